From an optimization exercise on the open Yosys and OpenROAD flow, aimed at small area and a short achievable clock period; shortcuts taken in it are not production practice.
In this exercise RTL edits were held to simulation tests only and were not proved equivalent to the original.
The runs stand in the order in which they began. Some may have run side by side, so a run need not build on the results above it, and the first need not be the original design.
Some runs may be left out. An edit can pass the tests and still lose a function that they never use.
No driver is modelled on the clock port, so clocking that relies on it looks cheaper here than on a real chip.
Power and IR drop assume default switching activity.

$ cat design/flow/run.sh
#!/bin/bash
# synth_recipe.tcl (not shown) runs the flow's synth.tcl, then flattens the netlist and writes it again
# the make line also repeats each setting of config.mk as NAME=value (left out here)
make -C /OpenROAD-flow-scripts/flow DESIGN_CONFIG=/design/flow/config.mk WORK_HOME=/design/flow/orfs CLKGATE_MAP_FILE= SYNTH_SCRIPT=/design/flow/synth_recipe.tcl finish
$ cat design/flow/config.mk
export PLATFORM = sky130hd
export DESIGN_NAME = RV32I
export DESIGN_NICKNAME = RV32I
export VERILOG_FILES = /design/flow/design.v
export SDC_FILE = /design/flow/constraint.sdc
export NUM_CORES = 4
export LEC_CHECK = 0
export CAP_MARGIN = 20
export CORE_MARGIN = 2
export CORE_UTILIZATION = 40
export PLACE_DENSITY = 0.6
export SETUP_SLACK_MARGIN = 0.6
export SLEW_MARGIN = 20
$ cat design/flow/constraint.sdc
create_clock -name core_clock -period 12.0 [get_ports {clk}]
set_input_delay 2.4000 -clock core_clock [delete_from_list [all_inputs] [get_ports {clk}]]
set_output_delay 2.4000 -clock core_clock [all_outputs]
set_load 0.01 [all_outputs]
$ cat design/flow/design.v
`timescale 1ns / 1ps
module ALU(A,B,flag_ex,ans_ex,op_dec
    );
input [31:0] A,B;
input [3:0] op_dec;
output [2:0] flag_ex;
output [31:0] ans_ex;
wire [31:0] ans_temp1,ans_temp2,ans_temp3,ans_temp4,ans_temp5,ans_temp6,ans_temp7,ans_temp8,ans_temp9;
wire [2:0] flag_ex1,flag_ex2,flag_ex3,flag_ex4,flag_ex5,flag_ex6,flag_ex7,flag_ex8,flag_ex9;
wire carry_add_temp;
wire carry_sub_temp;
wire previous_carry_add;
wire previous_carry_sub;
assign {previous_carry_add,ans_temp1[30:0]} =( A[30:0] + B[30:0]);
assign {carry_add_temp,ans_temp1[31]} = (A[31] + B[31] + previous_carry_add);
assign flag_ex1[2] =   previous_carry_add ^ carry_add_temp;
assign flag_ex1[0] =  (flag_ex1[2]&carry_add_temp) + ((~flag_ex1[2])&ans_temp1[31]);
assign flag_ex1[1] =  (ans_temp1 == 32'b0000_0000_0000_0000_0000_0000_0000_0000) ? 1'b1 : 1'b0;
wire [31 : 0] comp_B = (~B) + 1'b1;
assign {previous_carry_sub,ans_temp2[30:0]} =( A[30:0] + comp_B[30:0]);
assign {carry_sub_temp,ans_temp2[31]} = (A[31] + comp_B[31] + previous_carry_sub);
assign flag_ex2[2] = previous_carry_sub ^ carry_sub_temp;
assign flag_ex2[1] =  (ans_temp2 == 32'b0000_0000_0000_0000_0000_0000_0000_0000) ? 1'b1 : 1'b0;
assign flag_ex2[0] =  (flag_ex2[2]&carry_sub_temp) + ((~flag_ex2[2])&ans_temp2[31]);
assign ans_temp3 = (flag_ex2[2]==1'b1)?(32'b0000_0000_0000_0000_0000_0000_0000_0001):(32'b0000_0000_0000_0000_0000_0000_0000_0000);
assign flag_ex3[2] = 1'b0;
assign flag_ex3[1] =  (ans_temp3 == 32'b0000_0000_0000_0000_0000_0000_0000_0000) ? 1'b1 : 1'b0;
assign flag_ex3[0] =  1'b0;
assign ans_temp4 = A & B;
assign flag_ex4[0] = 1'b0;
assign flag_ex4[2] = 1'b0;
assign flag_ex4[1] = (ans_temp4 == 32'b0000_0000_0000_0000_0000_0000_0000_0000) ? 1'b1 : 1'b0;
assign ans_temp5 = A | B;
assign flag_ex5[0] = 1'b0;
assign flag_ex5[2] = 1'b0;
assign flag_ex5[1] = (ans_temp5 == 32'b0000_0000_0000_0000_0000_0000_0000_0000) ? 1'b1 : 1'b0;
assign ans_temp6 = A ^ B;
assign flag_ex6[0] = 1'b0;
assign flag_ex6[2] = 1'b0;
assign flag_ex6[1] = (ans_temp6 == 32'b0000_0000_0000_0000_0000_0000_0000_0000) ? 1'b1 : 1'b0;
assign ans_temp7 = A<<B;
assign flag_ex7[0] = 1'b0;
assign flag_ex7[2] = 1'b0;
assign flag_ex7[1] = (ans_temp7 == 32'b0000_0000_0000_0000_0000_0000_0000_0000) ? 1'b1 : 1'b0;
assign ans_temp8 = A>>B;
assign flag_ex8[0] = 1'b0;
assign flag_ex8[2] = 1'b0;
assign flag_ex8[1] = (ans_temp8 == 32'b0000_0000_0000_0000_0000_0000_0000_0000) ? 1'b1 : 1'b0;
assign ans_temp9 = $signed(A)>>>B;
assign flag_ex9[0] = 1'b0;
assign flag_ex9[2] = 1'b0;
assign flag_ex9[1] = (ans_temp9 == 32'b0000_0000_0000_0000_0000_0000_0000_0000) ? 1'b1 : 1'b0;
assign ans_ex = ((op_dec==4'b0000) ? ans_temp1 : (((op_dec==4'b0001) ? ans_temp2 : (((op_dec==4'b0010) ? ans_temp3 : (((op_dec==4'b0011) ? ans_temp4 : (((op_dec==4'b0100) ? ans_temp5 : (((op_dec==4'b0101) ? ans_temp6 : (((op_dec==4'b0110) ? ans_temp7 : (((op_dec==4'b0111) ? ans_temp8 :  ans_temp9)))))))))))))));
assign flag_ex = ((op_dec==4'b0000) ? flag_ex1 : (((op_dec==4'b0001) ? flag_ex2 : (((op_dec==4'b0010) ? flag_ex3 : (((op_dec==4'b0011) ? flag_ex4 : (((op_dec==4'b0100) ? flag_ex5 : (((op_dec==4'b0101) ? flag_ex6 : (((op_dec==4'b0110) ? flag_ex7 : (((op_dec==4'b0111) ? flag_ex8 :  flag_ex9)))))))))))))));
endmodule
`timescale 1ns / 1ps
module Controlunit(ins,op_dec,imm,immsel,enloadsize,enbranch,seldmresult,selrw,dm_en,dm_rw
    );
input [31:0] ins;
output [3:0] op_dec;
output [11:0] imm;
output immsel;
output [1:0] enloadsize;
output [1:0] enbranch;
output seldmresult;
output selrw;
output dm_en;
output dm_rw;  
assign op_dec = (({ins[31:25],ins[14:12],ins[6:0]} == 17'b00000000000110011) || ({ins[14:12],ins[6:0]} == 10'b0000010011) || (ins[6:0] == 7'b0000011) || (ins[6:0] == 7'b0100011)) ? 4'b0000 : ((({ins[31:25],ins[14:12],ins[6:0]} == 17'b01000000000110011) || ({ins[14:12],ins[6:0]} == 10'b0110010011) || ({ins[14:12],ins[6:0]} == 10'b0001100011) || ({ins[14:12],ins[6:0]} == 10'b0011100011) ) ? 4'b0001 : ((({ins[14:12],ins[6:0]} == 10'b0010110011) || ({ins[14:12],ins[6:0]} == 10'b0010010011)) ? 4'b0110 : ((({ins[31:25],ins[14:12],ins[6:0]} == 17'b00000001010110011) || ({ins[31:25],ins[14:12],ins[6:0]} == 17'b00000001010010011)) ? 4'b0111 : ((({ins[31:25],ins[14:12],ins[6:0]} == 17'b01000001010110011) || ({ins[31:25],ins[14:12],ins[6:0]} == 17'b01000001010010011)) ? 4'b1000 : ((({ins[14:12],ins[6:0]} == 10'b1100110011) || ({ins[14:12],ins[6:0]} == 10'b1100010011)) ? 4'b0011 : ( (({ins[14:12],ins[6:0]} == 10'b1110110011) || ({ins[14:12],ins[6:0]} == 10'b1110010011)) ? 4'b0100 : ((({ins[14:12],ins[6:0]} == 10'b1000110011) || ({ins[14:12],ins[6:0]} == 10'b1000010011)) ? 4'b0101 : 4'b0010 ) ) ) ) ) ) ) ;
assign imm = ((ins[6:0] == 7'b0000011) || (ins[6:0] == 7'b0010011)) ? ins[31:20] : ((ins[6:0] == 7'b0100011) ? ({ins[31:25],ins[11:7]}) : ((ins[6:0] == 7'b1100011) ? ({ins[31],ins[7],ins[30:25],ins[11:8]}) : 12'b000000000000) );
assign immsel = ((ins[6:0] == 7'b0000011) || (ins[6:0] == 7'b0010011) || (ins[6:0] == 7'b0100011) || (ins[6:0] == 7'b1100011)) ? 1'b1 : 1'b0 ;
assign enloadsize = (ins[6:0] == 7'b0100011) ? ins[13:12] : 2'b11 ;
assign enbranch = (ins[6:0] == 7'b1100011) ? {1'b1,ins[12]} : 2'b00 ;
assign seldmresult = (ins[6:0] == 7'b0000011) ? 1'b1 : 1'b0 ;
assign selrw = (ins[6:0] == 7'b0100011) ? 1'b1 : 1'b0 ;
assign dm_en = ((ins[6:0] == 7'b0000011) || (ins[6:0] == 7'b0100011)) ? 1'b1 : 1'b0 ;
assign dm_rw = (ins[6:0] == 7'b0100011) ? 1'b1 : 1'b0 ;
endmodule
`timescale 1ns / 1ps
module Decode_Block(writedata_wb,rw_wb,reset,clk,ins,op_dec,imm,immsel,enloadsize,enbranch,seldmresult,dm_en,dm_rw,pc_in,pc_out,A,B,rw
    );
input [31:0] writedata_wb;
input [4:0] rw_wb;
input reset,clk;
input [31:0] ins,pc_in;
output reg [31:0] pc_out;
output reg [31:0] A,B;
output reg [3:0] op_dec;
output reg [11:0] imm;
output reg immsel;
output reg [1:0] enloadsize;
output reg [1:0] enbranch;
output reg seldmresult;
output reg dm_en;
output reg dm_rw;  
output reg [4:0] rw;
wire selrw;
wire [4:0] rw_temp;
assign rw_temp = (selrw == 1'b1) ? ins[24:20] : ins[11:7] ;
wire [3:0] op_dec_temp;
wire [11:0] imm_temp;
wire immsel_temp;
wire [1:0] enloadsize_temp;
wire [1:0] enbranch_temp;
wire seldmresult_temp;
wire selrw_temp;
wire dm_en_temp;
wire dm_rw_temp;  
Controlunit inst1(ins,op_dec_temp,imm_temp,immsel_temp,enloadsize_temp,enbranch_temp,seldmresult_temp,selrw,dm_en_temp,dm_rw_temp);
reg [31:0] Reg_Bank[0 : 31];
integer k;
wire [31:0] temp , temp1;
assign temp = (reset == 0) ? 32'b0000_0000_0000_0000_0000_0000_0000_0000 : Reg_Bank[ins[19 : 15]];
assign temp1 = (reset == 0) ? 32'b0000_0000_0000_0000_0000_0000_0000_0000 : Reg_Bank[ins[24 : 20]];
always@(posedge clk)
begin
		A <= temp;
		B <= temp1;
		if (reset == 1'b0)
			for (k = 0; k < 32; k = k + 1)
				Reg_Bank[k] <= k;
		else
			Reg_Bank[rw_wb] <= writedata_wb;
		rw <= rw_temp;
		op_dec <= op_dec_temp;
		imm <= imm_temp;
		immsel <= immsel_temp;
		enloadsize <= enloadsize_temp;
		enbranch <= enbranch_temp;
		seldmresult <= seldmresult_temp;
		dm_en <= dm_en_temp;
		dm_rw <= dm_rw_temp;  
		pc_out <= pc_in;
end
endmodule
`timescale 1ns / 1ps
module ExecutionBlock(op_dec,A,B,imm,reset,clk,flag_ex,ans_ex,B_Bypass,pcsrc,immsel,enloadsize,enbranch,bjumppc,pc,seldmresult_in,dm_en_in,dm_rw_in,rw_in,seldmresult_out,dm_en_out,dm_rw_out,rw_out
    );
input [31:0] A,B;
input [3:0] op_dec;
input [11:0] imm;
input reset,clk;
output reg [2:0] flag_ex;
output reg [31:0] ans_ex;
output reg [31:0] B_Bypass;
output pcsrc;
input immsel;
input [1:0] enloadsize;
input [1:0] enbranch;
output [31:0] bjumppc;
input [31:0] pc;
output reg seldmresult_out;
output reg dm_en_out;
output reg dm_rw_out;  
output reg [4:0] rw_out;
input seldmresult_in,dm_en_in,dm_rw_in;
input [4:0] rw_in;
wire [2:0] flag_ex_temp;
wire [31:0] ans_ex_temp;
wire [31:0] ALUBin;
assign ALUBin = (immsel == 1'b1) ? {{20{imm[11]}},imm} : B ;
ALU inst1(A,ALUBin,flag_ex_temp,ans_ex_temp,op_dec);
wire [31:0] B_Bypass_temp;
assign B_Bypass_temp = (enloadsize[1] == 1'b1) ? B :((enloadsize[0] == 1'b1)? {16'b0000000000000000,B[15:0]} : {24'b000000000000000000000000,B[7:0]});
assign pcsrc = enbranch[1]&(enbranch[0]^flag_ex_temp[1]);
assign bjumppc = pc + {imm,1'b0}; 
wire [31:0] B_Bypass_tempr;
wire [2:0] flag_ex_tempr;
wire [31:0] ans_ex_tempr;
assign B_Bypass_tempr = (reset == 1'b0)? 32'b0000_0000_0000_0000_0000_0000_0000_0000 : B_Bypass_temp ;
assign ans_ex_tempr = (reset == 1'b0) ? 32'b0000_0000_0000_0000_0000_0000_0000_0000 : ans_ex_temp;
assign flag_ex_tempr = (reset == 1'b0) ? 3'b000 : flag_ex_temp;
always@(posedge clk)
begin
	ans_ex <= ans_ex_tempr;
	flag_ex <= flag_ex_tempr;
   B_Bypass <= B_Bypass_tempr;	  
	seldmresult_out <= seldmresult_in;
	dm_en_out <= dm_en_in;
	dm_rw_out <= dm_rw_in;  
	rw_out <= rw_in;
end
endmodule
`timescale 1ns / 1ps
module PC_and_IM_Block(bjumppc,pcsrc,reset,clk,ins,current_address_out,imem_addr,imem_rdata
    );
input [31:0] bjumppc;
input pcsrc,clk,reset;
output reg [31:0] ins;
output reg [31:0] current_address_out;
output [31:0] imem_addr;
input [31:0] imem_rdata;
wire [31:0] ins_temp,ins_tempr;
wire [31:0] current_address_temp,current_address,increment_temp,increment_temp_r;
reg [31:0] next_address;
assign current_address =(pcsrc==1'b0)?next_address:bjumppc;
assign increment_temp=current_address+1'b1;
assign imem_addr = current_address_temp;
assign ins_temp = imem_rdata;
assign increment_temp_r = (reset == 1'b0) ? 8'b0000_0000 : increment_temp;
assign current_address_temp = (reset == 1'b0) ? 8'b0000_0000 : current_address;
assign ins_tempr = (reset == 1'b0) ? 32'b0000_0000_0000_0000_0000_0000_0000_0000 : ins_temp;
always@(posedge clk)
begin
   next_address<=increment_temp_r;
	ins <= ins_tempr;
	current_address_out <= 	current_address_temp;
end
endmodule
`timescale 1ns / 1ps
module Data_Memory_Block(ans_ex,B_Bypass,seldmresult,dm_en,dm_rw,rw_in,rw_out,writedata,clk,dmem_en,dmem_we,dmem_addr,dmem_wdata,dmem_rdata
    );
input clk;
input [31:0] ans_ex,B_Bypass;
input seldmresult,dm_en,dm_rw;
output reg [4:0] rw_out;
input [4:0] rw_in;
output reg [31:0] writedata;
output dmem_en,dmem_we;
output [31:0] dmem_addr,dmem_wdata;
input [31:0] dmem_rdata;
wire [31:0] writedata_temp;
wire [31:0] dmout;
assign writedata_temp = (seldmresult == 1'b1) ? dmout : ans_ex ;
assign dmem_en = dm_en;
assign dmem_we = dm_rw;
assign dmem_addr = ans_ex;
assign dmem_wdata = B_Bypass;
assign dmout = dmem_rdata;
always@(posedge clk)
begin
	rw_out <= rw_in;
	writedata <= writedata_temp; 
end
endmodule
`timescale 1ns / 1ps
module Writeback(writedata_in,writedata_out,rw_out,rw_in,clk,reset
    );
input [31:0] writedata_in;
output reg [31:0] writedata_out;
output reg [4:0] rw_out;
input [4:0] rw_in;
input clk,reset;
wire [31:0] writedata_out_temp;
assign writedata_out_temp = (reset == 0) ? 32'b0000_0000_0000_0000_0000_0000_0000_0000 : writedata_in;
always@(posedge clk)
begin
	rw_out <= rw_in;
	writedata_out <= writedata_out_temp; 
end
endmodule
`timescale 1ns / 1ps
module RV32I(clk,reset,imem_addr,imem_rdata,dmem_en,dmem_we,dmem_addr,dmem_wdata,dmem_rdata,wb_rd,wb_data
    );
input clk,reset;
output [7:0] imem_addr;
input [31:0] imem_rdata;
output dmem_en,dmem_we;
output [8:0] dmem_addr;
output [31:0] dmem_wdata;
input [31:0] dmem_rdata;
output [4:0] wb_rd;
output [31:0] wb_data;
wire [31:0] imem_addr_full,dmem_addr_full;
wire [31:0] bjumppc;
wire pcsrc;
wire [31:0] ins;
wire [31:0] pc_in;
wire [31:0] pc_out;
wire [31:0] A,B;
wire [3:0] op_dec;
wire [11:0] imm;
wire immsel;
wire [1:0] enloadsize;
wire [1:0] enbranch;
wire seldmresult;
wire dm_en;
wire dm_rw;  
wire [4:0] rw;
wire [2:0] flag_ex;
wire [31:0] ans_ex;
wire [31:0] B_Bypass;
wire seldmresult_ex;
wire dm_en_ex;
wire dm_rw_ex;  
wire [4:0] rw_ex;
wire [4:0] rw_dm;
wire [4:0] rw_wb;
wire [31:0] writedata;
wire [31:0] writedata_wb;
PC_and_IM_Block inst1(bjumppc,pcsrc,reset,clk,ins,pc_in,imem_addr_full,imem_rdata);
Decode_Block inst2(writedata_wb,rw_wb,reset,clk,ins,op_dec,imm,immsel,enloadsize,enbranch,seldmresult,dm_en,dm_rw,pc_in,pc_out,A,B,rw);
ExecutionBlock inst3(op_dec,A,B,imm,reset,clk,flag_ex,ans_ex,B_Bypass,pcsrc,immsel,enloadsize,enbranch,bjumppc,pc_out,seldmresult,dm_en,dm_rw,rw,seldmresult_ex,dm_en_ex,dm_rw_ex,rw_ex);
Data_Memory_Block inst4(ans_ex,B_Bypass,seldmresult_ex,dm_en_ex,dm_rw_ex,rw_ex,rw_dm,writedata,clk,dmem_en,dmem_we,dmem_addr_full,dmem_wdata,dmem_rdata);
Writeback inst5(writedata,writedata_wb,rw_wb,rw_dm,clk,reset);
assign imem_addr = imem_addr_full[7:0];
assign dmem_addr = dmem_addr_full[8:0];
assign wb_rd = rw_wb;
assign wb_data = writedata_wb;
endmodule
==> impl_metrics.py, run 1 <==
metrics = {
    "status": {
        "status": "no timing/DRC/antenna violations",
    },
    "synth": {
        "async_reset_ff_frac": 0,
        "yosys-mux-area-fraction": 0.235,
        "sequential_share_of_the_synthesized_area": 0.487,
        "synth_compound_gate_area_share": 0.0699,
        "post_synth_xor_area_fraction": 0.00862,
        "synth_simple_gate_area_frac": 0.146,
        "yosys_warnings": 5,
        "dominantRegCellSynth": "sky130_fd_sc_hd__edfxtp_1",
        "ys_types": 89,
        "synthesized_nets": 5980,
        "synth_cells": 5808,
        "synth.avg_cell_area_sq_um": 12.9,
        "post_synth_fa_ha_maj_area_fraction": 0.0182,
        "postSynthRegisterBits": 1319,
        "synth_enable_flop_cells": 1024,
        "synthesis.area_sq_um": 75200,
        "synth_top_family_by_area": "multiplexers",
    },
    "sta": {
        "maxSlewViolCount": 0,
        "timing.slew.headroom": 0.194,
        "post-route-min-period_ns": 11.06,
        "rsz0062_at_grt": "no",
        "pnr_worst_setup_slack_ns": 0.942,
        "timing.setup.tns_ns": 0,
        "finalSetupViolCount": 0,
        "timing.final.crit_share": 0.922,
        "number_of_failing_hold_endpoints_at_the_final_stage": 0,
        "tightestPinTransition_ns": 1.21,
        "fin_worst_skew_ns": 0.0609,
        "fmax_mhz": 90.4,
    },
    "power_and_ir_drop": {
        "switching_power_share_of_the_total": 0.298,
        "combinational_share_of_power": 0.186,
        "power.share.clock": 0.382,
        "leakagePower_nw": 29.7,
        "vdd_ir_drop_max_uv": 125,
        "pwr_density_cell_nw_per_um2": 143,
        "p_seq_frac": 0.432,
        "power.net_switching_mw": 3.63,
        "power.internal_mw": 8.53,
    },
    "worst_setup_path": {
        "worst_setup_sp_type": "register",
        "crit_path_top_delay_cell": "sky130_fd_sc_hd__a2111oi_1",
        "cp.buffers_inverters": 5,
        "worst_setup_path_end_kind": "output port",
        "startpoint": "inst2.immsel",
        "crit_path_max_fanout": 46,
        "r2r_cells": 32,
        "critical_path_class": "register to output port",
        "crit_required_ns": 9.60,
        "critPathTopFamily": "compound AO/OA/AOI/OAI gates",
        "rrSetupSlack_ns": 3.59,
        "cp.arrival_ns": 8.66,
        "cpMostUsedCell": "sky130_fd_sc_hd__buf_4",
        "max_incr_delay_on_cp_ns": 1.01,
        "critical_path.reg2reg.endpoint": "inst1.next_address[6]",
        "path_cells": "buf_4 -> mux2i_4 -> buf_4 -> inv_2 -> ha_1 -> inv_1 -> fa_1 -> nor2b_1 -> o31ai_1 -> a21oi_1 -> o21ai_0 -> xnor2_1 -> a2111oi_1 -> o2111ai_1 -> and4b_1 -> and3_1 -> nor2_1 -> o2111ai_2 -> nand3_1 -> a21oi_2 -> clkdlybuf4s50_1",
        "timing.rr.start": "inst2.immsel",
    },
    "floorplan": {
        "io_pins": 154,
        "fp-row-count": 159,
        "core_region_area_sq_um": 187000,
        "die_width_um": 438,
        "initial_core_util": 0.402,
        "chipHeight_um": 438,
        "fp.dieArea_sq_um": 191000,
    },
    "placement": {
        "dp_wirelength_um": 195000,
        "buffer_ports.inserted": 153,
        "routabilityCongestion": 0.999,
        "place_ws_ns": 0.481,
    },
    "worst_hold_path": {
        "worstHoldPathType": "register to register",
        "worstHoldStart": "inst1.current_address_out[3]",
        "worstHoldEndpoint": "inst2.pc_out[3]",
        "hold_depth": 0,
    },
    "routing": {
        "drt_iter0_markers": 7433,
        "vias_per_cell": 6.38,
        "detailedRoute.firstPassIterationCount": 6,
        "drc": 0,
        "postRouteAntennaNets": 0,
        "routed_length_per_placed_instance_um": 35.4,
        "vias": 53473,
        "aggregate_routed_wire_length_um": 297000,
    },
    "clocking": {
        "largest_buffer_count_on_any_clock_path": 3,
        "tritoncts": "yes",
        "cts-buffers-inserted": 150,
        "clock_sink_count": 1319,
        "clock_latency_ns": 0.84,
        "clk_root_buffer_cell": "sky130_fd_sc_hd__clkbuf_16",
        "htree_num_levels": 4,
        "clk_pin_slew_worst_paths_ns": 0.06,
    },
    "job": {
        "maxCapViolCount": 0,
    },
    "finish": {
        "fill_cells": 16606,
        "fin_util": 0.454,
        "fin_nets": 5921,
        "multi_input_area_sq_um": 36800,
        "share_of_cells_above_drive_strength_1": 0.221,
        "area_delta_synth_final_pct": 13.1,
        "seqCellArea_sq_um": 36700,
    },
    "global_routing": {
        "global_route.overflow_total": 0,
        "gr-usage-all-layers": 0.306,
        "via_count_of_the_first_global_routing_pass": 52721,
        "antenna_violations_before_repair": 19,
        "grt_pass1_wl_um": 413000,
        "grt_max_degree": 126,
    },
}
## through the flow
step           power (mW)  instances  hold slack (ns)  instance area, sq um
2_1_floorplan        6.60       5808            0.310                 75200
6_report             12.2       8380            0.322                 85000
3_3_place_gp         7.53       8084            0.314                 79800
5_1_grt              12.5       8375            0.331                 85000
3_5_place_dp         7.52       8085            0.314                 79800
4_1_cts              12.1       8365            0.327                 84800
## cell type report
cell class	instances	area share
tap	2495	0.0367
clock inverter	78	0.00973
antenna	10	0.000294
multi-input combinational	3835	0.433
sequential	1319	0.432
timing repair buffer	343	0.0360
clock buffer	200	0.0484
inverter	100	0.00445
## worst register-to-register path: cells and delay by family (launching register included)
family | cells | cell delay (ns)
AND/OR/NAND/NOR | 12 | 2.55
AO/OA/AOI/OAI | 11 | 2.47
buffers and inverters | 4 | 1.26
adder cells (fa/ha/maj) | 3 | 1.17
flip-flops | 1 | 0.49
multiplexers | 1 | 0.26
XOR/XNOR | 1 | 0.13
## state kept, by name, indices dropped and copies added, names as in the netlist, 2 cells and up
signal	flops
inst5.rw_out	5
inst2.enloadsize	2
inst3.ans_ex	32
inst2.rw	5
inst2.Reg_Bank	1024
inst3.rw_out	5
inst1.next_address	8
inst2.op_dec	4
inst3.B_Bypass	32
inst2.B	32
inst1.ins	32
inst2.enbranch	2
inst4.writedata	32
inst1.current_address_out	8
inst2.imm	12
inst4.rw_out	5
inst5.writedata_out	32
inst2.pc_out	8
inst2.A	32
## routing by layer
metal,up-vias,track usage,routed length [um]
li1,22097,-,-
met1,27396,0.397,112000
met2,3244,0.496,141000
met3,732,0.0571,26700
met4,4,0.147,16600
met5,-,0,23
## kinds of logic (layout without fill, tap and decap cells)
kind of cell,Yosys count,in the layout
simple gates,1975,1975
fa+ha+maj,107,107
buf+inv,654,721
xor+xnor,74,74
compound gates,786,786
mux,893,893
other cells,0,10
flops,1319,1319
## cell usage after synthesis, drive strengths merged, types with 11 or more instances
library cell  instances  share of area
nor2                289          0.014
mux4                693           0.21
o21ai               199          0.013
a21o                 27         0.0027
or3                  94         0.0078
o21a                 21         0.0021
dfxtp               295          0.079
buf                 116         0.0073
xnor2                59         0.0069
clkbuf              438          0.022
o31ai                12         0.0014
o221ai               23         0.0028
mux2i               157          0.021
a211oi               57         0.0057
o2111ai              14         0.0017
or2                  15         0.0012
nand3                69         0.0046
o22ai                16         0.0013
nand4                31         0.0026
nor4                 30         0.0028
a311oi               14         0.0016
a21oi               179          0.012
o211ai               48         0.0049
ha                  102          0.017
and2               1039          0.086
edfxtp             1024           0.41
nand2               219          0.011
nand2b               21         0.0017
a31oi                16         0.0013
and3                 37         0.0031
nand3b               11         0.0011
nor2b                14         0.0012
mux2                 43         0.0064
a221oi               24         0.0028
xor2                 15         0.0017
inv                  95         0.0047
nor3                 75         0.0050
a2111oi              11         0.0014
## worst max-delay path by stage
stage	endpoint	slack (ns)	cells after the start
2_1_floorplan	imem_addr[3]	2.36	33
3_3_place_gp	imem_addr[0]	0.62	28
3_5_place_dp	imem_addr[0]	0.48	28
4_1_cts	imem_addr[1]	0.61	32
5_1_grt	imem_addr[2]	0.63	32
6_report	imem_addr[1]	0.94	21
## power by group through the flow
| stage | clock network, mW | logic (mW) | registers [mW] |
|---|---|---|---|
| global route | 4.88 | 2.34 | 5.27 |
| floorplan | 0 | 1.35 | 5.26 |
| global placement | 0 | 2.20 | 5.33 |
| finish | 4.64 | 2.27 | 5.25 |
| CTS | 4.70 | 2.19 | 5.25 |
| detailed placement | 0 | 2.18 | 5.34 |
## layout by cell type, fill, tap and decap left out, drive strengths merged, types with 37 or more instances in the layout
cell           instances
a211oi                57
a21oi                179
and2                1039
and3                  37
buf                  190
clkbuf               201
clkdlybuf4s50        150
clkinv                64
dfxtp                295
edfxtp              1024
ha                   102
inv                  104
mux2                  43
mux2i                157
mux4                 693
nand2                219
nand3                 69
nor2                 289
nor3                  75
o211ai                48
o21ai                199
or3                   94
xnor2                 59
## what timing repair did
| action | 4_1_cts | 5_1_grt |
|---|---|---|
| hold buffers | 0 | 0 |
| buffers inserted | 2 | 4 |
| endpoints found under the setup margin | 8 | 8 |
| resized for setup | 16 | 19 |
| cloned | 0 | 1 |
| pin swaps | 1 | 4 |
==> run 2: changes to the inputs <==
==> design/flow/design.v (replaced) <==
module RV32I(clk,reset,imem_addr,imem_rdata,dmem_en,dmem_we,dmem_addr,dmem_wdata,dmem_rdata,wb_rd,wb_data
    );
input clk,reset;
output [7:0] imem_addr;
input [31:0] imem_rdata;
output dmem_en,dmem_we;
output [8:0] dmem_addr;
output [31:0] dmem_wdata;
input [31:0] dmem_rdata;
output [4:0] wb_rd;
output [31:0] wb_data;
integer j;
genvar g;
reg        rst_q;       
reg  [7:0] pc_d;        
reg        br_q;        
reg  [7:0] bt_q;        
reg [31:0] ins;
wire [7:0] seq = pc_d + {7'd0, rst_q};
wire [7:0] cur = br_q ? bt_q : seq;
assign imem_addr = cur & {8{reset}};
always @(posedge clk) begin
  rst_q <= reset;
  pc_d  <= imem_addr;
  ins   <= imem_rdata & {32{reset}};
end
wire [6:0] opc = ins[6:0];
wire [2:0] f3  = ins[14:12];
wire [6:0] f7  = ins[31:25];
wire is_ld = (opc == 7'b0000011);
wire is_im = (opc == 7'b0010011);
wire is_st = (opc == 7'b0100011);
wire is_br = (opc == 7'b1100011);
wire is_rr = (opc == 7'b0110011);
wire is_ri = is_rr | is_im;
wire f7z = (f7 == 7'b0000000);
wire f7s = (f7 == 7'b0100000);
localparam OP_ADD = 4'd0, OP_SUB = 4'd1, OP_SLT = 4'd2, OP_AND = 4'd3,
           OP_OR  = 4'd4, OP_XOR = 4'd5, OP_SLL = 4'd6, OP_SRL = 4'd7,
           OP_SRA = 4'd8;
reg [3:0] op_n;
always @* begin
  if ((is_rr & f7z & (f3 == 3'b000)) | (is_im & (f3 == 3'b000)) | is_ld | is_st)
    op_n = OP_ADD;
  else if ((is_rr & f7s & (f3 == 3'b000)) | (is_im & (f3 == 3'b011)) | (is_br & (f3[2:1] == 2'b00)))
    op_n = OP_SUB;
  else if (is_ri & (f3 == 3'b001))
    op_n = OP_SLL;
  else if (is_ri & f7z & (f3 == 3'b101))
    op_n = OP_SRL;
  else if (is_ri & f7s & (f3 == 3'b101))
    op_n = OP_SRA;
  else if (is_ri & (f3 == 3'b110))
    op_n = OP_AND;
  else if (is_ri & (f3 == 3'b111))
    op_n = OP_OR;
  else if (is_ri & (f3 == 3'b100))
    op_n = OP_XOR;
  else
    op_n = OP_SLT;
end
wire [11:0] bimm = {ins[31], ins[7], ins[30:25], ins[11:8]};
wire [11:0] imm_n = (is_ld | is_im) ? ins[31:20] :
                    is_st ? {ins[31:25], ins[11:7]} :
                    is_br ? bimm : 12'd0;
wire immsel_n = is_ld | is_im | is_st | is_br;
wire [1:0] els_n = is_st ? f3[1:0] : 2'b11;
wire [4:0] rw_n = is_st ? ins[24:20] : ins[11:7];
reg  [4:0] rw_wb;
reg [31:0] wbd;
wire [1023:0] rf;
wire [31:0] wd0 = wbd & {32{reset}};      
wire [4:0]  wd1 = wbd[4:0] | {5{~reset}};  
generate
  for (g = 0; g < 32; g = g + 1) begin : regs
    reg [31:0] r;
    wire we = ~reset | (rw_wb == g);
    wire [4:0] gi = g;
    wire [31:0] d = {wd0[31:5], (wd1 & gi) | (wd0[4:0] & ~gi)};
    always @(posedge clk)
      if (we) r <= d;
    assign rf[g*32 +: 32] = r;
  end
endgenerate
wire [4:0] rs1 = ins[19:15];
wire [4:0] rs2 = ins[24:20];
reg [31:0] ra, rb;
always @* begin
  ra = 32'd0;
  rb = 32'd0;
  for (j = 0; j < 32; j = j + 1) begin
    ra = ra | (rf[j*32 +: 32] & {32{rs1 == j}});
    rb = rb | (rf[j*32 +: 32] & {32{rs2 == j}});
  end
end
wire bs = bimm[11];
wire hi_match = (ra[30:11] == {20{bs}});
wire lo_eq = (ra[10:0] == bimm[10:0]);
wire lo_lt = (ra[10:0] < bimm[10:0]);
wire b_eq  = hi_match & (ra[31] == bs) & lo_eq;         
wire b_ovf = hi_match & (ra[31] != bs) & (lo_lt ^ bs);  
wire b_zero = (f3[2:1] == 2'b00) ? b_eq : ~b_ovf;
wire br_n = is_br & (f3[0] ^ b_zero);
wire [7:0] bt_n = pc_d + {bimm[6:0], 1'b0};
reg [31:0] A, B;
reg [3:0]  op;
reg [11:0] imm;
reg        immsel;
reg [1:0]  els;
reg        sel_d, dmen_d, dmwe_d;
reg [4:0]  rw_d;
always @(posedge clk) begin
  br_q   <= br_n;
  bt_q   <= bt_n;
  A      <= ra;
  B      <= rb;
  op     <= op_n;
  imm    <= imm_n;
  immsel <= immsel_n;
  els    <= els_n;
  sel_d  <= is_ld;
  dmen_d <= is_ld | is_st;
  dmwe_d <= is_st;
  rw_d   <= rw_n;
end
wire [31:0] bv = immsel ? {{20{imm[11]}}, imm} : B;
wire sub = (op == OP_SUB) | (op == OP_SLT);
wire [31:0] bx = bv ^ {32{sub}};
wire [31:0] sum = A + bx + {31'd0, sub};
wire b_min = bv[31] & ~|bv[30:0];
wire ovf = ((A[31] == bx[31]) & (sum[31] != A[31])) ^ b_min;
wire big = |bv[31:5];
wire left = (op == OP_SLL);
wire fill = (op == OP_SRA) & A[31];
reg [31:0] a_rev;
always @* for (j = 0; j < 32; j = j + 1) a_rev[j] = A[31-j];
wire [31:0] sin = left ? a_rev : A;
wire [63:0] sext = {{32{fill}}, sin};
wire [31:0] sr = big ? {32{fill}} : sext[bv[4:0] +: 32];
reg [31:0] sl;
always @* for (j = 0; j < 32; j = j + 1) sl[j] = sr[31-j];
reg [31:0] res;
always @* begin
  case (op)
    OP_ADD, OP_SUB: res = sum;
    OP_AND: res = A & bv;
    OP_OR:  res = A | bv;
    OP_XOR: res = A ^ bv;
    OP_SLL: res = sl;
    OP_SRL, OP_SRA: res = sr;
    default: res = {31'd0, ovf};
  endcase
end
wire [31:0] bb_n = els[1] ? B : els[0] ? {16'd0, B[15:0]} : {24'd0, B[7:0]};
reg [31:0] ans_ex, bb;
reg        sel_e, dmen_e, dmwe_e;
reg [4:0]  rw_e;
always @(posedge clk) begin
  ans_ex <= res;
  bb     <= bb_n;
  sel_e  <= sel_d;
  dmen_e <= dmen_d;
  dmwe_e <= dmwe_d;
  rw_e   <= rw_d;
end
assign dmem_en    = dmen_e;
assign dmem_we    = dmwe_e;
assign dmem_addr  = ans_ex[8:0];
assign dmem_wdata = bb;
reg [31:0] wdm;
reg [4:0]  rw_m;
always @(posedge clk) begin
  wdm  <= sel_e ? dmem_rdata : ans_ex;
  rw_m <= rw_e;
end
always @(posedge clk) begin
  wbd   <= wdm;
  rw_wb <= rw_m;
end
assign wb_rd   = rw_wb;
assign wb_data = wbd;
endmodule
==> impl_metrics.py, run 2 <==
metrics = {
    "power_and_ir_drop": {
        "power.total_mw": 11.5,
        "vdd_ir_drop_max_uv": 139,
        "pwr_density_cell_nw_per_um2": 171,
        "leakagePower_nw": 24.3,
    },
    "routing": {
        "routed_length_per_placed_instance_um": 43.1,
        "detailedRoute.firstPassIterationCount": 14,
        "aggregate_routed_wire_length_um": 283000,
        "drt_iter0_markers": 11730,
        "vias": 48770,
        "drc": 0,
        "vias_per_cell": 7.42,
        "postRouteAntennaNets": 0,
    },
    "floorplan": {
        "io_pins": 154,
        "initial_core_util": 0.403,
        "core_region_area_sq_um": 143000,
        "chipHeight_um": 384,
        "fp-row-count": 139,
        "die_width_um": 384,
        "fp.dieArea_sq_um": 147000,
    },
    "placement": {
        "dp_wirelength_um": 161000,
        "buffer_ports.inserted": 153,
        "detailed_place.area_sq_um": 62400,
        "place_ws_ns": 5.82,
        "routabilityCongestion": 1.02,
        "dp_cells": 6305,
    },
    "synth": {
        "yosys-mux-area-fraction": 0.0302,
        "synthesis.area_sq_um": 57800,
        "ys_top_cells_by_area": "sky130_fd_sc_hd__edfxtp_1 53%, sky130_fd_sc_hd__dfxtp_1 9.9%, sky130_fd_sc_hd__a22oi_1 9.5%, sky130_fd_sc_hd__ha_1 2.4%, sky130_fd_sc_hd__a221oi_1 1.9%",
        "post_synth_xor_area_fraction": 0.0103,
        "sequential_share_of_the_synthesized_area": 0.632,
        "postSynthRegisterBits": 1311,
        "dominantRegCellSynth": "sky130_fd_sc_hd__edfxtp_1",
        "synth_top_family_by_area": "compound AO/OA/AOI/OAI gates",
        "synth_cells": 4414,
        "ys_types": 88,
        "synth_enable_flop_cells": 1024,
        "yosys.area.top_type_share": 0.532,
        "async_reset_ff_frac": 0,
        "synth_simple_gate_area_frac": 0.0963,
        "synth_compound_gate_area_share": 0.178,
        "synth.avg_cell_area_sq_um": 13.1,
        "post_synth_fa_ha_maj_area_fraction": 0.0252,
        "synthesized_nets": 4595,
        "synth.top_cells.by_count": "1024 x sky130_fd_sc_hd__edfxtp_1, 732 x sky130_fd_sc_hd__a22oi_1, 287 x sky130_fd_sc_hd__dfxtp_1",
        "yosys_warnings": 1,
        "synth_most_common_cell": "sky130_fd_sc_hd__edfxtp_1",
        "library_cell_occupying_the_most_area_in_the_post_synthesis_netlist": "sky130_fd_sc_hd__edfxtp_1",
    },
    "sta": {
        "post-route-min-period_ns": 6.20,
        "timing.final.crit_share": 0.517,
        "finalSetupViolCount": 0,
        "hold_ws_ns": 0.320,
        "timing.setup.tns_ns": 0,
        "maxSlewViolCount": 0,
        "timing.slew.headroom": 0.138,
        "pnr_worst_setup_slack_ns": 5.80,
        "tightestPinTransition_ns": 1.29,
        "rsz0062_at_grt": "no",
        "fmax_mhz": 161,
        "number_of_failing_hold_endpoints_at_the_final_stage": 0,
        "fin_worst_skew_ns": 0.0385,
    },
    "finish": {
        "fin_util": 0.467,
        "area_delta_synth_final_pct": 16.1,
        "fill_cells": 12617,
        "registers.top_by_ff_count": "regs.r",
        "mostFrequentLayoutCells": "1024 x sky130_fd_sc_hd__edfxtp_1, 732 x sky130_fd_sc_hd__a22oi_1, 286 x sky130_fd_sc_hd__dfxtp_1",
        "multi_input_area_sq_um": 20500,
        "seqCellArea_sq_um": 36500,
        "share_of_cells_above_drive_strength_1": 0.124,
        "largest_reg_flops": 1024,
        "cell_area_after_layout_sq_um": 67000,
        "layout_commonest_cell": "sky130_fd_sc_hd__edfxtp_1",
        "fin_nets": 4722,
        "layout.cells.non_filler": 6574,
    },
    "worst_setup_path": {
        "cp.arrival_ns": 3.80,
        "worst_setup_path_end_kind": "output port",
        "crit_path_top_delay_cell": "sky130_fd_sc_hd__clkdlybuf4s50_1",
        "crit_required_ns": 9.60,
        "max_incr_delay_on_cp_ns": 0.57,
        "critical_path_class": "input pin to output port",
        "crit_path_max_fanout": 65,
        "path_cells": "buf_6 -> nor2b_1 -> clkdlybuf4s50_1",
        "worst_setup_sp_type": "input pin",
    },
    "global_routing": {
        "via_count_of_the_first_global_routing_pass": 45023,
        "global_route.overflow_total": 0,
        "grt_max_degree": 66,
        "gr-usage-all-layers": 0.372,
        "antenna_violations_before_repair": 15,
        "grt_pass1_wl_um": 376000,
    },
    "clocking": {
        "cts.repair.resized": 0,
        "clock_latency_ns": 0.81,
        "clock_sink_count": 1311,
        "cts_hold_buffers": 0,
        "clk_root_buffer_cell": "sky130_fd_sc_hd__clkbuf_16",
        "htree_num_levels": 4,
        "clk_pin_slew_worst_paths_ns": 0.06,
        "setup_buffers_after_cts": 0,
        "cts-buffers-inserted": 137,
        "largest_buffer_count_on_any_clock_path": 3,
        "tritoncts": "yes",
    },
    "worst_hold_path": {
        "worstHoldPathType": "register to register",
    },
    "job": {
        "maxCapViolCount": 0,
    },
    "status": {
        "status": "no timing/DRC/antenna violations",
    },
}
-- run 2: cell count changes after synthesis, moves of 61 or more --
cell / change
sky130_fd_sc_hd__o21ai_0: -81
sky130_fd_sc_hd__and2_1: -945
sky130_fd_sc_hd__a22oi_1: +722
sky130_fd_sc_hd__clkbuf_1: -203
sky130_fd_sc_hd__a221oi_1: +100
sky130_fd_sc_hd__or3_1: -68
sky130_fd_sc_hd__a21oi_1: -86
sky130_fd_sc_hd__nand2_1: -61
sky130_fd_sc_hd__mux4_2: -667
sky130_fd_sc_hd__and3_1: +101
sky130_fd_sc_hd__mux2i_1: -87
sky130_fd_sc_hd__a22o_1: +103
sky130_fd_sc_hd__nor2_1: -133
sky130_fd_sc_hd__nand4_1: +112
-- run 2: cell type report --
cell class / instances / share of cell area
inverters: 94 / 0.00526
clock buffers: 170 / 0.0547
clock inverters: 81 / 0.0136
repair buffers: 298 / 0.0397
multi-input cells: 2699 / 0.306
well taps: 1903 / 0.0355
flip-flops and latches: 1311 / 0.544
diodes: 18 / 0.000672
-- run 2: where the power goes --
group | switching (mW) | total (mW) | internal [mW]
logic | 1.06 | 1.57 | 0.514
clock network | 1.88 | 4.40 | 2.52
registers | 0.278 | 5.48 | 5.20
-- run 2: worst paths after layout --
path,startpoint,end,slack (ns),depth (start not counted)
max reg2reg,ins[16],br_q,6.19,18
min reg2reg,rw_m[4],rw_wb[4],0.32,0
min,rw_m[4],rw_wb[4],0.32,0
max,reset,imem_addr[1],5.80,3
-- run 2: layer usage --
metal	up-vias	global-route usage	share of wire
li1	18148	-	-
met1	23411	0.442	0.33
met2	5529	0.527	0.41
met3	1666	0.175	0.17
met4	16	0.270	0.094
met5	-	0.00195	0.00071
-- run 2: worst max-delay path: cells and delay by family --
kind	cells	cell delay, ns
buf+inv	2	1.13
simple gates	1	0.27
-- run 2: kinds of logic (layout without fill, tap and decap cells) --
logic type               after synthesis  after routing
multiplexers                         136            136
other                                  0             18
flip-flops                          1311           1311
XOR/XNOR                              68             68
buffers and inverters                404            643
AND/OR/NAND/NOR                     1008           1008
AO/OA/AOI/OAI                       1372           1372
adder cells (fa/ha/maj)              115            115
==> run 3: changes to the inputs <==
--- a/design/flow/design.v
+++ b/design/flow/design.v
@@ -15,15 +15,16 @@
 reg  [7:0] pc_d;        
 reg        br_q;        
 reg  [7:0] bt_q;        
-reg [31:0] ins;
+reg [31:0] ins_q;      
 wire [7:0] seq = pc_d + {7'd0, rst_q};
 wire [7:0] cur = br_q ? bt_q : seq;
 assign imem_addr = cur & {8{reset}};
 always @(posedge clk) begin
   rst_q <= reset;
   pc_d  <= imem_addr;
-  ins   <= imem_rdata & {32{reset}};
+  ins_q <= imem_rdata;
 end
+wire [31:0] ins = ins_q & {32{rst_q}};
 wire [6:0] opc = ins[6:0];
 wire [2:0] f3  = ins[14:12];
 wire [6:0] f7  = ins[31:25];
@@ -69,12 +70,12 @@
 reg  [4:0] rw_wb;
 reg [31:0] wbd;
 wire [1023:0] rf;
-wire [31:0] wd0 = wbd & {32{reset}};      
-wire [4:0]  wd1 = wbd[4:0] | {5{~reset}};  
+wire [31:0] wd0 = wbd & {32{rst_q}};      
+wire [4:0]  wd1 = wbd[4:0] | {5{~rst_q}};  
 generate
   for (g = 0; g < 32; g = g + 1) begin : regs
     reg [31:0] r;
-    wire we = ~reset | (rw_wb == g);
+    wire we = ~rst_q | (rw_wb == g);
     wire [4:0] gi = g;
     wire [31:0] d = {wd0[31:5], (wd1 & gi) | (wd0[4:0] & ~gi)};
     always @(posedge clk)
@@ -126,7 +127,24 @@
 wire [31:0] bv = immsel ? {{20{imm[11]}}, imm} : B;
 wire sub = (op == OP_SUB) | (op == OP_SLT);
 wire [31:0] bx = bv ^ {32{sub}};
-wire [31:0] sum = A + bx + {31'd0, sub};
+wire [31:0] xp = A ^ bx;    
+wire [31:0] xg = A & bx;    
+reg [31:0] cg, cp;
+integer l, i;
+always @* begin
+  cg = xg;
+  cp = xp;
+  cg[0] = xg[0] | (xp[0] & sub);
+  for (l = 1; l < 32; l = l * 2)
+    for (i = 2 * l - 1; i < 32; i = i + 2 * l) begin
+      cg[i] = cg[i] | (cp[i] & cg[i - l]);
+      cp[i] = cp[i] & cp[i - l];
+    end
+  for (l = 8; l >= 1; l = l / 2)
+    for (i = 3 * l - 1; i < 32; i = i + 2 * l)
+      cg[i] = cg[i] | (cp[i] & cg[i - l]);
+end
+wire [31:0] sum = xp ^ {cg[30:0], sub};
 wire b_min = bv[31] & ~|bv[30:0];
 wire ovf = ((A[31] == bx[31]) & (sum[31] != A[31])) ^ b_min;
 wire big = |bv[31:5];
@@ -139,18 +157,16 @@
 wire [31:0] sr = big ? {32{fill}} : sext[bv[4:0] +: 32];
 reg [31:0] sl;
 always @* for (j = 0; j < 32; j = j + 1) sl[j] = sr[31-j];
-reg [31:0] res;
-always @* begin
-  case (op)
-    OP_ADD, OP_SUB: res = sum;
-    OP_AND: res = A & bv;
-    OP_OR:  res = A | bv;
-    OP_XOR: res = A ^ bv;
-    OP_SLL: res = sl;
-    OP_SRL, OP_SRA: res = sr;
-    default: res = {31'd0, ovf};
-  endcase
-end
+wire r_sum = (op == OP_ADD) | (op == OP_SUB);
+wire r_and = (op == OP_AND);
+wire r_or  = (op == OP_OR);
+wire r_xor = (op == OP_XOR);
+wire r_sl  = (op == OP_SLL);
+wire r_sr  = (op == OP_SRL) | (op == OP_SRA);
+wire r_slt = ~(r_sum | r_and | r_or | r_xor | r_sl | r_sr);
+wire [31:0] res = ({32{r_sum}} & sum) | ({32{r_and}} & xg) | ({32{r_or}} & (xp | xg)) |
+                  ({32{r_xor}} & xp) | ({32{r_sl}} & sl) | ({32{r_sr}} & sr) |
+                  {31'd0, r_slt & ovf};
 wire [31:0] bb_n = els[1] ? B : els[0] ? {16'd0, B[15:0]} : {24'd0, B[7:0]};
 reg [31:0] ans_ex, bb;
 reg        sel_e, dmen_e, dmwe_e;
==> impl_metrics.py, run 3 <==
metrics = {
    "placement": {
        "routabilityCongestion": 0.954,
        "dp_wirelength_um": 149000,
        "buffer_ports.inserted": 153,
        "place_ws_ns": 5.63,
    },
    "worst_setup_path": {
        "crit_required_ns": 9.60,
        "path_cells": "clkdlybuf4s50_1 -> nor2b_1 -> clkdlybuf4s50_1",
        "max_incr_delay_on_cp_ns": 0.77,
        "crit_path_top_delay_cell": "sky130_fd_sc_hd__clkdlybuf4s50_1",
        "cp.arrival_ns": 3.98,
        "cpMostUsedCell": "sky130_fd_sc_hd__clkdlybuf4s50_1",
        "critical_path_class": "input pin to output port",
        "crit_path_max_fanout": 9,
        "worst_setup_sp_type": "input pin",
        "worst_setup_path_end_kind": "output port",
    },
    "finish": {
        "share_of_cells_above_drive_strength_1": 0.115,
        "seqCellArea_sq_um": 36500,
        "multi_input_area_sq_um": 20000,
        "layout_commonest_cell": "sky130_fd_sc_hd__edfxtp_1",
        "mostFrequentLayoutCells": "1024 x sky130_fd_sc_hd__edfxtp_1, 609 x sky130_fd_sc_hd__a22oi_1, 374 x sky130_fd_sc_hd__nand3_1",
        "area_delta_synth_final_pct": 15.6,
        "fin_nets": 4745,
        "largest_reg_flops": 1024,
        "fill_cells": 12474,
        "registers.top_by_ff_count": "regs.r",
    },
    "clocking": {
        "clk_pin_slew_worst_paths_ns": 0.06,
        "clock_latency_ns": 0.81,
        "cts_hold_buffers": 0,
        "clk_root_buffer_cell": "sky130_fd_sc_hd__clkbuf_16",
        "tritoncts": "yes",
        "setup_buffers_after_cts": 0,
        "htree_num_levels": 4,
        "cts.repair.resized": 0,
        "largest_buffer_count_on_any_clock_path": 3,
        "clock_sink_count": 1311,
        "cts-buffers-inserted": 137,
    },
    "routing": {
        "detailedRoute.firstPassIterationCount": 14,
        "postRouteAntennaNets": 0,
        "routed_length_per_placed_instance_um": 40.9,
        "vias": 48257,
        "drt_iter0_markers": 11100,
        "drc": 0,
        "vias_per_cell": 7.33,
        "aggregate_routed_wire_length_um": 270000,
    },
    "power_and_ir_drop": {
        "power.total_mw": 11.9,
        "power.share.clock": 0.368,
        "power.internal_mw": 8.49,
        "combinational_share_of_power": 0.134,
        "switching_power_share_of_the_total": 0.284,
        "pwr_density_cell_nw_per_um2": 179,
        "vdd_ir_drop_max_uv": 144,
        "p_seq_frac": 0.498,
        "power.net_switching_mw": 3.36,
        "leakagePower_nw": 23.8,
    },
    "synth": {
        "postSynthRegisterBits": 1311,
        "ys_types": 77,
        "library_cell_occupying_the_most_area_in_the_post_synthesis_netlist": "sky130_fd_sc_hd__edfxtp_1",
        "yosys_warnings": 1,
        "dominantRegCellSynth": "sky130_fd_sc_hd__edfxtp_1",
        "synth.top_cells.by_count": "1024 x sky130_fd_sc_hd__edfxtp_1, 609 x sky130_fd_sc_hd__a22oi_1, 374 x sky130_fd_sc_hd__nand3_1",
        "async_reset_ff_frac": 0,
        "ys_top_cells_by_area": "sky130_fd_sc_hd__edfxtp_1 54%, sky130_fd_sc_hd__dfxtp_1 10%, sky130_fd_sc_hd__a22oi_1 8.0%, sky130_fd_sc_hd__nand3_1 3.3%, sky130_fd_sc_hd__nand4_1 2.4%",
        "synthesized_nets": 4655,
        "yosys.area.top_type_share": 0.536,
        "synthesis.area_sq_um": 57400,
        "synth_cells": 4489,
        "synth_most_common_cell": "sky130_fd_sc_hd__edfxtp_1",
        "sequential_share_of_the_synthesized_area": 0.636,
        "synth_enable_flop_cells": 1024,
        "synth.avg_cell_area_sq_um": 12.8,
    },
    "status": {
        "status": "no timing/DRC/antenna violations",
    },
    "floorplan": {
        "initial_core_util": 0.404,
        "core_region_area_sq_um": 142000,
        "fp.dieArea_sq_um": 146000,
        "chipHeight_um": 383,
        "die_width_um": 383,
        "io_pins": 154,
        "fp-row-count": 138,
    },
    "global_routing": {
        "antenna_violations_before_repair": 17,
        "gr-usage-all-layers": 0.356,
        "global_route.overflow_total": 0,
        "grt_pass1_wl_um": 363000,
        "via_count_of_the_first_global_routing_pass": 44437,
        "grt_max_degree": 58,
    },
    "sta": {
        "pnr_worst_setup_slack_ns": 5.62,
        "tightestPinTransition_ns": 1.20,
        "maxSlewViolCount": 0,
        "number_of_failing_hold_endpoints_at_the_final_stage": 0,
        "fmax_mhz": 157,
        "timing.final.crit_share": 0.532,
        "timing.slew.headroom": 0.200,
        "post-route-min-period_ns": 6.38,
        "timing.setup.tns_ns": 0,
        "rsz0062_at_grt": "no",
        "fin_worst_skew_ns": 0.0270,
        "finalSetupViolCount": 0,
    },
    "job": {
        "maxCapViolCount": 0,
    },
    "worst_hold_path": {
        "worstHoldPathType": "register to register",
    },
}
==> run 3: area by class of cell <==
type,count,share of cell area
multi-input cells,2743,0.301
clock inverters,71,0.0115
flip-flops and latches,1311,0.550
inverters,87,0.00492
repair buffers,299,0.0397
well taps,1890,0.0357
clock buffers,175,0.0568
diodes,7,0.000264
==> run 3: worst max-delay path: cells and delay by family <==
kind / cells / cell delay (ns)
buffers and inverters: 2 / 1.34
and+or+nand+nor: 1 / 0.24
==> run 3: worst paths after layout <==
kind | start | to | slack, ns | cells past startpoint
worst min-delay path | rw_m[3] | rw_wb[3] | 0.32 | 0
worst min register to register | rw_m[3] | rw_wb[3] | 0.32 | 0
worst max register to register | rst_q | br_q | 5.79 | 20
worst max-delay path | reset | imem_addr[0] | 5.62 | 3
==> run 3: metal layers <==
metal	wire, um	part of all wire	GRT usage	vias up
met5	180	0.00067	0.00265	-
met4	23100	0.086	0.228	14
met2	111000	0.41	0.510	5370
met3	45900	0.17	0.153	1535
met1	89800	0.33	0.439	23123
li1	-	-	-	18215
==> run 3: power groups by stage <==
| stage | Combinational [mW] | Sequential [mW] | Clock (mW) |
|---|---|---|---|
| 6_report | 1.58 | 5.91 | 4.36 |
| 5_1_grt | 1.64 | 5.94 | 4.53 |
| 4_1_cts | 1.51 | 5.89 | 4.36 |
| 3_5_place_dp | 1.51 | 5.98 | 0 |
| 3_3_place_gp | 1.49 | 5.98 | 0 |
| 2_1_floorplan | 0.827 | 5.79 | 0 |
==> run 3: cells by family (layout without fill, tap and decap cells) <==
logic type | after synthesis | after routing | synth area share
adders and majority gates | 100 | 100 | 0.0240
muxes | 131 | 131 | 0.0297
and+or+nand+nor | 1290 | 1290 | 0.120
other | 0 | 7 | 0
AOI/OAI and AO/OA | 1173 | 1173 | 0.153
DFF | 1311 | 1311 | 0.636
buffers and inverters | 435 | 632 | 0.0296
xor gates and xnor gates | 49 | 49 | 0.00748
==> run 3: stage by stage <==
step / cells / hold WS (ns) / utilization / area, sq um
floorplan: 4489 / 0.310 / - / 57400
global placement: 6329 / 0.310 / 0.435 / 61700
detailed placement: 6329 / 0.312 / 0.435 / 61700
CTS: 6575 / 0.321 / 0.467 / 66300
global route: 6577 / 0.325 / 0.467 / 66300
finish: 6583 / 0.319 / 0.467 / 66300
==> run 4: changes to the inputs <==
==> design/flow/flow/run.sh (new file) <==
#!/bin/bash
# Layout flow: the standard ORFS flow (standard.sh, unchanged synthesis),
# with three layout choices made differently:
#  * ports are buffered with buf_2 cells instead of the default delay-buffer cell;
#  * clock tree: smaller clock buffers, no dummy loads;
#  * after CTS, one extra setup repair pass aimed at the achieved period.
# Each tool's output goes to its own log under orfs/logs (ORFS) and to
# make.log in the work folder.
set -euo pipefail
W=$(pwd)
bash standard.sh \
  "BUFFER_PORTS_ARGS=-buffer_cell sky130_fd_sc_hd__buf_2" \
  "CTS_ARGS=-sink_clustering_enable -repair_clock_nets -dont_use_dummy_load" \
  "POST_CTS_TCL=$W/flow/post_cts.tcl" \
  finish > "$W/make.log" 2>&1
==> design/flow/flow/post_cts.tcl (new file) <==
# Extra setup repair after CTS, toward the period the design can reach
# (the clock stays at the design's period; only the repair's margin changes).
estimate_parasitics -placement
repair_timing -setup -setup_margin 6.4 -repair_tns 0 -skip_last_gasp -verbose
detailed_placement
check_placement -verbose
report_checks -path_delay max -format end -group_path_count 5
==> design/flow/standard.sh (new file) <==
#!/bin/bash
# synth_recipe.tcl (not shown) runs the flow's synth.tcl, then flattens the netlist and writes it again
# the make line also repeats each setting of config.mk as NAME=value (left out here)
make -C /OpenROAD-flow-scripts/flow DESIGN_CONFIG=/design/flow/config.mk WORK_HOME=/design/flow/orfs CLKGATE_MAP_FILE= SYNTH_SCRIPT=/design/flow/synth_recipe.tcl "${@:-finish}"
removed: design/flow/run.sh
==> impl_metrics.py, run 4 <==
metrics = {
    "global_routing": {
        "global_route.overflow_total": 0,
        "grt_pass1_wl_um": 366000,
        "gr-usage-all-layers": 0.359,
        "via_count_of_the_first_global_routing_pass": 44883,
        "antenna_violations_before_repair": 17,
        "grt_max_degree": 57,
    },
    "worst_setup_path": {
        "timing.rr.start": "ins_q[16]",
        "cp.arrival_ns": 6.69,
        "worst_setup_sp_type": "register",
        "critical_path_class": "register to register",
        "worst_setup_path_end_kind": "register",
        "cp-endpoint": "br_q",
        "startpoint": "ins_q[16]",
        "rrSetupSlack_ns": 6.04,
        "r2r_cells": 20,
        "crit_required_ns": 12.72,
        "crit_path_max_fanout": 35,
        "critical_path.reg2reg.endpoint": "br_q",
    },
    "synth": {
        "dominantRegCellSynth": "sky130_fd_sc_hd__edfxtp_1",
        "ys_top_cells_by_area": "sky130_fd_sc_hd__edfxtp_1 54%, sky130_fd_sc_hd__dfxtp_1 10%, sky130_fd_sc_hd__a22oi_1 8.0%, sky130_fd_sc_hd__nand3_1 3.3%, sky130_fd_sc_hd__nand4_1 2.4%",
        "synthesized_nets": 4655,
        "synth_enable_flop_cells": 1024,
        "postSynthRegisterBits": 1311,
        "library_cell_occupying_the_most_area_in_the_post_synthesis_netlist": "sky130_fd_sc_hd__edfxtp_1",
        "yosys_warnings": 1,
        "synth_cells": 4489,
        "synthesis.area_sq_um": 57400,
        "ys_types": 77,
        "async_reset_ff_frac": 0,
        "synth.top_cells.by_count": "1024 x sky130_fd_sc_hd__edfxtp_1, 609 x sky130_fd_sc_hd__a22oi_1, 374 x sky130_fd_sc_hd__nand3_1",
        "synth_most_common_cell": "sky130_fd_sc_hd__edfxtp_1",
        "synth.avg_cell_area_sq_um": 12.8,
        "sequential_share_of_the_synthesized_area": 0.636,
        "yosys.area.top_type_share": 0.536,
    },
    "job": {
        "maxCapViolCount": 0,
    },
    "sta": {
        "number_of_failing_hold_endpoints_at_the_final_stage": 0,
        "post-route-min-period_ns": 5.96,
        "maxSlewViolCount": 0,
        "rsz0062_at_grt": "no",
        "fmax_mhz": 168,
        "tightestPinTransition_ns": 1.20,
        "timing.slew.headroom": 0.202,
        "timing.final.crit_share": 0.497,
        "finalSetupViolCount": 0,
        "timing.setup.tns_ns": 0,
        "pnr_worst_setup_slack_ns": 6.04,
        "fin_worst_skew_ns": 0.0536,
    },
    "power_and_ir_drop": {
        "leakagePower_nw": 23.5,
        "pwr_density_cell_nw_per_um2": 172,
        "power.total_mw": 11.1,
        "vdd_ir_drop_max_uv": 131,
    },
    "clocking": {
        "clock_latency_ns": 0.81,
        "clk_pin_slew_worst_paths_ns": 0.06,
        "clock_sink_count": 1311,
        "tritoncts": "yes",
    },
    "worst_hold_path": {
        "hold_depth": 0,
        "worstHoldPathType": "register to register",
    },
    "finish": {
        "layout.cells.non_filler": 6499,
        "mostFrequentLayoutCells": "1024 x sky130_fd_sc_hd__edfxtp_1, 609 x sky130_fd_sc_hd__a22oi_1, 374 x sky130_fd_sc_hd__nand3_1",
        "fin_nets": 4754,
        "layout_commonest_cell": "sky130_fd_sc_hd__edfxtp_1",
        "area_delta_synth_final_pct": 12.6,
        "share_of_cells_above_drive_strength_1": 0.139,
        "largest_reg_flops": 1024,
        "fill_cells": 12676,
        "registers.top_by_ff_count": "regs.r",
    },
    "floorplan": {
        "fp.dieArea_sq_um": 146000,
        "chipHeight_um": 383,
        "core_region_area_sq_um": 142000,
        "initial_core_util": 0.404,
        "io_pins": 154,
        "die_width_um": 383,
        "fp-row-count": 138,
    },
    "placement": {
        "dp_wirelength_um": 153000,
        "buffer_ports.inserted": 153,
        "routabilityCongestion": 0.969,
        "dp_cells": 6338,
        "place_ws_ns": 6.26,
    },
    "routing": {
        "drc": 0,
        "wl_met2_um": 110000,
        "detailedRoute.firstPassIterationCount": 15,
        "wl_met1_um": 91100,
        "vias_per_cell": 7.46,
        "topRoutingLayerUsed": "met5",
        "vias": 48515,
        "postRouteAntennaNets": 0,
        "wl_met3_um": 46100,
        "drt_iter0_markers": 11741,
        "aggregate_routed_wire_length_um": 272000,
        "routed_length_per_placed_instance_um": 41.8,
    },
    "status": {
        "status": "no timing/DRC/antenna violations",
    },
}
==> run 4: worst min path at each step <==
stage            start        to  slack (ns)
6_report       wdm[31]   wbd[31]        0.31
5_1_grt        wdm[31]   wbd[31]        0.30
3_5_place_dp   rw_d[2]   rw_e[2]        0.31
3_3_place_gp   rw_m[0]  rw_wb[0]        0.31
2_1_floorplan   dmen_d    dmen_e        0.31
==> run 4: power by group <==
part / total, mW / switching [mW] / internal (mW) / leakage [nW]
sequential: 5.93 / 0.426 / 5.50 / 12.9
combinational: 1.54 / 1.08 / 0.455 / 8.88
clock: 3.66 / 1.67 / 2.00 / 1.69
total: 11.1 / 3.17 / 7.96 / 23.5
==> run 4: cell families (layout without fill, tap and decap cells) <==
logic type / count (synthesis) / count (layout) / share of synthesized area
AOI/OAI and AO/OA: 1173 / 1173 / 0.153
xor gates and xnor gates: 49 / 49 / 0.00748
and+or+nand+nor: 1290 / 1290 / 0.120
other: 0 / 23 / 0
adders and majority gates: 100 / 100 / 0.0240
buffers and inverters: 435 / 532 / 0.0296
DFF: 1311 / 1311 / 0.636
muxes: 131 / 131 / 0.0297
==> run 4: stage by stage <==
step | area (sq um) | hold slack (ns) | utilization
floorplan | 57400 | 0.310 | -
global placement | 61000 | 0.310 | 0.430
detailed placement | 61100 | 0.312 | 0.430
global route | 64600 | 0.300 | 0.455
finish | 64600 | 0.307 | 0.455
==> run 4: worst max-delay path, cell delays in order, from the launching register on <==
cell	delay [ns]
sky130_fd_sc_hd__dfxtp_1	0.61
sky130_fd_sc_hd__nor4bb_4	0.36
sky130_fd_sc_hd__buf_4	0.38
sky130_fd_sc_hd__buf_4	0.56
sky130_fd_sc_hd__and2_1	0.47
sky130_fd_sc_hd__buf_4	0.52
sky130_fd_sc_hd__a22oi_1	0.19
sky130_fd_sc_hd__nand2_1	0.12
sky130_fd_sc_hd__a2111oi_0	0.08
sky130_fd_sc_hd__and3_1	0.37
sky130_fd_sc_hd__ha_1	0.27
sky130_fd_sc_hd__nor2b_1	0.12
sky130_fd_sc_hd__o21a_1	0.11
sky130_fd_sc_hd__o21ai_0	0.07
sky130_fd_sc_hd__a211o_1	0.27
sky130_fd_sc_hd__o211a_1	0.23
sky130_fd_sc_hd__o311ai_1	0.25
sky130_fd_sc_hd__o311ai_0	0.24
sky130_fd_sc_hd__or3_1	0.37
sky130_fd_sc_hd__a21o_1	0.18
sky130_fd_sc_hd__nand3_1	0.07
==> run 4: area by class of cell <==
| class | count | area [sq um] | share of cell area |
|---|---|---|---|
| sequential | 1311 | 36500 | 0.565 |
| multi-input combinational | 2743 | 20000 | 0.309 |
| clock buffer | 137 | 3430 | 0.0531 |
| tap | 1890 | 2360 | 0.0366 |
| timing repair buffer | 308 | 1980 | 0.0307 |
| inverter | 87 | 327 | 0.00505 |
| antenna | 23 | 57.6 | 0.000891 |
==> run 4: metal layers <==
layer | vias to the layer above | GRT usage
li1 | 18158 | -
met1 | 23131 | 0.436
met2 | 5559 | 0.513
met3 | 1661 | 0.160
met4 | 6 | 0.241
met5 | - | 0.00397
==> run 5: changes to the inputs <==
--- a/design/flow/design.v
+++ b/design/flow/design.v
@@ -13,19 +13,20 @@
 genvar g;
 reg        rst_q;       
 reg  [7:0] pc_d;        
-reg        br_q;        
-reg  [7:0] bt_q;        
-reg [31:0] ins_q;      
-wire [7:0] seq = pc_d + {7'd0, rst_q};
-wire [7:0] cur = br_q ? bt_q : seq;
-assign imem_addr = cur & {8{reset}};
+reg  [7:0] cur_q;
+reg [31:0] ins_q;       
+assign imem_addr = cur_q & {8{reset}};
+wire       br_n;        
+wire [7:0] bt_n;        
+wire [7:0] seq_n = imem_addr + {7'd0, reset};
 always @(posedge clk) begin
   rst_q <= reset;
   pc_d  <= imem_addr;
+  cur_q <= br_n ? bt_n : seq_n;
   ins_q <= imem_rdata;
 end
-wire [31:0] ins = ins_q & {32{rst_q}};
-wire [6:0] opc = ins[6:0];
+wire [31:0] ins = ins_q;
+wire [6:0] opc = ins[6:0] & {7{rst_q}};
 wire [2:0] f3  = ins[14:12];
 wire [6:0] f7  = ins[31:25];
 wire is_ld = (opc == 7'b0000011);
@@ -66,32 +67,50 @@
                     is_br ? bimm : 12'd0;
 wire immsel_n = is_ld | is_im | is_st | is_br;
 wire [1:0] els_n = is_st ? f3[1:0] : 2'b11;
-wire [4:0] rw_n = is_st ? ins[24:20] : ins[11:7];
+wire [4:0] rw_n = (is_st ? ins[24:20] : ins[11:7]) & {5{rst_q}};
 reg  [4:0] rw_wb;
 reg [31:0] wbd;
+reg  [4:0] rw_wb_n;
+reg        rst_q_n;
 wire [1023:0] rf;
 wire [31:0] wd0 = wbd & {32{rst_q}};      
 wire [4:0]  wd1 = wbd[4:0] | {5{~rst_q}};  
 generate
   for (g = 0; g < 32; g = g + 1) begin : regs
     reg [31:0] r;
-    wire we = ~rst_q | (rw_wb == g);
     wire [4:0] gi = g;
+    wire ld = ~rst_q | (rw_wb == gi);           
+    wire hd = ~rst_q_n & (rw_wb_n != ~gi);      
     wire [31:0] d = {wd0[31:5], (wd1 & gi) | (wd0[4:0] & ~gi)};
     always @(posedge clk)
-      if (we) r <= d;
+      r <= ({32{ld}} & d) | ({32{hd}} & r);
     assign rf[g*32 +: 32] = r;
   end
 endgenerate
-wire [4:0] rs1 = ins[19:15];
-wire [4:0] rs2 = ins[24:20];
+reg [3:0] h1, h2;
+reg [7:0] l1, l2;
+reg [31:0] s1, s2;
+always @* begin
+  for (j = 0; j < 4; j = j + 1) begin
+    h1[j] = rst_q & (ins[19:18] == j);
+    h2[j] = rst_q & (ins[24:23] == j);
+  end
+  for (j = 0; j < 8; j = j + 1) begin
+    l1[j] = (ins[17:15] == j);
+    l2[j] = (ins[22:20] == j);
+  end
+  for (j = 0; j < 32; j = j + 1) begin
+    s1[j] = h1[j / 8] & l1[j % 8];
+    s2[j] = h2[j / 8] & l2[j % 8];
+  end
+end
 reg [31:0] ra, rb;
 always @* begin
   ra = 32'd0;
   rb = 32'd0;
   for (j = 0; j < 32; j = j + 1) begin
-    ra = ra | (rf[j*32 +: 32] & {32{rs1 == j}});
-    rb = rb | (rf[j*32 +: 32] & {32{rs2 == j}});
+    ra = ra | (rf[j*32 +: 32] & {32{s1[j]}});
+    rb = rb | (rf[j*32 +: 32] & {32{s2[j]}});
   end
 end
 wire bs = bimm[11];
@@ -101,8 +120,8 @@
 wire b_eq  = hi_match & (ra[31] == bs) & lo_eq;         
 wire b_ovf = hi_match & (ra[31] != bs) & (lo_lt ^ bs);  
 wire b_zero = (f3[2:1] == 2'b00) ? b_eq : ~b_ovf;
-wire br_n = is_br & (f3[0] ^ b_zero);
-wire [7:0] bt_n = pc_d + {bimm[6:0], 1'b0};
+assign br_n = is_br & (f3[0] ^ b_zero);
+assign bt_n = pc_d + {bimm[6:0], 1'b0};
 reg [31:0] A, B;
 reg [3:0]  op;
 reg [11:0] imm;
@@ -111,8 +130,6 @@
 reg        sel_d, dmen_d, dmwe_d;
 reg [4:0]  rw_d;
 always @(posedge clk) begin
-  br_q   <= br_n;
-  bt_q   <= bt_n;
   A      <= ra;
   B      <= rb;
   op     <= op_n;
@@ -147,26 +164,29 @@
 wire [31:0] sum = xp ^ {cg[30:0], sub};
 wire b_min = bv[31] & ~|bv[30:0];
 wire ovf = ((A[31] == bx[31]) & (sum[31] != A[31])) ^ b_min;
-wire big = |bv[31:5];
+wire big  = |bv[31:5];
 wire left = (op == OP_SLL);
-wire fill = (op == OP_SRA) & A[31];
-reg [31:0] a_rev;
-always @* for (j = 0; j < 32; j = j + 1) a_rev[j] = A[31-j];
-wire [31:0] sin = left ? a_rev : A;
-wire [63:0] sext = {{32{fill}}, sin};
-wire [31:0] sr = big ? {32{fill}} : sext[bv[4:0] +: 32];
-reg [31:0] sl;
-always @* for (j = 0; j < 32; j = j + 1) sl[j] = sr[31-j];
-wire r_sum = (op == OP_ADD) | (op == OP_SUB);
-wire r_and = (op == OP_AND);
-wire r_or  = (op == OP_OR);
-wire r_xor = (op == OP_XOR);
-wire r_sl  = (op == OP_SLL);
-wire r_sr  = (op == OP_SRL) | (op == OP_SRA);
-wire r_slt = ~(r_sum | r_and | r_or | r_xor | r_sl | r_sr);
-wire [31:0] res = ({32{r_sum}} & sum) | ({32{r_and}} & xg) | ({32{r_or}} & (xp | xg)) |
-                  ({32{r_xor}} & xp) | ({32{r_sl}} & sl) | ({32{r_sr}} & sr) |
-                  {31'd0, r_slt & ovf};
+wire sra  = (op == OP_SRA);
+wire fill = sra & A[31];
+integer k;
+reg [31:0] x, xr;
+always @* begin
+  for (i = 0; i < 32; i = i + 1) x[i] = left ? A[31-i] : A[i];
+  for (k = 0; k < 5; k = k + 1)
+    for (i = 0; i < 32; i = i + 1)
+      if (bv[k]) x[i] = (i + (1 << k) < 32) ? x[i + (1 << k)] : fill;
+  for (i = 0; i < 32; i = i + 1) xr[i] = x[31-i];
+end
+wire c_sum  = (op == OP_ADD) | (op == OP_SUB);
+wire c_and  = (op == OP_AND);
+wire c_or   = (op == OP_OR);
+wire c_xor  = (op == OP_XOR);
+wire c_sr   = ((op == OP_SRL) | sra) & ~big;
+wire c_sl   = left & ~big;
+wire c_fill = sra & big & A[31];
+wire c_slt  = ~(c_sum | c_and | c_or | c_xor | left | (op == OP_SRL) | sra);
+wire [31:0] res = ({32{c_sum}} & sum) | ({32{c_and | c_or}} & xg) | ({32{c_xor | c_or}} & xp) |
+                  ({32{c_sr}} & x) | ({32{c_sl}} & xr) | {32{c_fill}} | {31'd0, c_slt & ovf};
 wire [31:0] bb_n = els[1] ? B : els[0] ? {16'd0, B[15:0]} : {24'd0, B[7:0]};
 reg [31:0] ans_ex, bb;
 reg        sel_e, dmen_e, dmwe_e;
@@ -190,8 +210,10 @@
   rw_m <= rw_e;
 end
 always @(posedge clk) begin
-  wbd   <= wdm;
-  rw_wb <= rw_m;
+  wbd     <= wdm;
+  rw_wb   <= rw_m;
+  rw_wb_n <= ~rw_m;
+  rst_q_n <= ~reset;
 end
 assign wb_rd   = rw_wb;
 assign wb_data = wbd;
==> design/flow/flow/run.sh (replaced) <==
#!/bin/bash
# Layout flow: the standard ORFS flow (standard.sh, with its unchanged
# synthesis), with these layout choices made differently:
#  * ports are buffered with buf_2 cells instead of the default delay-buffer cell;
#  * clock tree: clkbuf_16 buffers in clusters of up to 25 sinks within 70 um,
#    no dummy loads;
set -euo pipefail
W=$(pwd)
bash standard.sh \
  "BUFFER_PORTS_ARGS=-buffer_cell sky130_fd_sc_hd__buf_2" \
  "CTS_ARGS=-sink_clustering_enable -repair_clock_nets -dont_use_dummy_load -buf_list sky130_fd_sc_hd__clkbuf_16 -sink_clustering_size 25 -sink_clustering_max_diameter 70" \
  "SETUP_SLACK_MARGIN=6.8" \
  finish > "$W/make.log" 2>&1
removed: design/flow/flow/post_cts.tcl
==> impl_metrics.py, run 5 <==
metrics = {
    "placement": {
        "routabilityCongestion": 1.03,
        "dp_wirelength_um": 202000,
        "buffer_ports.inserted": 153,
        "dp_cells": 8147,
        "place_ws_ns": 5.51,
    },
    "synth": {
        "synthesis.area_sq_um": 56100,
        "ys_top_cells_by_area": "sky130_fd_sc_hd__dfxtp_1 47%, sky130_fd_sc_hd__a22oi_1 10%, sky130_fd_sc_hd__o21ai_0 8.9%, sky130_fd_sc_hd__nand2_1 8.3%, sky130_fd_sc_hd__clkbuf_1 3.4%",
        "postSynthRegisterBits": 1316,
        "yosys_warnings": 1,
        "synth.top_cells.by_count": "1316 x sky130_fd_sc_hd__dfxtp_1, 1238 x sky130_fd_sc_hd__nand2_1, 994 x sky130_fd_sc_hd__o21ai_0",
        "yosys.area.top_type_share": 0.470,
        "synth_most_common_cell": "sky130_fd_sc_hd__dfxtp_1",
        "sequential_share_of_the_synthesized_area": 0.470,
        "synthesized_nets": 6683,
        "synth_cells": 6550,
        "ys_types": 78,
        "synth.avg_cell_area_sq_um": 8.56,
        "synth_enable_flop_cells": 0,
        "library_cell_occupying_the_most_area_in_the_post_synthesis_netlist": "sky130_fd_sc_hd__dfxtp_1",
        "async_reset_ff_frac": 0,
        "dominantRegCellSynth": "sky130_fd_sc_hd__dfxtp_1",
    },
    "routing": {
        "routed_length_per_placed_instance_um": 42.3,
        "drc": 0,
        "drt_iter0_markers": 14087,
        "vias_per_cell": 7.45,
        "postRouteAntennaNets": 0,
        "aggregate_routed_wire_length_um": 355000,
        "vias": 62367,
        "detailedRoute.firstPassIterationCount": 15,
    },
    "floorplan": {
        "fp.dieArea_sq_um": 143000,
        "fp-row-count": 137,
        "io_pins": 154,
        "initial_core_util": 0.402,
        "core_region_area_sq_um": 139000,
        "chipHeight_um": 378,
        "die_width_um": 378,
    },
    "global_routing": {
        "gr-usage-all-layers": 0.476,
        "grt_pass1_wl_um": 470000,
        "antenna_violations_before_repair": 48,
        "global_route.overflow_total": 0,
        "via_count_of_the_first_global_routing_pass": 55679,
        "grt_max_degree": 71,
    },
    "sta": {
        "timing.setup.tns_ns": 0,
        "pnr_worst_setup_slack_ns": 6.63,
        "rsz0062_at_grt": "yes",
        "post-route-min-period_ns": 5.37,
        "maxSlewViolCount": 0,
        "fin_worst_skew_ns": 0.0723,
        "tightestPinTransition_ns": 1.34,
        "hold_ws_ns": 0.310,
        "timing.slew.headroom": 0.0967,
        "number_of_failing_hold_endpoints_at_the_final_stage": 0,
        "finalSetupViolCount": 0,
        "fmax_mhz": 186,
        "timing.final.crit_share": 0.448,
    },
    "worst_hold_path": {
        "worstHoldPathType": "register to register",
        "hold_depth": 0,
        "worstHoldEndpoint": "wbd[27]",
        "worstHoldStart": "wdm[27]",
    },
    "clocking": {
        "largest_buffer_count_on_any_clock_path": 3,
        "tritoncts": "yes",
        "clk_pin_slew_worst_paths_ns": 0.10,
        "clk_root_buffer_cell": "sky130_fd_sc_hd__clkbuf_16",
        "htree_num_levels": 3,
        "clock_sink_count": 1316,
        "cts_hold_buffers": 0,
        "clock_latency_ns": 0.76,
        "cts-buffers-inserted": 92,
    },
    "job": {
        "maxCapViolCount": 0,
    },
    "power_and_ir_drop": {
        "vdd_ir_drop_max_uv": 115,
        "pwr_density_cell_nw_per_um2": 130,
        "power.total_mw": 8.18,
        "leakagePower_nw": 22.6,
    },
    "worst_setup_path": {
        "worst_setup_sp_type": "register",
        "timing.rr.start": "rst_q",
        "rrSetupSlack_ns": 6.63,
        "critical_path.reg2reg.endpoint": "cur_q[1]",
        "crit_required_ns": 12.63,
        "critical_path_class": "register to register",
        "worst_setup_path_end_kind": "register",
        "r2r_cells": 18,
        "crit_path_max_fanout": 20,
        "cp.arrival_ns": 6.00,
    },
    "finish": {
        "registers.top_by_ff_count": "regs.r",
        "layout.cells.non_filler": 8372,
        "fin_nets": 6581,
        "share_of_cells_above_drive_strength_1": 0.115,
        "mostFrequentLayoutCells": "1304 x sky130_fd_sc_hd__dfxtp_1, 1201 x sky130_fd_sc_hd__nand2_1, 991 x sky130_fd_sc_hd__o21ai_0",
        "fill_cells": 13635,
        "layout_commonest_cell": "sky130_fd_sc_hd__dfxtp_1",
        "largest_reg_flops": 1024,
        "area_delta_synth_final_pct": 11.9,
    },
    "status": {
        "status": "no timing/DRC/antenna violations",
    },
}
[run 5: cell count changes in the layout (fill, tap and decap cells not counted), moves of 41 or more]
| cell | previous run | this run |
|---|---|---|
| sky130_fd_sc_hd__nand2_1 | 161 | 1201 |
| sky130_fd_sc_hd__edfxtp_1 | 1024 | 0 |
| sky130_fd_sc_hd__dfxtp_1 | 285 | 1304 |
| sky130_fd_sc_hd__o21ai_0 | 55 | 991 |
| sky130_fd_sc_hd__nand3_1 | 374 | 99 |
| sky130_fd_sc_hd__a22oi_1 | 609 | 771 |
| sky130_fd_sc_hd__o211ai_1 | 17 | 92 |
| sky130_fd_sc_hd__buf_4 | 151 | 211 |
| sky130_fd_sc_hd__nand4_1 | 218 | 165 |
| sky130_fd_sc_hd__and2_1 | 77 | 25 |
| sky130_fd_sc_hd__mux2i_1 | 60 | 105 |
| sky130_fd_sc_hd__a221oi_1 | 66 | 107 |
| sky130_fd_sc_hd__clkbuf_16 | 137 | 96 |
[run 5: stage by stage]
step / area [sq um] / utilization
2_1_floorplan: 56100 / -
3_3_place_gp: 59100 / 0.424
3_5_place_dp: 59100 / 0.424
4_1_cts: 62100 / 0.445
5_1_grt: 62600 / 0.450
6_report: 62800 / 0.450
[run 5: area by class of cell]
class                      count  area (sq um)  share of cell area
multi-input combinational   4578         28400               0.452
sequential                  1316         26400               0.420
timing repair buffer         398          2990              0.0477
tap                         1876          2350              0.0374
clock buffer                  92          2300              0.0367
inverter                      62           239             0.00381
antenna                       50           125             0.00199
[run 5: worst max-delay path: stages (launching register included)]
cell and delay [ns]:
sky130_fd_sc_hd__dfxtp_4 0.57, sky130_fd_sc_hd__nor4b_2 0.32, sky130_fd_sc_hd__buf_6 0.28, sky130_fd_sc_hd__and2_4 0.36
sky130_fd_sc_hd__clkbuf_8 0.45, sky130_fd_sc_hd__a22oi_1 0.12, sky130_fd_sc_hd__nand4_1 0.15, sky130_fd_sc_hd__nor2_1 0.06
sky130_fd_sc_hd__nand2_1 0.42, sky130_fd_sc_hd__ha_1 0.29, sky130_fd_sc_hd__nand3b_1 0.11, sky130_fd_sc_hd__o21ai_0 0.08
sky130_fd_sc_hd__a31oi_1 0.34, sky130_fd_sc_hd__mux2_2 0.43, sky130_fd_sc_hd__a31o_2 0.26, sky130_fd_sc_hd__and3_4 0.20
sky130_fd_sc_hd__nor3_4 0.19, sky130_fd_sc_hd__buf_4 0.19, sky130_fd_sc_hd__mux2_4 0.29
[run 5: cell families (layout without fill, tap and decap cells)]
kind of cell	after synthesis	after routing	share of synthesized area
AOI/OAI and AO/OA	2313	2313	0.268
xor gates and xnor gates	63	63	0.00984
adders and majority gates	67	67	0.0172
buffers and inverters	656	552	0.0461
DFF	1316	1316	0.470
muxes	157	157	0.0294
other	0	50	0
and+or+nand+nor	1978	1978	0.160
[run 5: worst max path at each step]
stage	slack (ns)	cells after the start	to	startpoint
floorplan	6.82	23	ans_ex[30]	immsel
finish	6.63	18	cur_q[1]	rst_q
detailed placement	5.51	21	ans_ex[30]	op[2]
global route	6.78	22	cur_q[1]	rst_q
CTS	6.80	3	imem_addr[4]	reset
global placement	5.63	21	ans_ex[30]	op[2]
[run 5: where the power goes]
group          internal [mW]  leakage [nW]  switching, mW
Combinational          0.192          10.8          0.569
Sequential              4.41          10.7         0.0676
Clock                   1.35          1.13           1.59
[run 5: timing repair]
action	4_1_cts	5_1_grt
resized for setup	75	33
gates cloned	3	4
buffers inserted	41	29
setup endpoints to repair	31	18
pin swaps	31	18
[run 5: routing by layer]
metal | global-route usage | routed length (um) | vias to the layer above
li1 | - | - | 23670
met2 | 0.644 | 135000 | 6982
met3 | 0.255 | 60300 | 2411
met1 | 0.547 | 120000 | 29272
met5 | 0.0123 | 319 | -
met4 | 0.391 | 38400 | 32
==> run 6: changes to the inputs <==
==> design/flow/flow/run.sh (replaced) <==
#!/bin/bash
# Layout flow: the standard ORFS flow (standard.sh, with its unchanged
# synthesis), with these layout choices made differently:
#  * ports are buffered with buf_2 cells instead of the default delay-buffer cell;
#  * clock tree: clkbuf_16 buffers in clusters of up to 24 sinks within 90 um,
#    no dummy loads;
set -euo pipefail
W=$(pwd)
bash standard.sh \
  "BUFFER_PORTS_ARGS=-buffer_cell sky130_fd_sc_hd__buf_2" \
  "CTS_ARGS=-sink_clustering_enable -repair_clock_nets -dont_use_dummy_load -buf_list sky130_fd_sc_hd__clkbuf_16 -sink_clustering_size 24 -sink_clustering_max_diameter 90" \
  "SETUP_SLACK_MARGIN=6.8" \
  finish > "$W/make.log" 2>&1
==> impl_metrics.py, run 6 <==
metrics = {
    "finish": {
        "layout_commonest_cell": "sky130_fd_sc_hd__dfxtp_1",
        "registers.top_by_ff_count": "regs.r",
        "area_delta_synth_final_pct": 10.8,
        "largest_reg_flops": 1024,
        "share_of_cells_above_drive_strength_1": 0.112,
        "mostFrequentLayoutCells": "1304 x sky130_fd_sc_hd__dfxtp_1, 1200 x sky130_fd_sc_hd__nand2_1, 991 x sky130_fd_sc_hd__o21ai_0",
        "fin_nets": 6555,
    },
    "floorplan": {
        "initial_core_util": 0.402,
        "io_pins": 154,
        "core_region_area_sq_um": 139000,
        "die_width_um": 378,
        "fp.dieArea_sq_um": 143000,
        "chipHeight_um": 378,
        "fp-row-count": 137,
    },
    "global_routing": {
        "global_route.overflow_total": 0,
        "via_count_of_the_first_global_routing_pass": 55337,
        "antenna_violations_before_repair": 44,
        "grt_pass1_wl_um": 469000,
        "grt_max_degree": 71,
        "gr-usage-all-layers": 0.476,
    },
    "worst_setup_path": {
        "crit_path_max_fanout": 20,
        "r2r_cells": 18,
        "critical_path.reg2reg.endpoint": "cur_q[1]",
        "critical_path_class": "register to register",
        "crit_required_ns": 12.60,
        "rrSetupSlack_ns": 6.69,
        "timing.rr.start": "rst_q",
        "cp.arrival_ns": 5.92,
        "worst_setup_sp_type": "register",
        "worst_setup_path_end_kind": "register",
    },
    "worst_hold_path": {
        "worstHoldEndpoint": "wbd[29]",
        "hold_depth": 0,
        "worstHoldStart": "wdm[29]",
        "worstHoldPathType": "register to register",
    },
    "synth": {
        "synth_cells": 6550,
        "ys_top_cells_by_area": "sky130_fd_sc_hd__dfxtp_1 47%, sky130_fd_sc_hd__a22oi_1 10%, sky130_fd_sc_hd__o21ai_0 8.9%, sky130_fd_sc_hd__nand2_1 8.3%, sky130_fd_sc_hd__clkbuf_1 3.4%",
        "dominantRegCellSynth": "sky130_fd_sc_hd__dfxtp_1",
        "synthesis.area_sq_um": 56100,
        "yosys_warnings": 1,
        "synth_enable_flop_cells": 0,
        "library_cell_occupying_the_most_area_in_the_post_synthesis_netlist": "sky130_fd_sc_hd__dfxtp_1",
        "synth_most_common_cell": "sky130_fd_sc_hd__dfxtp_1",
        "postSynthRegisterBits": 1316,
        "async_reset_ff_frac": 0,
        "synth.avg_cell_area_sq_um": 8.56,
        "synth.top_cells.by_count": "1316 x sky130_fd_sc_hd__dfxtp_1, 1238 x sky130_fd_sc_hd__nand2_1, 994 x sky130_fd_sc_hd__o21ai_0",
        "sequential_share_of_the_synthesized_area": 0.470,
        "synthesized_nets": 6683,
        "ys_types": 78,
        "yosys.area.top_type_share": 0.470,
    },
    "job": {
        "maxCapViolCount": 0,
    },
    "power_and_ir_drop": {
        "leakagePower_nw": 22.3,
        "power.net_switching_mw": 2.16,
        "switching_power_share_of_the_total": 0.277,
        "power.share.clock": 0.328,
        "pwr_density_cell_nw_per_um2": 125,
        "combinational_share_of_power": 0.098,
        "p_seq_frac": 0.574,
        "power.internal_mw": 5.63,
        "vdd_ir_drop_max_uv": 112,
        "power.total_mw": 7.78,
    },
    "sta": {
        "tightestPinTransition_ns": 1.29,
        "number_of_failing_hold_endpoints_at_the_final_stage": 0,
        "rsz0062_at_grt": "yes",
        "finalSetupViolCount": 0,
        "timing.slew.headroom": 0.141,
        "timing.setup.tns_ns": 0,
        "post-route-min-period_ns": 5.31,
        "fmax_mhz": 188,
        "maxSlewViolCount": 0,
        "fin_worst_skew_ns": 0.0662,
        "timing.final.crit_share": 0.443,
    },
    "clocking": {
        "largest_buffer_count_on_any_clock_path": 3,
        "cts-buffers-inserted": 69,
        "clk_root_buffer_cell": "sky130_fd_sc_hd__clkbuf_16",
        "clock_sink_count": 1316,
        "clk_pin_slew_worst_paths_ns": 0.10,
        "clock_latency_ns": 0.73,
        "cts_hold_buffers": 0,
        "tritoncts": "yes",
        "htree_num_levels": 3,
    },
    "routing": {
        "drc": 0,
        "wl_met3_um": 60000,
        "routed_length_per_placed_instance_um": 42.5,
        "vias_per_cell": 7.45,
        "drt_iter0_markers": 13907,
        "aggregate_routed_wire_length_um": 354000,
        "topRoutingLayerUsed": "met5",
        "detailedRoute.firstPassIterationCount": 13,
        "wl_met1_um": 120000,
        "vias": 62149,
        "wl_met2_um": 134000,
        "postRouteAntennaNets": 0,
    },
    "placement": {
        "buffer_ports.inserted": 153,
        "dp_wirelength_um": 202000,
        "routabilityCongestion": 1.03,
    },
    "status": {
        "status": "no timing/DRC/antenna violations",
    },
}
## run 6: worst max-delay path by stage
stage                       from  slack, ns            to  cells past startpoint
after global placement     op[2]       5.63    ans_ex[30]                     21
after global routing       reset       6.79  imem_addr[6]                      3
final                      rst_q       6.69      cur_q[1]                     18
after detailed placement   op[2]       5.51    ans_ex[30]                     21
after CTS                  reset       6.80  imem_addr[2]                      3
after floorplan           immsel       6.82    ans_ex[30]                     23
## run 6: per-stage QoR
step	instance area [sq um]	std cells	setup slack, ns	hold WS (ns)	util
global route	62000	8303	6.79	0.334	0.445
global placement	59100	8147	5.63	0.310	0.424
floorplan	56100	6550	6.82	0.310	-
finish	62100	8340	6.69	0.327	0.446
CTS	61500	8259	6.80	0.328	0.441
detailed placement	59100	8147	5.51	0.312	0.424
## run 6: routing by layer
layer / up-vias / global-route usage
met5: - / 0.0154
met4: 41 / 0.388
met3: 2443 / 0.252
met2: 6838 / 0.643
met1: 29221 / 0.551
li1: 23606 / -
## run 6: area by class of cell
cell class	count	area [sq um]
diodes	44	110
clock buffers	69	1730
fillers	13701	77200
inverters	62	239
multi-input cells	4578	28400
flip-flops and latches	1316	26400
well taps	1876	2350
repair buffers	395	2940
## run 6: power by group through the flow
stage / clock network (mW) / registers [mW] / logic, mW
2_1_floorplan: 0 / 4.53 / 0.338
4_1_cts: 2.53 / 4.47 / 0.686
3_3_place_gp: 0 / 4.57 / 0.664
3_5_place_dp: 0 / 4.57 / 0.664
6_report: 2.55 / 4.47 / 0.763
5_1_grt: 2.67 / 4.47 / 0.754
## run 6: cell families after synthesis
family,after synthesis,synth area share
compound gates,2313,0.268
xor+xnor,63,0.00984
fa+ha+maj,67,0.0172
buf+inv,656,0.0461
flops,1316,0.470
mux,157,0.0294
simple gates,1978,0.160
## run 6: worst max-delay path, cell delays in order (launching register included)
cell and delay, ns:
sky130_fd_sc_hd__dfxtp_4 0.58, sky130_fd_sc_hd__nor4b_2 0.32, sky130_fd_sc_hd__buf_6 0.29, sky130_fd_sc_hd__and2_4 0.39, sky130_fd_sc_hd__buf_6 0.48, sky130_fd_sc_hd__a22oi_1 0.12
sky130_fd_sc_hd__nand4_1 0.16, sky130_fd_sc_hd__nor2_1 0.06, sky130_fd_sc_hd__nand2_1 0.41, sky130_fd_sc_hd__ha_1 0.28, sky130_fd_sc_hd__nand3b_1 0.11, sky130_fd_sc_hd__o21ai_0 0.08
sky130_fd_sc_hd__a31oi_1 0.32, sky130_fd_sc_hd__mux2_2 0.43, sky130_fd_sc_hd__a31o_2 0.26, sky130_fd_sc_hd__and3_4 0.20, sky130_fd_sc_hd__nor3_4 0.19, sky130_fd_sc_hd__buf_4 0.18
sky130_fd_sc_hd__mux2_4 0.29
## run 6: timing repair
action | CTS | global route
resized for setup | 74 | 36
pin swaps | 31 | 18
hold endpoints to repair | 0 | 0
gates cloned | 3 | 3
endpoints found under the setup margin | 31 | 16
setup buffers | 40 | 29
==> run 7: changes to the inputs <==
--- a/design/flow/design.v
+++ b/design/flow/design.v
@@ -92,8 +92,8 @@
 reg [31:0] s1, s2;
 always @* begin
   for (j = 0; j < 4; j = j + 1) begin
-    h1[j] = rst_q & (ins[19:18] == j);
-    h2[j] = rst_q & (ins[24:23] == j);
+    h1[j] = (ins[19:18] == j);
+    h2[j] = (ins[24:23] == j);
   end
   for (j = 0; j < 8; j = j + 1) begin
     l1[j] = (ins[17:15] == j);
@@ -104,23 +104,22 @@
     s2[j] = h2[j / 8] & l2[j % 8];
   end
 end
-reg [31:0] ra, rb;
-always @* begin
-  ra = 32'd0;
-  rb = 32'd0;
-  for (j = 0; j < 32; j = j + 1) begin
-    ra = ra | (rf[j*32 +: 32] & {32{s1[j]}});
-    rb = rb | (rf[j*32 +: 32] & {32{s2[j]}});
-  end
-end
+wire [31:0] ra, rb;
+rf_read read_a (.rf(rf), .sel(s1), .q(ra));
+rf_read read_b (.rf(rf), .sel(s2), .q(rb));
 wire bs = bimm[11];
-wire hi_match = (ra[30:11] == {20{bs}});
+wire hi1 = &ra[30:11];
+wire hi0 = ~|ra[30:11];
+wire hi_match = bs ? hi1 : hi0;                          
 wire lo_eq = (ra[10:0] == bimm[10:0]);
 wire lo_lt = (ra[10:0] < bimm[10:0]);
 wire b_eq  = hi_match & (ra[31] == bs) & lo_eq;         
 wire b_ovf = hi_match & (ra[31] != bs) & (lo_lt ^ bs);  
-wire b_zero = (f3[2:1] == 2'b00) ? b_eq : ~b_ovf;
-assign br_n = is_br & (f3[0] ^ b_zero);
+wire t_eq  = is_br & (f3[2:1] == 2'b00) & ~f3[0];
+wire t_ne  = is_br & (f3[2:1] == 2'b00) &  f3[0];
+wire t_nov = is_br & (f3[2:1] != 2'b00) & ~f3[0];
+wire t_ov  = is_br & (f3[2:1] != 2'b00) &  f3[0];
+assign br_n = (t_eq & b_eq) | (t_ne & ~b_eq) | (t_nov & ~b_ovf) | (t_ov & b_ovf);
 assign bt_n = pc_d + {bimm[6:0], 1'b0};
 reg [31:0] A, B;
 reg [3:0]  op;
@@ -218,3 +217,14 @@
 assign wb_rd   = rw_wb;
 assign wb_data = wbd;
 endmodule
+module rf_read(rf, sel, q);
+input [1023:0] rf;
+input [31:0] sel;
+output reg [31:0] q;
+integer j;
+always @* begin
+  q = 32'd0;
+  for (j = 0; j < 32; j = j + 1)
+    q = q | (rf[j*32 +: 32] & {32{sel[j]}});
+end
+endmodule
==> design/flow/flow/run.sh (replaced) <==
#!/bin/bash
set -euo pipefail
W=$(pwd)
bash standard.sh \
  "BUFFER_PORTS_ARGS=-buffer_cell sky130_fd_sc_hd__buf_2" \
  "CTS_ARGS=-sink_clustering_enable -repair_clock_nets -dont_use_dummy_load -buf_list sky130_fd_sc_hd__clkbuf_16 -sink_clustering_size 24 -sink_clustering_max_diameter 90" \
  "SETUP_SLACK_MARGIN=6.8" \
  finish > "$W/make.log" 2>&1
--- a/design/flow/config.mk
+++ b/design/flow/config.mk
@@ -11,3 +11,4 @@
 export PLACE_DENSITY = 0.6
 export SETUP_SLACK_MARGIN = 0.6
 export SLEW_MARGIN = 20
+export SYNTH_HIERARCHICAL = 1
==> impl_metrics.py, run 7 <==
metrics = {
    "status": {
        "status": "no timing/DRC/antenna violations",
    },
    "power_and_ir_drop": {
        "power.total_mw": 7.66,
        "vdd_ir_drop_max_uv": 99.3,
        "leakagePower_nw": 20.7,
        "pwr_density_cell_nw_per_um2": 127,
    },
    "routing": {
        "aggregate_routed_wire_length_um": 256000,
        "vias_per_cell": 6.61,
        "detailedRoute.firstPassIterationCount": 7,
        "drc": 0,
        "drt_iter0_markers": 8321,
        "routed_length_per_placed_instance_um": 31.4,
        "vias": 53779,
        "postRouteAntennaNets": 0,
    },
    "sta": {
        "number_of_failing_hold_endpoints_at_the_final_stage": 0,
        "timing.slew.headroom": 0.155,
        "timing.final.crit_share": 0.432,
        "fmax_mhz": 193,
        "maxSlewViolCount": 0,
        "post-route-min-period_ns": 5.19,
        "finalSetupViolCount": 0,
        "pnr_worst_setup_slack_ns": 6.81,
        "timing.setup.tns_ns": 0,
        "rsz0062_at_grt": "yes",
        "hold_ws_ns": 0.266,
        "tightestPinTransition_ns": 1.26,
        "fin_worst_skew_ns": 0.0965,
    },
    "synth": {
        "sequential_share_of_the_synthesized_area": 0.470,
        "async_reset_ff_frac": 0,
        "synth_enable_flop_cells": 0,
        "yosys.area.top_type_share": 0.470,
        "ys_types": 69,
        "synth.avg_cell_area_sq_um": 8.70,
        "library_cell_occupying_the_most_area_in_the_post_synthesis_netlist": "sky130_fd_sc_hd__dfxtp_1",
        "synth_cells": 6440,
        "dominantRegCellSynth": "sky130_fd_sc_hd__dfxtp_1",
        "ys_top_cells_by_area": "sky130_fd_sc_hd__dfxtp_1 47%, sky130_fd_sc_hd__a22oi_1 14%, sky130_fd_sc_hd__o21ai_0 8.9%, sky130_fd_sc_hd__nand2_1 7.9%, sky130_fd_sc_hd__clkbuf_1 3.0%",
        "synthesized_nets": 6573,
        "synthesis.area_sq_um": 56000,
        "synth.top_cells.by_count": "1316 x sky130_fd_sc_hd__dfxtp_1, 1181 x sky130_fd_sc_hd__nand2_1, 1038 x sky130_fd_sc_hd__a22oi_1",
        "yosys_warnings": 8,
        "synth_most_common_cell": "sky130_fd_sc_hd__dfxtp_1",
        "postSynthRegisterBits": 1316,
    },
    "worst_setup_path": {
        "worst_setup_path_end_kind": "output port",
        "cp.buffers_inverters": 2,
        "crit_path_top_delay_cell": "sky130_fd_sc_hd__and2_4",
        "max_incr_delay_on_cp_ns": 0.14,
        "r2r_cells": 14,
        "rrSetupSlack_ns": 6.95,
        "critical_path_class": "input pin to output port",
        "worst_setup_sp_type": "input pin",
        "critPathTopFamily": "buffers and inverters",
        "crit_required_ns": 9.60,
        "crit_path_max_fanout": 6,
        "path_cells": "clkbuf_16 -> and2_4 -> buf_6",
        "cp.arrival_ns": 2.79,
        "timing.rr.start": "ins_q[19]",
        "critical_path.reg2reg.endpoint": "cur_q[0]",
    },
    "floorplan": {
        "initial_core_util": 0.402,
        "io_pins": 154,
        "fp.dieArea_sq_um": 143000,
        "core_region_area_sq_um": 139000,
        "fp-row-count": 137,
        "chipHeight_um": 378,
        "die_width_um": 378,
    },
    "clocking": {
        "clock_sink_count": 1316,
        "clk_root_buffer_cell": "sky130_fd_sc_hd__clkbuf_16",
        "cts-buffers-inserted": 69,
        "largest_buffer_count_on_any_clock_path": 3,
        "clock_latency_ns": 0.74,
        "clk_pin_slew_worst_paths_ns": 0.08,
        "htree_num_levels": 3,
        "tritoncts": "yes",
        "cts_hold_buffers": 0,
    },
    "finish": {
        "registers.top_by_ff_count": "regs.r",
        "cell_area_after_layout_sq_um": 60500,
        "largest_reg_flops": 1024,
        "share_of_cells_above_drive_strength_1": 0.0997,
        "fill_cells": 13854,
        "area_delta_synth_final_pct": 8.04,
        "seqCellArea_sq_um": 26400,
        "fin_nets": 6375,
        "mostFrequentLayoutCells": "1311 x sky130_fd_sc_hd__dfxtp_1, 1167 x sky130_fd_sc_hd__nand2_1, 1038 x sky130_fd_sc_hd__a22oi_1",
        "layout_commonest_cell": "sky130_fd_sc_hd__dfxtp_1",
        "multi_input_area_sq_um": 27800,
    },
    "global_routing": {
        "gr-usage-all-layers": 0.345,
        "global_route.overflow_total": 0,
        "grt_max_degree": 65,
        "via_count_of_the_first_global_routing_pass": 48810,
        "antenna_violations_before_repair": 39,
        "grt_pass1_wl_um": 361000,
    },
    "placement": {
        "dp_wirelength_um": 167000,
        "routabilityCongestion": 1.05,
        "buffer_ports.inserted": 153,
        "place_ws_ns": 6.08,
        "detailed_place.area_sq_um": 58500,
    },
    "worst_hold_path": {
        "worstHoldStart": "wdm[20]",
        "hold_depth": 0,
        "worstHoldEndpoint": "wbd[20]",
        "worstHoldPathType": "register to register",
    },
    "job": {
        "maxCapViolCount": 0,
    },
}
==> run 7: cell types whose count changed in the layout (fill, tap and decap cells not counted), moves of 23 or more <==
cell,previous run,this run
sky130_fd_sc_hd__nor2_2,2,46
sky130_fd_sc_hd__nor2_4,54,22
sky130_fd_sc_hd__and3_1,108,10
sky130_fd_sc_hd__buf_4,212,157
sky130_fd_sc_hd__nand2_1,1200,1167
sky130_fd_sc_hd__a22oi_1,771,1038
sky130_fd_sc_hd__or4_1,37,69
sky130_fd_sc_hd__inv_1,58,33
sky130_fd_sc_hd__a221oi_1,107,21
sky130_fd_sc_hd__a22o_1,92,7
sky130_fd_sc_hd__mux2i_1,105,82
sky130_fd_sc_hd__nand4_1,165,270
sky130_fd_sc_hd__nand3_1,98,26
sky130_fd_sc_hd__a2111oi_0,27,2
==> run 7: where the power goes <==
group	leakage [nW]	switching [mW]	total, mW	internal [mW]
clock	0.850	1.47	2.50	1.03
combinational	9.19	0.488	0.693	0.205
sequential	10.7	0.0609	4.47	4.41
total	20.7	2.02	7.66	5.65
==> run 7: final cells by class <==
class	instances	area share
Timing Repair Buffer	316	0.0350
Sequential cell	1316	0.435
Multi-Input combinational cell	4505	0.459
Clock buffer	69	0.0285
Inverter	34	0.00215
Tap cell	1876	0.0388
Antenna cell	24	0.000992
==> run 7: what timing repair did <==
item                                   4_1_cts  5_1_grt
gates cloned                                 1        1
setup endpoints to repair                   28       24
endpoints found under the hold margin        0        0
pin swaps                                    4        1
resized for setup                           11       24
buffers inserted                             7        1
==> run 7: logic make-up (layout without fill, tap and decap cells) <==
kind of cell | after synthesis | count (layout) | synth area share
other | 0 | 24 | 0
buffers and inverters | 620 | 419 | 0.0476
multiplexers | 167 | 167 | 0.0361
XOR/XNOR | 62 | 62 | 0.00969
AND/OR/NAND/NOR | 1832 | 1833 | 0.148
AO/OA/AOI/OAI | 2376 | 2376 | 0.272
adder cells (fa/ha/maj) | 67 | 67 | 0.0172
flip-flops | 1316 | 1316 | 0.470
==> run 7: per-module statistics from Yosys (local to each module, per instance) <==
module | cells | copies in the design | flip-flops and latches | area [sq um]
RV32I | 4904 | 1 | 1316 | 45300
rf_read | 768 | 2 | 0 | 5380
==> run 7: through the flow <==
stage               cells   util
floorplan            6440      -
global placement     8034  0.420
detailed placement   8035  0.420
CTS                  8112  0.433
global route         8131  0.434
finish               8140  0.434
==> run 7: how the worst max path moves through the flow <==
stage                   start            to  cells past startpoint
floorplan               reset  imem_addr[5]                      3
global placement    ins_q[19]      cur_q[1]                     13
detailed placement  ins_q[19]      cur_q[1]                     13
CTS                     reset  imem_addr[2]                      3
global route           immsel    ans_ex[31]                     21
finish                  reset  imem_addr[3]                      3
==> run 7: layer usage <==
metal  up-vias  GRT usage  wire [um]
met2      3794      0.504     107000
met5         -          0        189
met3       718      0.108      33200
li1      23208          -          -
met4        26      0.204      17500
met1     26033      0.445      98600
==> run 8: changes to the inputs <==
==> design/flow/flow/run.sh (replaced) <==
#!/bin/bash
set -euo pipefail
W=$(pwd)
bash standard.sh \
  "BUFFER_PORTS_ARGS=-buffer_cell sky130_fd_sc_hd__buf_2" \
  "CTS_ARGS=-sink_clustering_enable -repair_clock_nets -dont_use_dummy_load -buf_list sky130_fd_sc_hd__clkbuf_16 -sink_clustering_size 24 -sink_clustering_max_diameter 90" \
  "SETUP_SLACK_MARGIN=7.0" \
  finish > "$W/make.log" 2>&1
==> impl_metrics.py, run 8 <==
metrics = {
    "sta": {
        "timing.slew.headroom": 0.134,
        "finalSetupViolCount": 0,
        "post-route-min-period_ns": 5.19,
        "rsz0062_at_grt": "yes",
        "fin_worst_skew_ns": 0.112,
        "tightestPinTransition_ns": 1.30,
        "fmax_mhz": 193,
        "maxSlewViolCount": 0,
        "timing.final.crit_share": 0.432,
        "timing.setup.tns_ns": 0,
        "number_of_failing_hold_endpoints_at_the_final_stage": 0,
    },
    "worst_setup_path": {
        "cp.depth": 3,
        "rrSetupSlack_ns": 7.11,
        "startpoint": "reset",
        "critPathTopFamily": "buffers and inverters",
        "cp.buffers_inverters": 2,
        "critical_path_class": "input pin to output port",
        "cp-endpoint": "imem_addr[1]",
        "worst_setup_path_end_kind": "output port",
        "crit_path_max_fanout": 5,
        "crit_path_top_delay_cell": "sky130_fd_sc_hd__and2_4",
        "r2r_cells": 17,
        "critical_path.reg2reg.endpoint": "ans_ex[26]",
        "cp.arrival_ns": 2.79,
        "worst_setup_sp_type": "input pin",
        "path_cells": "buf_12 -> and2_4 -> buf_6",
        "crit_required_ns": 9.60,
        "timing.rr.start": "op[0]",
        "max_incr_delay_on_cp_ns": 0.16,
    },
    "synth": {
        "synthesized_nets": 6573,
        "synth_most_common_cell": "sky130_fd_sc_hd__dfxtp_1",
        "yosys.area.top_type_share": 0.470,
        "yosys_warnings": 8,
        "synth.avg_cell_area_sq_um": 8.70,
        "synth_enable_flop_cells": 0,
        "synth_cells": 6440,
        "library_cell_occupying_the_most_area_in_the_post_synthesis_netlist": "sky130_fd_sc_hd__dfxtp_1",
        "synth.top_cells.by_count": "1316 x sky130_fd_sc_hd__dfxtp_1, 1181 x sky130_fd_sc_hd__nand2_1, 1038 x sky130_fd_sc_hd__a22oi_1",
        "synthesis.area_sq_um": 56000,
        "ys_top_cells_by_area": "sky130_fd_sc_hd__dfxtp_1 47%, sky130_fd_sc_hd__a22oi_1 14%, sky130_fd_sc_hd__o21ai_0 8.9%, sky130_fd_sc_hd__nand2_1 7.9%, sky130_fd_sc_hd__clkbuf_1 3.0%",
        "sequential_share_of_the_synthesized_area": 0.470,
        "async_reset_ff_frac": 0,
        "ys_types": 69,
        "postSynthRegisterBits": 1316,
        "dominantRegCellSynth": "sky130_fd_sc_hd__dfxtp_1",
    },
    "power_and_ir_drop": {
        "leakagePower_nw": 20.8,
        "switching_power_share_of_the_total": 0.264,
        "power.total_mw": 7.64,
        "power.internal_mw": 5.63,
        "vdd_ir_drop_max_uv": 104,
        "pwr_density_cell_nw_per_um2": 126,
        "p_seq_frac": 0.586,
        "combinational_share_of_power": 0.092,
        "power.net_switching_mw": 2.01,
        "power.share.clock": 0.322,
    },
    "clocking": {
        "clk_root_buffer_cell": "sky130_fd_sc_hd__clkbuf_16",
        "htree_num_levels": 3,
        "clock_latency_ns": 0.73,
        "clk_pin_slew_worst_paths_ns": 0.09,
        "largest_buffer_count_on_any_clock_path": 3,
        "cts-buffers-inserted": 67,
        "clock_sink_count": 1316,
        "tritoncts": "yes",
        "cts_hold_buffers": 0,
    },
    "finish": {
        "area_delta_synth_final_pct": 8.53,
        "largest_reg_flops": 1024,
        "registers.top_by_ff_count": "regs.r",
        "fill_cells": 13712,
        "mostFrequentLayoutCells": "1310 x sky130_fd_sc_hd__dfxtp_1, 1161 x sky130_fd_sc_hd__nand2_1, 1038 x sky130_fd_sc_hd__a22oi_1",
        "cell_area_after_layout_sq_um": 60800,
        "share_of_cells_above_drive_strength_1": 0.103,
        "fin_util": 0.436,
        "layout_commonest_cell": "sky130_fd_sc_hd__dfxtp_1",
        "fin_nets": 6377,
    },
    "placement": {
        "routabilityCongestion": 1.02,
        "detailed_place.area_sq_um": 58600,
        "buffer_ports.inserted": 153,
        "dp_wirelength_um": 167000,
    },
    "floorplan": {
        "fp.dieArea_sq_um": 143000,
        "die_width_um": 378,
        "initial_core_util": 0.402,
        "core_region_area_sq_um": 139000,
        "io_pins": 154,
        "fp-row-count": 137,
        "chipHeight_um": 378,
    },
    "routing": {
        "routed_length_per_placed_instance_um": 31.7,
        "vias": 53719,
        "vias_per_cell": 6.60,
        "aggregate_routed_wire_length_um": 258000,
        "postRouteAntennaNets": 0,
        "drt_iter0_markers": 8431,
        "detailedRoute.firstPassIterationCount": 10,
        "drc": 0,
    },
    "worst_hold_path": {
        "worstHoldPathType": "register to register",
    },
    "status": {
        "status": "no timing/DRC/antenna violations",
    },
    "global_routing": {
        "antenna_violations_before_repair": 40,
        "grt_pass1_wl_um": 362000,
        "grt_max_degree": 66,
        "global_route.overflow_total": 0,
        "via_count_of_the_first_global_routing_pass": 48659,
        "gr-usage-all-layers": 0.347,
    },
    "job": {
        "maxCapViolCount": 0,
    },
}
-- run 8: changes by cell type in the layout (fill, tap and decap cells not counted), moves of 4 or more --
cell	before	now
sky130_fd_sc_hd__nand2_2	14	20
sky130_fd_sc_hd__buf_12	3	7
sky130_fd_sc_hd__buf_4	157	149
sky130_fd_sc_hd__buf_16	1	7
sky130_fd_sc_hd__nand2_1	1167	1161
-- run 8: repair_timing --
item | in CTS | in global routing
pin swaps | 4 | 6
buffers inserted | 10 | 3
cloned | 1 | 3
endpoints found under the setup margin | 26 | 23
resized for setup | 36 | 21
endpoints found under the hold margin | 0 | 0
-- run 8: kinds of logic after synthesis --
group,after synthesis,share of synthesized area
mux,167,0.0361
fa+ha+maj,67,0.0172
buf+inv,620,0.0476
simple gates,1832,0.148
compound gates,2376,0.272
flops,1316,0.470
xor+xnor,62,0.00969
-- run 8: cell type report --
type | instances | area (sq um) | area share
timing repair inverter | 1 | 5.00 | 0.0000823
tap | 1876 | 2350 | 0.0386
sequential | 1316 | 26400 | 0.433
inverter | 34 | 139 | 0.00228
timing repair buffer | 320 | 2350 | 0.0387
antenna | 24 | 60.1 | 0.000987
clock buffer | 67 | 1680 | 0.0276
multi-input combinational | 4504 | 27900 | 0.458
-- run 8: how the worst min path moves through the flow --
stage                       start  endpoint  slack, ns  cells after the start
after floorplan            dmen_d    dmen_e       0.31                      0
after global placement    rw_e[4]   rw_m[4]       0.31                      0
after detailed placement  rw_e[4]   rw_m[4]       0.31                      0
after CTS                  dmen_d    dmen_e       0.33                      0
after global routing      rw_d[3]   rw_e[3]       0.34                      0
final                     wdm[25]   wbd[25]       0.33                      0
-- run 8: metrics by stage --
stage / instances / setup slack [ns] / hold slack (ns)
after floorplan: 6440 / 6.90 / 0.310
after CTS: 8110 / 6.81 / 0.333
after detailed placement: 8032 / 6.45 / 0.312
after global routing: 8130 / 6.81 / 0.337
after global placement: 8023 / 6.05 / 0.309
final: 8142 / 6.81 / 0.331
-- run 8: metal layers --
layer	track usage	vias up	routed length (um)	part of all wire
li1	-	23240	-	-
met5	0	-	175	0.00068
met3	0.111	734	33700	0.13
met1	0.450	25968	99100	0.38
met2	0.499	3753	106000	0.41
met4	0.215	24	18700	0.072
-- run 8: modules after synthesis, one instance, submodules excluded --
module / area, sq um / flip-flops and latches / cells
RV32I: 45300 / 1316 / 4904
rf_read: 5380 / 0 / 768
-- run 8: power by group through the flow --
stage | clock [mW] | combinational [mW] | sequential, mW
after floorplan | 0 | 0.405 | 4.54
after global placement | 0 | 0.649 | 4.58
after detailed placement | 0 | 0.660 | 4.58
after CTS | 2.48 | 0.672 | 4.48
after global routing | 2.63 | 0.732 | 4.49
final | 2.46 | 0.703 | 4.48
==> run 9: changes to the inputs <==
--- a/design/flow/design.v
+++ b/design/flow/design.v
@@ -93,7 +93,7 @@
 always @* begin
   for (j = 0; j < 4; j = j + 1) begin
     h1[j] = (ins[19:18] == j);
-    h2[j] = (ins[24:23] == j);
+    h2[j] = rst_q & (ins[24:23] == j);
   end
   for (j = 0; j < 8; j = j + 1) begin
     l1[j] = (ins[17:15] == j);
==> design/flow/flow/run.sh (replaced) <==
#!/bin/bash
set -euo pipefail
W=$(pwd)
bash standard.sh \
  "BUFFER_PORTS_ARGS=-buffer_cell sky130_fd_sc_hd__buf_2" \
  "CTS_ARGS=-sink_clustering_enable -repair_clock_nets -dont_use_dummy_load -buf_list sky130_fd_sc_hd__clkbuf_16 -sink_clustering_size 24 -sink_clustering_max_diameter 90" \
  "SETUP_SLACK_MARGIN=6.8" \
  finish > "$W/make.log" 2>&1
==> impl_metrics.py, run 9 <==
metrics = {
    "finish": {
        "layout_commonest_cell": "sky130_fd_sc_hd__dfxtp_1",
        "mostFrequentLayoutCells": "1311 x sky130_fd_sc_hd__dfxtp_1, 1184 x sky130_fd_sc_hd__nand2_1, 1033 x sky130_fd_sc_hd__a22oi_1",
        "largest_reg_flops": 1024,
        "registers.top_by_ff_count": "regs.r",
        "share_of_cells_above_drive_strength_1": 0.0989,
        "area_delta_synth_final_pct": 7.84,
        "fin_nets": 6417,
    },
    "sta": {
        "tightestPinTransition_ns": 1.33,
        "post-route-min-period_ns": 5.26,
        "timing.final.crit_share": 0.438,
        "finalSetupViolCount": 0,
        "pnr_worst_setup_slack_ns": 6.74,
        "fin_worst_skew_ns": 0.0924,
        "timing.setup.tns_ns": 0,
        "number_of_failing_hold_endpoints_at_the_final_stage": 0,
        "timing.slew.headroom": 0.113,
        "rsz0062_at_grt": "yes",
        "maxSlewViolCount": 0,
        "fmax_mhz": 190,
    },
    "worst_setup_path": {
        "crit_path_max_fanout": 12,
        "worst_setup_path_end_kind": "output port",
        "worst_setup_sp_type": "input pin",
        "critPathTopFamily": "buffers and inverters",
        "path_cells": "buf_12 -> and2_1 -> buf_2",
        "critical_path_class": "input pin to output port",
        "crit_path_top_delay_cell": "sky130_fd_sc_hd__and2_1",
        "cp.arrival_ns": 2.86,
        "cp.buffers_inverters": 2,
        "max_incr_delay_on_cp_ns": 0.19,
        "crit_required_ns": 9.60,
    },
    "placement": {
        "buffer_ports.inserted": 153,
        "routabilityCongestion": 1.01,
        "dp_wirelength_um": 168000,
        "place_ws_ns": 6.49,
    },
    "synth": {
        "synthesis.area_sq_um": 56300,
        "yosys.area.top_type_share": 0.468,
        "synth.avg_cell_area_sq_um": 8.67,
        "ys_types": 74,
        "synth_most_common_cell": "sky130_fd_sc_hd__dfxtp_1",
        "synth.top_cells.by_count": "1316 x sky130_fd_sc_hd__dfxtp_1, 1209 x sky130_fd_sc_hd__nand2_1, 1033 x sky130_fd_sc_hd__a22oi_1",
        "library_cell_occupying_the_most_area_in_the_post_synthesis_netlist": "sky130_fd_sc_hd__dfxtp_1",
        "yosys_warnings": 8,
        "async_reset_ff_frac": 0,
        "sequential_share_of_the_synthesized_area": 0.468,
        "synth_cells": 6490,
        "ys_top_cells_by_area": "sky130_fd_sc_hd__dfxtp_1 47%, sky130_fd_sc_hd__a22oi_1 14%, sky130_fd_sc_hd__o21ai_0 8.8%, sky130_fd_sc_hd__nand2_1 8.1%, sky130_fd_sc_hd__nand4_1 3.0%",
        "dominantRegCellSynth": "sky130_fd_sc_hd__dfxtp_1",
        "synthesized_nets": 6623,
        "postSynthRegisterBits": 1316,
        "synth_enable_flop_cells": 0,
    },
    "global_routing": {
        "via_count_of_the_first_global_routing_pass": 49362,
        "gr-usage-all-layers": 0.352,
        "antenna_violations_before_repair": 37,
        "grt_max_degree": 51,
        "grt_pass1_wl_um": 369000,
        "global_route.overflow_total": 0,
    },
    "routing": {
        "drc": 0,
        "aggregate_routed_wire_length_um": 262000,
        "detailedRoute.firstPassIterationCount": 6,
        "drt_iter0_markers": 8568,
        "vias_per_cell": 6.63,
        "routed_length_per_placed_instance_um": 32.0,
        "vias": 54232,
        "postRouteAntennaNets": 0,
    },
    "clocking": {
        "htree_num_levels": 3,
        "cts-buffers-inserted": 68,
        "clock_latency_ns": 0.72,
        "clk_root_buffer_cell": "sky130_fd_sc_hd__clkbuf_16",
        "cts_hold_buffers": 0,
        "clk_pin_slew_worst_paths_ns": 0.05,
        "tritoncts": "yes",
        "largest_buffer_count_on_any_clock_path": 3,
        "clock_sink_count": 1316,
    },
    "power_and_ir_drop": {
        "power.internal_mw": 5.62,
        "vdd_ir_drop_max_uv": 106,
        "power.net_switching_mw": 1.99,
        "combinational_share_of_power": 0.084,
        "power.share.clock": 0.328,
        "leakagePower_nw": 20.8,
        "power.total_mw": 7.61,
        "switching_power_share_of_the_total": 0.262,
        "p_seq_frac": 0.589,
        "pwr_density_cell_nw_per_um2": 125,
    },
    "worst_hold_path": {
        "worstHoldPathType": "register to register",
    },
    "job": {
        "maxCapViolCount": 0,
    },
    "floorplan": {
        "die_width_um": 379,
        "fp-row-count": 137,
        "core_region_area_sq_um": 140000,
        "io_pins": 154,
        "chipHeight_um": 379,
        "initial_core_util": 0.403,
        "fp.dieArea_sq_um": 144000,
    },
    "status": {
        "status": "no timing/DRC/antenna violations",
    },
}
## run 9: cell types whose count changed in the layout (fill, tap and decap cells not counted), moves of 6 or more
cell / previous run / this run
sky130_fd_sc_hd__nor2_4: 19 / 27
sky130_fd_sc_hd__a221o_1: 30 / 19
sky130_fd_sc_hd__buf_16: 7 / 1
sky130_fd_sc_hd__a221oi_1: 18 / 25
sky130_fd_sc_hd__nand2_1: 1161 / 1184
sky130_fd_sc_hd__buf_6: 9 / 3
sky130_fd_sc_hd__nor2_2: 49 / 40
sky130_fd_sc_hd__nor2_1: 71 / 82
sky130_fd_sc_hd__and2_1: 22 / 28
sky130_fd_sc_hd__mux4_2: 22 / 13
sky130_fd_sc_hd__and2_4: 7 / 1
## run 9: power by group through the flow
stage	combinational, mW	clock, mW	sequential [mW]
after floorplan	0.377	0	4.54
after global placement	0.605	0	4.58
after CTS	0.611	2.51	4.47
after global routing	0.663	2.66	4.48
after detailed placement	0.608	0	4.58
final	0.636	2.49	4.48
## run 9: worst paths after layout
path,from,cells after the start,end,slack (ns)
max,reset,3,imem_addr[1],6.74
max reg2reg,ins_q[19],16,cur_q[1],6.97
min,wdm[12],0,wbd[12],0.29
min reg2reg,wdm[12],0,wbd[12],0.29
## run 9: repair_timing
action,4_1_cts,5_1_grt
gates resized for setup,12,13
pin swaps,2,4
gates cloned,1,0
setup endpoints to repair,20,23
setup buffers,1,9
## run 9: cell families after synthesis
group | count (synthesis) | synth area share
and+or+nand+nor | 1877 | 0.150
DFF | 1316 | 0.468
adders and majority gates | 67 | 0.0172
AOI/OAI and AO/OA | 2379 | 0.271
xor gates and xnor gates | 62 | 0.00965
buffers and inverters | 621 | 0.0483
muxes | 168 | 0.0352
## run 9: per-module statistics from Yosys, one instance, submodules excluded
module | cells | copies in the design | area, sq um | flip-flops and latches
rf_read | 768 | 2 | 5380 | 0
RV32I | 4954 | 1 | 45500 | 1316
## run 9: per-layer routing
layer,track usage,vias up,part of all wire
li1,-,23353,-
met1,0.447,26336,0.38
met2,0.515,3775,0.42
met3,0.107,746,0.13
met4,0.227,22,0.077
met5,0,-,0.00055
## run 9: through the flow
| stage | utilization | hold WS, ns | instances | instance area, sq um |
|---|---|---|---|---|
| after global placement | 0.420 | 0.309 | 8074 | 58600 |
| after global routing | 0.435 | 0.295 | 8167 | 60600 |
| after CTS | 0.433 | 0.293 | 8146 | 60400 |
| final | 0.435 | 0.293 | 8180 | 60700 |
| after floorplan | - | 0.310 | 6490 | 56300 |
| after detailed placement | 0.420 | 0.312 | 8076 | 58700 |
## run 9: final cells by class
| class | count | area [sq um] |
|---|---|---|
| Clock buffer | 68 | 1700 |
| Inverter | 34 | 130 |
| Multi-Input combinational cell | 4554 | 28000 |
| Antenna cell | 22 | 55.1 |
| Fill cell | 13876 | 78900 |
| Timing Repair Buffer | 310 | 2070 |
| Sequential cell | 1316 | 26400 |
| Tap cell | 1876 | 2350 |
==> run 10: changes to the inputs <==
==> design/flow/flow/run.sh (replaced) <==
#!/bin/bash
set -euo pipefail
W=$(pwd)
bash standard.sh \
  "BUFFER_PORTS_ARGS=-buffer_cell sky130_fd_sc_hd__buf_2" \
  "CTS_ARGS=-sink_clustering_enable -repair_clock_nets -dont_use_dummy_load -buf_list sky130_fd_sc_hd__clkbuf_16 -sink_clustering_size 26 -sink_clustering_max_diameter 100" \
  "SETUP_SLACK_MARGIN=6.8" \
  finish > "$W/make.log" 2>&1
==> impl_metrics.py, run 10 <==
metrics = {
    "power_and_ir_drop": {
        "leakagePower_nw": 20.7,
        "power.total_mw": 7.44,
        "vdd_ir_drop_max_uv": 126,
        "pwr_density_cell_nw_per_um2": 123,
    },
    "worst_setup_path": {
        "crit_path_top_delay_cell": "sky130_fd_sc_hd__and2_4",
        "path_cells": "buf_12 -> and2_4 -> buf_2",
        "max_incr_delay_on_cp_ns": 0.14,
        "critical_path_class": "input pin to output port",
        "crit_path_max_fanout": 12,
        "cp.buffers_inverters": 2,
        "cp.arrival_ns": 2.79,
        "critPathTopFamily": "buffers and inverters",
        "worst_setup_sp_type": "input pin",
        "cp.depth": 3,
        "r2r_cells": 14,
        "worst_setup_path_end_kind": "output port",
        "crit_required_ns": 9.60,
    },
    "worst_hold_path": {
        "hold_depth": 0,
        "worstHoldPathType": "register to register",
    },
    "placement": {
        "routabilityCongestion": 1.01,
        "dp_wirelength_um": 168000,
        "buffer_ports.inserted": 153,
        "place_ws_ns": 6.49,
    },
    "synth": {
        "synth.avg_cell_area_sq_um": 8.67,
        "synth_cells": 6490,
        "yosys.area.top_type_share": 0.468,
        "synth_most_common_cell": "sky130_fd_sc_hd__dfxtp_1",
        "dominantRegCellSynth": "sky130_fd_sc_hd__dfxtp_1",
        "postSynthRegisterBits": 1316,
        "synth.top_cells.by_count": "1316 x sky130_fd_sc_hd__dfxtp_1, 1209 x sky130_fd_sc_hd__nand2_1, 1033 x sky130_fd_sc_hd__a22oi_1",
        "yosys_warnings": 8,
        "async_reset_ff_frac": 0,
        "ys_top_cells_by_area": "sky130_fd_sc_hd__dfxtp_1 47%, sky130_fd_sc_hd__a22oi_1 14%, sky130_fd_sc_hd__o21ai_0 8.8%, sky130_fd_sc_hd__nand2_1 8.1%, sky130_fd_sc_hd__nand4_1 3.0%",
        "synthesis.area_sq_um": 56300,
        "library_cell_occupying_the_most_area_in_the_post_synthesis_netlist": "sky130_fd_sc_hd__dfxtp_1",
        "ys_types": 74,
        "synth_enable_flop_cells": 0,
        "synthesized_nets": 6623,
        "sequential_share_of_the_synthesized_area": 0.468,
    },
    "sta": {
        "fmax_mhz": 193,
        "tightestPinTransition_ns": 1.31,
        "rsz0062_at_grt": "no",
        "timing.final.crit_share": 0.433,
        "post-route-min-period_ns": 5.19,
        "finalSetupViolCount": 0,
        "timing.slew.headroom": 0.123,
        "number_of_failing_hold_endpoints_at_the_final_stage": 0,
        "maxSlewViolCount": 0,
        "pnr_worst_setup_slack_ns": 6.81,
        "timing.setup.tns_ns": 0,
        "fin_worst_skew_ns": 0.0805,
    },
    "floorplan": {
        "initial_core_util": 0.403,
        "die_width_um": 379,
        "chipHeight_um": 379,
        "fp.dieArea_sq_um": 144000,
        "core_region_area_sq_um": 140000,
        "fp-row-count": 137,
        "io_pins": 154,
    },
    "finish": {
        "fill_cells": 13921,
        "largest_reg_flops": 1024,
        "area_delta_synth_final_pct": 7.53,
        "registers.top_by_ff_count": "regs.r",
        "share_of_cells_above_drive_strength_1": 0.0992,
        "fin_nets": 6413,
        "layout_commonest_cell": "sky130_fd_sc_hd__dfxtp_1",
        "fin_util": 0.434,
        "mostFrequentLayoutCells": "1311 x sky130_fd_sc_hd__dfxtp_1, 1184 x sky130_fd_sc_hd__nand2_1, 1033 x sky130_fd_sc_hd__a22oi_1",
    },
    "clocking": {
        "clock_sink_count": 1316,
        "clk_pin_slew_worst_paths_ns": 0.10,
        "clk_root_buffer_cell": "sky130_fd_sc_hd__clkbuf_16",
        "largest_buffer_count_on_any_clock_path": 3,
        "tritoncts": "yes",
        "cts-buffers-inserted": 59,
        "htree_num_levels": 2,
        "clock_latency_ns": 0.76,
    },
    "routing": {
        "vias_per_cell": 6.65,
        "detailedRoute.firstPassIterationCount": 8,
        "drt_iter0_markers": 8523,
        "routed_length_per_placed_instance_um": 32.0,
        "drc": 0,
        "aggregate_routed_wire_length_um": 261000,
        "vias": 54340,
        "postRouteAntennaNets": 0,
    },
    "global_routing": {
        "antenna_violations_before_repair": 44,
        "gr-usage-all-layers": 0.351,
        "grt_max_degree": 51,
        "grt_pass1_wl_um": 368000,
        "via_count_of_the_first_global_routing_pass": 49251,
        "global_route.overflow_total": 0,
    },
    "status": {
        "status": "no timing/DRC/antenna violations",
    },
    "job": {
        "maxCapViolCount": 0,
    },
}
-- run 10: cell counts after synthesis --
No cell type changed its count.
-- run 10: cell families (layout without fill, tap and decap cells) --
kind of cell,after synthesis,count (layout),share of synthesized area
compound gates,2379,2379,0.271
simple gates,1877,1878,0.150
flops,1316,1316,0.468
buf+inv,621,408,0.0483
mux,168,168,0.0352
fa+ha+maj,67,67,0.0172
xor+xnor,62,62,0.00965
other cells,0,17,0
-- run 10: per-module statistics from Yosys (local to each module, per instance) --
| module | cells | flip-flops and latches | area [sq um] |
|---|---|---|---|
| RV32I | 4954 | 1316 | 45500 |
| rf_read | 768 | 0 | 5380 |
-- run 10: layer usage --
metal  global-route usage  wire length [um]
met1                0.448             98800
met2                0.513            109000
met3                0.102             33500
met4                0.227             19200
met5              0.00172               214
-- run 10: layout make-up --
class | instances | area [sq um] | share of cell area
timing repair buffer | 315 | 2120 | 0.0350
clock buffer | 59 | 1480 | 0.0244
tap | 1876 | 2350 | 0.0388
sequential | 1316 | 26400 | 0.436
antenna | 17 | 42.5 | 0.000703
multi-input combinational | 4554 | 28000 | 0.463
inverter | 34 | 130 | 0.00215
-- run 10: worst reg2reg max path, stage by stage (launching register included) --
cell and delay [ns]:
sky130_fd_sc_hd__dfxtp_1 0.39, sky130_fd_sc_hd__nand2b_1 0.49, sky130_fd_sc_hd__nor2_2 0.05, sky130_fd_sc_hd__buf_4 0.30, sky130_fd_sc_hd__a22oi_1 0.30, sky130_fd_sc_hd__nand4_1 0.46, sky130_fd_sc_hd__or4_1 0.80, sky130_fd_sc_hd__ha_1 0.36
sky130_fd_sc_hd__nand4_1 0.12, sky130_fd_sc_hd__nor2_1 0.21, sky130_fd_sc_hd__nor4b_1 0.56, sky130_fd_sc_hd__a2111oi_0 0.30, sky130_fd_sc_hd__nor3_4 0.21, sky130_fd_sc_hd__buf_12 0.15, sky130_fd_sc_hd__mux2_2 0.33
-- run 10: stage by stage --
step | cell area, sq um | hold slack [ns] | instances
final | 60500 | 0.264 | 8171
after global routing | 60500 | 0.256 | 8160
after CTS | 60200 | 0.256 | 8137
after detailed placement | 58700 | 0.312 | 8076
after global placement | 58600 | 0.309 | 8074
after floorplan | 56300 | 0.310 | 6490
-- run 10: repair_timing --
action / in CTS / in global routing
cloned: 1 / 0
gates resized for setup: 11 / 21
endpoints found under the setup margin: 20 / 23
pin swaps: 2 / 5
hold buffers: 0 / 0
buffers inserted: 1 / 14
-- run 10: report_power, final --
| part | switching (mW) | total [mW] | internal [mW] |
|---|---|---|---|
| Clock | 1.44 | 2.32 | 0.877 |
| Sequential | 0.0690 | 4.48 | 4.41 |
| Combinational | 0.448 | 0.638 | 0.190 |
-- run 10: path summary, 6_finish.rpt --
check,startpoint,to,slack [ns]
hold / removal,wdm[12],wbd[12],0.26
setup / recovery,reset,imem_addr[0],6.81
setup reg to reg,ins_q[19],cur_q[1],6.89
hold reg to reg,wdm[12],wbd[12],0.26
==> run 11: changes to the inputs <==
--- a/design/flow/config.mk
+++ b/design/flow/config.mk
@@ -8,7 +8,7 @@
 export CAP_MARGIN = 20
 export CORE_MARGIN = 2
 export CORE_UTILIZATION = 40
-export PLACE_DENSITY = 0.6
+export PLACE_DENSITY = 0.8
 export SETUP_SLACK_MARGIN = 0.6
 export SLEW_MARGIN = 20
 export SYNTH_HIERARCHICAL = 1
==> impl_metrics.py, run 11 <==
metrics = {
    "floorplan": {
        "fp-row-count": 137,
        "die_width_um": 379,
        "chipHeight_um": 379,
        "core_region_area_sq_um": 140000,
        "fp.dieArea_sq_um": 144000,
        "initial_core_util": 0.403,
        "io_pins": 154,
    },
    "global_routing": {
        "global_route.overflow_total": 0,
        "grt_pass1_wl_um": 365000,
        "via_count_of_the_first_global_routing_pass": 50478,
        "grt_util_met1": 0.430,
        "globalRoute.busiestLayer": "met2",
        "gr-usage-all-layers": 0.346,
        "grt_max_degree": 69,
        "antenna_violations_before_repair": 44,
        "gr-usage-met3": 0.129,
        "globalRouteMet2Util": 0.499,
    },
    "routing": {
        "postRouteAntennaNets": 0,
        "vias_per_cell": 6.82,
        "detailedRoute.firstPassIterationCount": 9,
        "drt_iter0_markers": 11234,
        "aggregate_routed_wire_length_um": 259000,
        "vias": 55700,
        "drc": 0,
        "routed_length_per_placed_instance_um": 31.7,
    },
    "placement": {
        "routabilityCongestion": 1.05,
        "buffer_ports.inserted": 153,
        "detailed_place.area_sq_um": 58500,
        "dp_wirelength_um": 167000,
    },
    "synth": {
        "async_reset_ff_frac": 0,
        "synth_enable_flop_cells": 0,
        "library_cell_occupying_the_most_area_in_the_post_synthesis_netlist": "sky130_fd_sc_hd__dfxtp_1",
        "yosys_warnings": 8,
        "synthesized_nets": 6623,
        "synth.top_cells.by_count": "1316 x sky130_fd_sc_hd__dfxtp_1, 1209 x sky130_fd_sc_hd__nand2_1, 1033 x sky130_fd_sc_hd__a22oi_1",
        "ys_top_cells_by_area": "sky130_fd_sc_hd__dfxtp_1 47%, sky130_fd_sc_hd__a22oi_1 14%, sky130_fd_sc_hd__o21ai_0 8.8%, sky130_fd_sc_hd__nand2_1 8.1%, sky130_fd_sc_hd__nand4_1 3.0%",
        "synthesis.area_sq_um": 56300,
        "synth.avg_cell_area_sq_um": 8.67,
        "synth_most_common_cell": "sky130_fd_sc_hd__dfxtp_1",
        "sequential_share_of_the_synthesized_area": 0.468,
        "yosys.area.top_type_share": 0.468,
        "synth_cells": 6490,
        "ys_types": 74,
        "dominantRegCellSynth": "sky130_fd_sc_hd__dfxtp_1",
        "postSynthRegisterBits": 1316,
    },
    "worst_setup_path": {
        "worst_setup_sp_type": "input pin",
        "critical_path_class": "input pin to output port",
        "path_cells": "buf_12 -> and2_4 -> buf_6",
        "max_incr_delay_on_cp_ns": 0.17,
        "cp.arrival_ns": 2.81,
        "crit_path_max_fanout": 5,
        "crit_required_ns": 9.60,
        "worst_setup_path_end_kind": "output port",
        "cp.buffers_inverters": 2,
        "crit_path_top_delay_cell": "sky130_fd_sc_hd__and2_4",
        "critPathTopFamily": "buffers and inverters",
    },
    "finish": {
        "share_of_cells_above_drive_strength_1": 0.0991,
        "registers.top_by_ff_count": "regs.r",
        "mostFrequentLayoutCells": "1311 x sky130_fd_sc_hd__dfxtp_1, 1182 x sky130_fd_sc_hd__nand2_1, 1033 x sky130_fd_sc_hd__a22oi_1",
        "area_delta_synth_final_pct": 7.11,
        "fill_cells": 13705,
        "fin_nets": 6413,
        "largest_reg_flops": 1024,
        "cell_area_after_layout_sq_um": 60300,
        "layout_commonest_cell": "sky130_fd_sc_hd__dfxtp_1",
    },
    "power_and_ir_drop": {
        "pwr_density_cell_nw_per_um2": 123,
        "leakagePower_nw": 20.7,
        "vdd_ir_drop_max_uv": 122,
    },
    "clocking": {
        "htree_num_levels": 2,
        "largest_buffer_count_on_any_clock_path": 3,
        "tritoncts": "yes",
        "clock_sink_count": 1316,
        "clock_latency_ns": 0.76,
        "cts-buffers-inserted": 58,
        "clk_pin_slew_worst_paths_ns": 0.09,
        "clk_root_buffer_cell": "sky130_fd_sc_hd__clkbuf_16",
    },
    "sta": {
        "post-route-min-period_ns": 5.21,
        "fmax_mhz": 192,
        "rsz0062_at_grt": "yes",
        "fin_worst_skew_ns": 0.0807,
        "timing.setup.tns_ns": 0,
        "tightestPinTransition_ns": 1.18,
        "maxSlewViolCount": 0,
        "timing.final.crit_share": 0.434,
        "number_of_failing_hold_endpoints_at_the_final_stage": 0,
        "finalSetupViolCount": 0,
        "timing.slew.headroom": 0.210,
    },
    "status": {
        "status": "no timing/DRC/antenna violations",
    },
    "job": {
        "maxCapViolCount": 0,
    },
    "worst_hold_path": {
        "worstHoldPathType": "register to register",
    },
}
[run 11: changes by cell type in the layout (fill, tap and decap cells not counted), sizes merged]
cell | previous run | this run
diode | 17 | 15
[run 11: path summary, 6_finish.rpt]
kind	endpoint	slack [ns]	start	cells past startpoint
worst max-delay path	imem_addr[7]	6.79	reset	3
worst min-delay path	wbd[8]	0.28	wdm[8]	0
worst max register to register	cur_q[1]	6.96	ins_q[15]	13
worst min register to register	wbd[8]	0.28	wdm[8]	0
[run 11: cell type report]
class                   count  area, sq um  share of cell area
multi-input cells        4554        27900               0.463
flip-flops and latches   1316        26400               0.437
well taps                1876         2350              0.0389
repair buffers            316         2070              0.0344
clock buffers              58         1450              0.0241
inverters                  34          128             0.00212
diodes                     15         37.5            0.000623
[run 11: what timing repair did]
action,in CTS,in global routing
hold buffers,0,0
cloned,0,2
pin swaps,1,4
setup endpoints to repair,25,25
gates resized for setup,19,14
buffers inserted,2,10
[run 11: kinds of logic (layout without fill, tap and decap cells)]
group | after synthesis | after routing | synth area share
compound gates | 2379 | 2379 | 0.271
buf+inv | 621 | 408 | 0.0483
flops | 1316 | 1316 | 0.468
mux | 168 | 168 | 0.0352
fa+ha+maj | 67 | 67 | 0.0172
other cells | 0 | 15 | 0
simple gates | 1877 | 1878 | 0.150
xor+xnor | 62 | 62 | 0.00965
[run 11: where the power goes]
| part | internal, mW | switching (mW) | total (mW) | leakage (nW) |
|---|---|---|---|---|
| Combinational | 0.189 | 0.452 | 0.641 | 9.30 |
| Clock | 0.863 | 1.41 | 2.28 | 0.715 |
| Sequential | 4.41 | 0.0665 | 4.48 | 10.6 |
| Total | 5.46 | 1.93 | 7.39 | 20.7 |
[run 11: per-module statistics from Yosys, one instance, submodules excluded]
module	cells	times used	cell area [sq um]	flops+latches
RV32I	4954	1	45500	1316
rf_read	768	2	5380	0
[run 11: layer usage]
metal	up-vias	share of wire
li1	23316	-
met1	26488	0.36
met2	4766	0.40
met3	1104	0.15
met4	26	0.084
met5	-	0.0010
[run 11: stage by stage]
stage                     worst slack (ns)  power, mW  utilization  instances  hold WS (ns)
after floorplan                       6.82       4.92            -       6490         0.310
after global placement                6.21       5.17        0.419       8081         0.310
after detailed placement              6.26       5.17        0.419       8081         0.312
after CTS                             6.78       7.35        0.430       8141         0.291
after global routing                  6.76       7.56        0.432       8157         0.281
final                                 6.79       7.39        0.432       8169         0.284

-- static timing again, ports no longer ideal --
The results above use ideal ports. As a check the final layouts listed here were re-extracted and re-timed, cells and wires unchanged.
Step 1, drivers: a clkbuf_16 drives clk and a buf_2 each remaining input, both assumed.
Step 2 times the ports against the registers' clock, not the clock port: input delays grow and output delays shrink by t, the midpoint of the rising clock arrivals with the driver on.
Three values: no drivers, after step 1, after step 2; two values: the first two.
| run | t (ns) | setup WS [ns] | worst data-port slew with drivers (ns) |
|---|---|---|---|
| run 1 | 0.893 | 0.942 / 0.857 / 1.750 | 0.06 |
| run 2 | 0.876 | 5.801 / 5.760 / 5.760 | 0.09 |
| run 3 | 0.885 | 5.618 / 5.596 / 5.596 | 0.10 |
| run 4 | 0.851 | 6.037 / 6.037 / 6.037 | 0.08 |
| run 5 | 0.817 | 6.630 / 6.630 / 6.630 | 0.12 |
| run 6 | 0.780 | 6.685 / 6.685 / 6.685 | 0.11 |
| run 7 | 0.777 | 6.812 / 6.699 / 6.699 | 0.12 |
| run 8 | 0.755 | 6.814 / 6.710 / 6.710 | 0.15 |
| run 9 | 0.759 | 6.741 / 6.692 / 6.692 | 0.08 |
| run 10 | 0.793 | 6.807 / 6.751 / 6.751 | 0.07 |
| run 11 | 0.796 | 6.794 / 6.692 / 6.692 | 0.11 |
After both steps setup and hold are still met in every run listed. For run 7, which loses most, drivers alone change the setup slack by -0.113 ns; drivers and shift together by -0.113 ns.
